Background: an optimization exercise with open tools, aiming at small area. Do not read the settings as production practice.
RTL that was checked went through simulation tests only; none was proved equivalent to the original.
Order is by start time. A run may have started before the one above it ended, and the first run may already hold edits.
Some runs may be left out. An edit can pass the tests and still lose a function that they never use.
For run 2, only the layout was checked, not whether the RTL still works.
Power is estimated from default activity; no workload was simulated.

$ cat config.mk
export PLATFORM = sky130hd
export DESIGN_NAME = data_checker
export DESIGN_NICKNAME = data_checker
export VERILOG_FILES = /design/flow/design.v
export SDC_FILE = /design/flow/constraint.sdc
export NUM_CORES = 4
export LEC_CHECK = 0
export CAP_MARGIN = 20
export CORE_AREA = 5 5 645 645
export DIE_AREA = 0 0 650 650
export SLEW_MARGIN = 20
$ cat constraint.sdc
create_clock -name core_clock -period 10.0 [get_ports {clk}]
set_input_delay 2.0000 -clock core_clock [delete_from_list [all_inputs] [get_ports {clk}]]
set_output_delay 2.0000 -clock core_clock [all_outputs]
set_load 0.01 [all_outputs]
$ cat design.v
module byte_swap #
(
    parameter DW = 32    
)
(
    input  [DW-1:0] I,
    output [DW-1:0] O
);  
localparam BC = DW / 8;
genvar i;
for (i=0; i<BC; i=i+1) begin
    assign O[i*8 +:8] = I[(BC-1-i)*8 +:8];
end 
endmodule
module data_checker # (FREQ_HZ = 1000)
(
    input   clk, resetn,
    input   channel,
    input[31:0]     axis_pattern_tdata,
    input           axis_pattern_tvalid,
    output          axis_pattern_tready,
    input[511:0]    axis_eth_tdata,
    input           axis_eth_tvalid,
    input           axis_eth_tlast,
    input           axis_eth_tuser,
    output          axis_eth_tready,
    input[15:0]     PACKET_SIZE,
    input[31:0]     FRAME_SIZE,
    input[63:0]     RFD_ADDR, RFD_SIZE,
    input[63:0]     RMD_ADDR, RMD_SIZE,
    input[63:0]     RFC_ADDR,
    input[31:0]     PACKETS_PER_GROUP,
    output eth_active,
    output reg[63:0] total_packets_rcvd,
    output reg[63:0] malformed_packets,
    output reg[31:0] expected_fc,
    output reg[31:0] expected_frame_pattern,
    output reg[63:0] expected_rdmx_addr, 
    output reg[15:0] expected_rdmx_seq,
    output reg[17:0] error,
    output reg[511:0] error_data,
    output all_good
);
localparam DATA_TIMEOUT = FREQ_HZ * 2;
localparam PACKET_OVERHEAD   = 50;
wire[31:0] FD_IP_PACKET_SIZE = PACKET_SIZE + PACKET_OVERHEAD;
localparam MD_IP_PACKET_SIZE = 128         + PACKET_OVERHEAD;
localparam FC_IP_PACKET_SIZE = 4           + PACKET_OVERHEAD;
localparam RDMX_MAGIC = 16'h0122;
wire[511:0] be_tdata;
byte_swap#(.DW(512)) i_byte_swap (.I(axis_eth_tdata), .O(be_tdata));
wire[47:0]  w_eth_dst_mac    = be_tdata[511:464];
wire[47:0]  w_eth_src_mac    = be_tdata[463:416];
wire[15:0]  w_eth_frame_type = be_tdata[415:400];
wire[15:0]  w_ip4_ver_dsf    = be_tdata[399:384];
wire[15:0]  w_ip4_length     = be_tdata[383:368];
wire[15:0]  w_ip4_id         = be_tdata[367:352];
wire[15:0]  w_ip4_flags      = be_tdata[351:336];
wire[15:0]  w_ip4_ttl_prot   = be_tdata[335:320];
wire[15:0]  w_ip4_checksum   = be_tdata[319:304];
wire[31:0]  w_ip4_src_ip     = be_tdata[303:272];
wire[31:0]  w_ip4_dst_ip     = be_tdata[271:240];
wire[15:0]  w_udp_src_port   = be_tdata[239:224];
wire[15:0]  w_udp_dst_port   = be_tdata[223:208];
wire[15:0]  w_udp_length     = be_tdata[207:192];
wire[15:0]  w_udp_checksum   = be_tdata[191:176];
wire[15:0]  w_rdmx_magic     = be_tdata[175:160];
wire[63:0]  w_rdmx_address   = be_tdata[159:096];
wire[15:0]  w_rdmx_seq_num   = be_tdata[095:080];
assign all_good = (error == 0);
reg[2:0]   fsm_state;
localparam FSM_GET_PATTERN      = 0;
localparam FSM_GET_FDATA_HEADER = 1;
localparam FSM_GET_FDATA_PACKET = 2;
localparam FSM_GET_MDATA_HEADER = 3;
localparam FSM_GET_MDATA_PACKET = 4;
localparam FSM_GET_FC_HEADER    = 5;
localparam FSM_GET_FC_PACKET    = 6;
localparam[511:0] FRAME_HEADER_MASK = {8{64'hFFFF_FFFF_FFFF_FF00}};
localparam[255:0] FFMASK_1 = {4{64'h00FF_FFFF_FFFF_FFFF}};
localparam[255:0] FFMASK_0 = {32{8'hFF}};
localparam[511:0] FRAME_FOOTER_MASK = {FFMASK_1, FFMASK_0};
assign axis_pattern_tready = (resetn == 1) & (error || (fsm_state == FSM_GET_PATTERN));
assign axis_eth_tready     = (resetn == 1) & (error || (fsm_state != FSM_GET_PATTERN));
wire axis_pattern_handshake = axis_pattern_tvalid & axis_pattern_tready;
wire axis_eth_handshake     = axis_eth_tvalid     & axis_eth_tready;
reg [511:0] expected_frame_data, expected_frame_header, expected_frame_footer;
reg        inc_fd_offs;
reg [63:0] expected_fd_offs;
wire[63:0] next_fd_offs = expected_fd_offs + PACKET_SIZE;
wire[63:0] expected_fd_addr = RFD_ADDR + expected_fd_offs;
always @(posedge clk) begin
    if (resetn == 0)
        expected_fd_offs <= 0;
    else if (inc_fd_offs) begin
        if (next_fd_offs < RFD_SIZE)
            expected_fd_offs <= next_fd_offs;
        else
            expected_fd_offs <= 0;
    end
end
reg        inc_md_offs;
reg [63:0] expected_md_offs;
wire[63:0] next_md_offs = expected_md_offs + 128;
wire[63:0] expected_md_addr = RMD_ADDR + expected_md_offs;
always @(posedge clk) begin
    if (resetn == 0)
        expected_md_offs <= 0;
    else if (inc_md_offs) begin
        if (next_md_offs < RMD_SIZE)
            expected_md_offs <= next_md_offs;
        else
            expected_md_offs <= 0;
    end
end
reg[31:0] eth_active_timer;
assign eth_active = (eth_active_timer != 0);
always @(posedge clk) begin
    if (eth_active_timer)
        eth_active_timer <= eth_active_timer - 1;
    if (resetn == 0) 
        eth_active_timer <= 0;
    else if (axis_eth_tvalid)
        eth_active_timer <= FREQ_HZ * 2;
end
reg [31:0] packets_per_frame;
wire[31:0] packets_per_hframe = packets_per_frame / 2;
always @* begin
    case (PACKET_SIZE)
          64:   packets_per_frame = FRAME_SIZE /   64;
         128:   packets_per_frame = FRAME_SIZE /  128;
         256:   packets_per_frame = FRAME_SIZE /  256;
         512:   packets_per_frame = FRAME_SIZE /  512;
        1024:   packets_per_frame = FRAME_SIZE / 1024;
        2048:   packets_per_frame = FRAME_SIZE / 2048;
        4096:   packets_per_frame = FRAME_SIZE / 4096;
        8192:   packets_per_frame = FRAME_SIZE / 8192;
     default:   packets_per_frame = 1;
    endcase
end
wire[7:0] cycles_per_fdata_packet = PACKET_SIZE / 64;
reg[7:0] cycles_in_packet;
reg[31:0] hframe_cycle;
wire[31:0] cycles_per_hframe = (FRAME_SIZE / 64) / 2;
wire[31:0] first_footer_hframe_cycle = cycles_per_hframe - 256;
reg[31:0] fd_packet_count;
reg        reg_valid;
reg        reg_tlast;
reg[511:0] reg_tdata, reg_be_tdata, reg_frame_header, reg_frame_footer;
reg[ 15:0] reg_rdmx_magic;
reg[ 63:0] reg_rdmx_address;
reg[ 15:0] reg_rdmx_seq_num;
reg[ 15:0] reg_ip4_length;
reg[ 31:0] reg_frame_counter;
reg        reg_well_formed;
always @(posedge clk) begin
    reg_valid <= 0;
    reg_tlast <= 0;
    if (axis_eth_handshake) begin
        reg_well_formed   <= (axis_eth_tuser == 0);
        reg_tdata         <= axis_eth_tdata;
        reg_frame_header  <= axis_eth_tdata & FRAME_HEADER_MASK;
        reg_frame_footer  <= axis_eth_tdata & FRAME_FOOTER_MASK;
        reg_be_tdata      <= be_tdata;
        reg_tlast         <= axis_eth_tlast;
        reg_frame_counter <= axis_eth_tdata[31:0];
        reg_rdmx_magic    <= w_rdmx_magic;
        reg_rdmx_address  <= w_rdmx_address;
        reg_rdmx_seq_num  <= w_rdmx_seq_num;
        reg_ip4_length    <= w_ip4_length;
        reg_valid         <= 1;
    end
end
localparam BAD_FD_MAGIC =  0;
localparam BAD_FD_SEQ   =  1;
localparam BAD_FD_PSIZE =  2;
localparam BAD_FD_TADDR =  3;
localparam BAD_FD       =  4;
localparam BAD_FD_PLEN  =  5;
localparam BAD_MD_MAGIC =  6;
localparam BAD_MD_SEQ   =  7;
localparam BAD_MD_PSIZE =  8;
localparam BAD_MD_TADDR =  9;
localparam BAD_MD       = 10;
localparam BAD_MD_PLEN  = 11;
localparam BAD_FC_MAGIC = 12;
localparam BAD_FC_SEQ   = 13;
localparam BAD_FC_PSIZE = 14;
localparam BAD_FC_TADDR = 15;
localparam BAD_FC       = 16;
localparam BAD_FC_PLEN  = 17;
always @(posedge clk) begin
    inc_fd_offs <= 0;
    inc_md_offs <= 0;
    if (reg_valid & reg_tlast & !reg_well_formed)
        malformed_packets <= malformed_packets + 1;
    if (resetn == 0) begin
        fsm_state          <= FSM_GET_PATTERN;
        expected_fc        <= 0;
        error              <= 0;
        total_packets_rcvd <= 0;
        malformed_packets  <= 0;
        expected_rdmx_addr <= 0;
        expected_rdmx_seq  <= 1;
    end
    else if (error == 0) begin
        if (reg_valid)
            cycles_in_packet <= cycles_in_packet + 1;
        if (reg_valid & reg_tlast) begin
            total_packets_rcvd <= total_packets_rcvd + 1;
            expected_rdmx_seq  <= expected_rdmx_seq  + 1;
        end
        case(fsm_state)
        FSM_GET_PATTERN:
            if (axis_pattern_handshake) begin
                expected_frame_pattern <= axis_pattern_tdata;
                expected_frame_data    <= {16{axis_pattern_tdata}};
                expected_frame_header  <= {16{axis_pattern_tdata}} & FRAME_HEADER_MASK;
                expected_frame_footer  <= {16{axis_pattern_tdata}} & FRAME_FOOTER_MASK;                
                expected_fc            <= expected_fc + 1;
                fd_packet_count        <= 0;
                hframe_cycle           <= 0;
                fsm_state              <= FSM_GET_FDATA_HEADER;
            end
        FSM_GET_FDATA_HEADER:
            if (reg_valid) begin
                if (reg_well_formed) begin
                    if (reg_rdmx_magic != RDMX_MAGIC) begin
                        error[BAD_FD_MAGIC] <= 1; 
                        error_data          <= reg_be_tdata;                   
                    end
                    if (reg_rdmx_seq_num != expected_rdmx_seq) begin
                        error[BAD_FD_SEQ] <= 1;
                        error_data        <= reg_be_tdata;                   
                    end
                    if (reg_ip4_length != FD_IP_PACKET_SIZE) begin
                        error[BAD_FD_PSIZE] <= 1;
                        error_data          <= reg_be_tdata;
                    end
                    if (reg_rdmx_address != expected_fd_addr) begin
                        error[BAD_FD_TADDR] <= 1;
                        error_data          <= reg_be_tdata;
                        expected_rdmx_addr  <= expected_fd_addr;
                    end
                end
                inc_fd_offs      <= 1;
                fd_packet_count  <= fd_packet_count + 1;
                cycles_in_packet <= 1;
                fsm_state        <= FSM_GET_FDATA_PACKET;
            end
        FSM_GET_FDATA_PACKET:
            if (reg_valid) begin
                if (reg_well_formed) begin
                    if (channel == 0 && hframe_cycle < 256 && hframe_cycle[1:0] == 0) begin
                        if (reg_frame_header != expected_frame_header) begin
                            error_data    <= reg_tdata;
                            error[BAD_FD] <= 1;
                        end
                    end
                    else if (channel == 0 && hframe_cycle < 256 && hframe_cycle[1:0] == 1) begin
                        if (reg_frame_header != expected_frame_header) begin
                            error_data    <= reg_tdata;
                            error[BAD_FD] <= 1;
                        end
                    end
                    else if (channel == 1 && hframe_cycle >= first_footer_hframe_cycle && hframe_cycle[1:0] == 3) begin
                        if (reg_frame_footer != expected_frame_footer) begin
                            error_data    <= reg_tdata;
                            error[BAD_FD] <= 1;
                        end
                    end
                    else begin
                        if (reg_tdata != expected_frame_data) begin
                            error_data    <= reg_tdata;
                            error[BAD_FD] <= 1;
                        end
                    end
                    if (reg_tlast & (cycles_in_packet != cycles_per_fdata_packet)) begin
                        error_data         <= cycles_in_packet;                        
                        error[BAD_FD_PLEN] <= 1;
                    end
                end
                hframe_cycle <= hframe_cycle + 1;
                if (reg_tlast) begin
                    if (fd_packet_count == packets_per_hframe)
                        fsm_state <= FSM_GET_MDATA_HEADER;
                    else
                        fsm_state <= FSM_GET_FDATA_HEADER;
                end
            end
        FSM_GET_MDATA_HEADER:
            if (reg_valid) begin
                if (reg_well_formed) begin
                    if (reg_rdmx_magic != RDMX_MAGIC) begin
                        error[BAD_MD_MAGIC] <= 1;                    
                        error_data          <= reg_be_tdata;
                    end
                    if (reg_rdmx_seq_num != expected_rdmx_seq) begin
                        error[BAD_MD_SEQ]   <= 1;
                        error_data          <= reg_be_tdata;                   
                    end
                    if (reg_ip4_length != MD_IP_PACKET_SIZE) begin
                        error[BAD_MD_PSIZE] <= 1;
                        error_data          <= reg_be_tdata;                    
                    end
                    if (reg_rdmx_address != expected_md_addr) begin
                        error[BAD_MD_TADDR] <= 1;
                        expected_rdmx_addr  <= expected_md_addr;                    
                        error_data          <= reg_be_tdata;
                    end
                end
                inc_md_offs      <= 1;
                cycles_in_packet <= 1;
                fsm_state        <= FSM_GET_MDATA_PACKET;
            end
        FSM_GET_MDATA_PACKET:
            if (reg_valid) begin
                if (reg_well_formed) begin
                    if (reg_tlast & (cycles_in_packet != 2)) begin
                        error[BAD_MD_PLEN] <= 1;
                        error_data         <= cycles_in_packet;
                    end
                end
                if (reg_tlast) fsm_state <= FSM_GET_FC_HEADER;
            end
        FSM_GET_FC_HEADER:
            if (reg_valid) begin
                if (reg_well_formed) begin
                    if (reg_rdmx_magic != RDMX_MAGIC) begin
                        error[BAD_FC_MAGIC] <= 1; 
                        error_data          <= reg_be_tdata;
                    end
                    if (reg_rdmx_seq_num != expected_rdmx_seq) begin
                        error[BAD_FC_SEQ]   <= 1;
                        error_data          <= reg_be_tdata;                   
                    end
                    if (reg_ip4_length != FC_IP_PACKET_SIZE) begin
                        error[BAD_FC_PSIZE] <= 1;
                        error_data          <= reg_be_tdata;                    
                    end
                    if (reg_rdmx_address != RFC_ADDR) begin
                        error[BAD_FC_TADDR] <= 1;
                        expected_rdmx_addr  <= RFC_ADDR;
                        error_data          <= reg_be_tdata;
                    end
                end
                cycles_in_packet <= 1;
                fsm_state        <= FSM_GET_FC_PACKET;
            end
        FSM_GET_FC_PACKET:
            if (reg_valid) begin
                if (reg_well_formed) begin
                    if (reg_frame_counter != expected_fc) begin
                        error[BAD_FC] <= 1;
                        error_data    <= reg_be_tdata;
                    end
                    if (reg_tlast & (cycles_in_packet != 1)) begin
                        error[BAD_FC_PLEN] <= 1;
                        error_data         <= cycles_in_packet;                          
                    end
                end
                if (reg_tlast) fsm_state <= FSM_GET_PATTERN;
            end
        endcase
    end
end
endmodule
$ cat run.sh
#!/bin/bash
# synth_recipe.tcl (not shown) runs the flow's synth.tcl, then flattens the netlist and writes it again
# the make line also repeats each setting of config.mk as NAME=value (left out here)
make -C /OpenROAD-flow-scripts/flow DESIGN_CONFIG=/design/flow/config.mk WORK_HOME=/design/flow/orfs CLKGATE_MAP_FILE= SYNTH_SCRIPT=/design/flow/synth_recipe.tcl finish
==> flow_metrics.py, run 1 <==
metrics = {
    "status": {
        "outcome": "finished clean",
    },
    "pwr": {
        "power_density_mw_per_mm2": 142.7,
        "p_leak_uw": 0.04313,
        "ir_drop_v": 0.0001419,
    },
    "placement": {
        "dp.cells": 15610,
        "pre_cts_ws_ns": 0.6192,
        "place_congestion": 0.9813,
        "dp_hpwl_um": 526600,
        "place.port_buffers": 1716,
    },
    "die": {
        "die_area_mm2": 0.4225,
        "initial_core_util": 0.2200,
        "die_x_um": 650,
        "std_cell_rows": 235,
        "core-area_mm2": 0.4090,
        "io_pins": 1757,
        "die_y_um": 650,
    },
    "timing": {
        "relSlewSlack": 0.1308,
        "setup_slack_ns": 1.396,
        "period_needed_ns": 8.604,
        "setup_viol": 0,
        "maxSlewViolCount": 0,
        "hold_viol_final": 0,
        "fmax_mhz": 116.2,
        "rsz0062_at_grt": "no",
        "skew_ns": 0.07078,
        "min_period_over_period": 0.8604,
        "tightest_slew_ns": 1.304,
    },
    "finish": {
        "drive_gt1_frac": 0.07282,
        "area_growth_pct": 34.66,
        "final_util": 0.2962,
        "nNetsFinal": 11610,
        "final_cells": 16080,
    },
    "clocking": {
        "cts_sinks": 1546,
        "clockBufferDepth": 4,
        "root_buffer": "clkbuf_16",
        "cts_tree": "yes",
        "clkSlewWorstSetupHoldPaths_ns": 0.06,
        "h-tree-depth": 4,
        "postCtsHoldBufs": 0,
        "postCtsSetupBuffers": 0,
        "clk_latency_ns": 0.92,
        "cts-resized-gates": 0,
        "cts_buffers": 191,
    },
    "yosys": {
        "synthTopCellsByCount": "edfxtp_1, nor2_1, and2_1",
        "syn_area_per_cell_um2": 10.39,
        "synth_most_common_cell": "edfxtp_1",
        "synthTopCellsByArea": "edfxtp_1, dfxtp_1, a221o_1",
        "synth_warnings": 1,
        "synth_top_cell_by_area": "edfxtp_1",
        "synthesis.area_mm2": 0.08997,
        "async_reset_ff_frac": 0,
        "synth_top_cell_area_share": 0.3768,
        "synthCells": 8660,
        "syn_nets": 9916,
        "yosysSeqAreaShare": 0.4696,
        "ys_types": 114,
        "synth_ff_type": "edfxtp_1",
        "synth_edf_count": 1129,
        "ys_ff_latch": 1546,
    },
    "global_routing": {
        "track_usage": 0.2898,
        "antenna_found_initial": 205,
        "overflow": 0,
        "grt_max_degree": 190,
        "grt_pass1_vias": 77920,
        "grt_first_pass_wirelength_um": 812800,
    },
    "drt": {
        "ant_nets": 0,
        "dr.pass1.iters": 8,
        "wl_per_cell_um": 40.15,
        "drtIter0Drc": 10210,
        "via_per_inst": 5.296,
        "drc": 0,
        "drt-total-wl_um": 645600,
        "dr_total_vias": 85150,
    },
    "critical_path": {
        "endpoint": "expected_fd_offs[60]",
        "cp.required_ns": 10.80,
        "r2r_setup_slack_ns": 2.69,
        "reg2reg_depth": 18,
        "setup.worst_path.start": "PACKET_SIZE[1]",
        "start_kind": "input pin",
        "critical_path.max_stage_delay_ns": 0.66,
        "slowest_stage": "clkdlybuf4s50_1",
        "arrival_ns": 9.40,
        "cp_common_cell": "a21o_1",
        "crit_type": "in -> reg",
        "r2r_end": "error_data[192]",
        "cp_max_fo": 48,
        "end_kind": "flip-flop",
        "reg2reg_from": "expected_md_offs[54]",
    },
    "flow_run": {
        "drv_cap": 0,
    },
    "worst_hold_path": {
        "hold_path.class": "reg -> reg",
    },
}
-- metal layers --
metal  vias up  part of all wire  global-route usage
met1     42230              0.34              0.3069
met5         -           0.00059                   0
li1      36220                 -                   -
met4        58              0.10              0.2476
met2      5276              0.47              0.4783
met3      1370             0.087             0.07878
-- flip-flops by register name, summed over array words and instances, names as in the netlist, 15 cells and up --
signal,count
reg_rdmx_magic,15
malformed_packets,64
expected_fc,32
reg_be_tdata,433
expected_fd_offs,64
total_packets_rcvd,64
expected_md_offs,57
error,17
hframe_cycle,32
error_data,512
expected_frame_data,32
expected_rdmx_seq,16
expected_rdmx_addr,64
fd_packet_count,32
eth_active_timer,32
reg_rdmx_address,63
-- worst min path at each step --
stage                            to  slack (ns)                  from  cells after the start
6_report       eth_active_timer[23]        0.46  eth_active_timer[23]                      2
3_3_place_gp   eth_active_timer[19]        0.45  eth_active_timer[19]                      2
3_5_place_dp   eth_active_timer[23]        0.45  eth_active_timer[23]                      2
5_1_grt        eth_active_timer[23]        0.48  eth_active_timer[23]                      2
2_1_floorplan  eth_active_timer[19]        0.44  eth_active_timer[19]                      2
4_1_cts        eth_active_timer[23]        0.46  eth_active_timer[23]                      2
-- layout by cell type, fill, tap and decap left out, drive strengths merged, types with 25 or more instances in the layout --
cell type / n
nand4: 213
a221oi: 28
a22oi: 75
buf: 338
xnor2: 433
and2: 555
nor3: 190
o22ai: 79
a22o: 46
a211oi: 43
o21a: 34
a21o: 132
nor2b: 74
nand2: 481
a21oi: 310
and3: 205
and4: 35
a31oi: 69
xor2: 479
o21ai: 274
a2111oi: 25
clkdlybuf4s50: 1715
edfxtp: 1129
inv: 253
o31ai: 37
nor2: 628
or4: 50
nor4: 133
or3: 80
a221o: 508
ha: 303
nand2b: 48
diode: 122
clkbuf: 237
nand3: 280
clkinv: 66
o211ai: 27
dfxtp: 417
mux2i: 117
-- cells by family after synthesis --
group | share of synthesized area
buf+inv | 0.03941
compound gates | 0.1622
xor+xnor | 0.09365
simple gates | 0.1791
flops | 0.4696
other cells | 0.00004168
mux | 0.01339
fa+ha+maj | 0.04258
-- final cells by class --
type,instances,area (um^2)
Multi-Input combinational cell,6322,44480
Sequential cell,1546,42250
Inverter,238,900.9
Clock inverter,110,1099
Timing Repair Buffer,2053,20170
Tap cell,5451,6820
Fill cell,42370,287800
Clock buffer,237,5130
Antenna cell,122,305.3
-- critical path, delay by kind of cell --
family | cells | cell delay (ns)
buf+inv | 7 | 1.71
fa+ha+maj | 2 | 0.66
simple gates | 6 | 0.92
xor+xnor | 1 | 0.18
mux | 1 | 0.14
compound gates | 18 | 3.71
-- stage by stage --
| step | TNS [ns] | cell area [um^2] | power [uW] | hold WS, ns |
|---|---|---|---|---|
| 2_1_floorplan | -6207.85 | 90060 | 8670 | 0.4367 |
| 3_3_place_gp | 0 | 114500 | 10190 | 0.4491 |
| 3_5_place_dp | 0 | 114600 | 10210 | 0.4497 |
| 4_1_cts | 0 | 120800 | 17390 | 0.4580 |
| 5_1_grt | 0 | 121000 | 17720 | 0.4792 |
| 6_report | 0 | 121200 | 17290 | 0.4578 |
-- where the power goes --
part           internal [uW]  switching [uW]
registers               7160             362
clock network           3990            3190
logic                   1060            1540
total                  12200            5080
==> inputs of run 2 (changes only) <==
==> design.v (replaced) <==
module byte_swap #
(
    parameter DW = 32    
)
(
    input  [DW-1:0] I,
    output [DW-1:0] O
);  
localparam BC = DW / 8;
genvar i;
for (i=0; i<BC; i=i+1) begin
    assign O[i*8 +:8] = I[(BC-1-i)*8 +:8];
end 
endmodule
module data_checker # (FREQ_HZ = 1000)
(
    input   clk, resetn,
    input   channel,
    input[31:0]     axis_pattern_tdata,
    input           axis_pattern_tvalid,
    output          axis_pattern_tready,
    input[511:0]    axis_eth_tdata,
    input           axis_eth_tvalid,
    input           axis_eth_tlast,
    input           axis_eth_tuser,
    output          axis_eth_tready,
    input[15:0]     PACKET_SIZE,
    input[31:0]     FRAME_SIZE,
    input[63:0]     RFD_ADDR, RFD_SIZE,
    input[63:0]     RMD_ADDR, RMD_SIZE,
    input[63:0]     RFC_ADDR,
    input[31:0]     PACKETS_PER_GROUP,
    output eth_active,
    output reg[63:0] total_packets_rcvd,
    output reg[63:0] malformed_packets,
    output reg[31:0] expected_fc,
    output reg[31:0] expected_frame_pattern,
    output    [63:0] expected_rdmx_addr,
    output    [15:0] expected_rdmx_seq,
    output reg[17:0] error,
    output    [511:0] error_data,
    output all_good
);
localparam DATA_TIMEOUT = FREQ_HZ * 2;
localparam TW = $clog2(DATA_TIMEOUT + 1);
localparam RDMX_MAGIC = 16'h0122;
function [63:0] inc64;
    input [63:0] a;
    input        ci;
    integer j, k;
    reg cb, cs;
    begin
        cs = ci;
        for (j = 0; j < 8; j = j + 1) begin
            cb = cs;
            for (k = 0; k < 8; k = k + 1) begin
                inc64[8*j+k] = a[8*j+k] ^ cb;
                cb = cb & a[8*j+k];
            end
            cs = cs & (&a[8*j +: 8]);
        end
    end
endfunction
function [63:0] dec64;
    input [63:0] a;
    input        bi;
    integer j, k;
    reg cb, cs;
    begin
        cs = bi;
        for (j = 0; j < 8; j = j + 1) begin
            cb = cs;
            for (k = 0; k < 8; k = k + 1) begin
                dec64[8*j+k] = a[8*j+k] ^ cb;
                cb = cb & ~a[8*j+k];
            end
            cs = cs & ~(|a[8*j +: 8]);
        end
    end
endfunction
function [16:0] add16;
    input [15:0] a, b;
    integer k;
    reg c;
    begin
        c = 1'b0;
        for (k = 0; k < 16; k = k + 1) begin
            add16[k] = a[k] ^ b[k] ^ c;
            c = (a[k] & b[k]) | (c & (a[k] ^ b[k]));
        end
        add16[16] = c;
    end
endfunction
function le16;
    input [15:0] a, b;
    integer k, w;
    reg [15:0] lt, eq;
    begin
        lt = ~a & b;
        eq = ~(a ^ b);
        for (w = 1; w < 16; w = w * 2)
            for (k = 0; k < 16; k = k + 2 * w) begin
                lt[k] = lt[k + w] | (eq[k + w] & lt[k]);
                eq[k] = eq[k + w] & eq[k];
            end
        le16 = lt[0] | eq[0];
    end
endfunction
function [16:0] sub16;
    input [15:0] a, b;
    integer k;
    reg c;
    begin
        c = 1'b1;
        for (k = 0; k < 16; k = k + 1) begin
            sub16[k] = a[k] ^ ~b[k] ^ c;
            c = (a[k] & ~b[k]) | (c & (a[k] ^ ~b[k]));
        end
        sub16[16] = ~c;
    end
endfunction
localparam FSM_GET_PATTERN      = 0;
localparam FSM_GET_FDATA_HEADER = 1;
localparam FSM_GET_FDATA_PACKET = 2;
localparam FSM_GET_MDATA_HEADER = 3;
localparam FSM_GET_MDATA_PACKET = 4;
localparam FSM_GET_FC_HEADER    = 5;
localparam FSM_GET_FC_PACKET    = 6;
reg [2:0] fsm_state;
wire checking = (error == 0);
assign all_good = checking;
assign axis_pattern_tready = resetn & (~checking | (fsm_state == FSM_GET_PATTERN));
assign axis_eth_tready     = resetn & (~checking | (fsm_state != FSM_GET_PATTERN));
wire axis_pattern_handshake = axis_pattern_tvalid & axis_pattern_tready;
wire axis_eth_handshake     = axis_eth_tvalid     & axis_eth_tready;
wire take_pattern = checking & (fsm_state == FSM_GET_PATTERN) & axis_pattern_tvalid & resetn;
reg reg_valid, reg_tlast, reg_well_formed;
always @(posedge clk) begin
    reg_valid <= axis_eth_handshake;
    if (axis_eth_handshake) begin
        reg_tlast       <= axis_eth_tlast;
        reg_well_formed <= ~axis_eth_tuser;
    end
end
wire[511:0] e = error_data;
wire[15:0]  h_ip4_length    = e[383:368];      
wire[15:0]  h_rdmx_magic    = e[175:160];
wire[63:0]  h_rdmx_address  = e[159:096];
wire[15:0]  h_rdmx_seq_num  = e[095:080];
wire[31:0]  h_frame_counter = {e[487:480], e[495:488], e[503:496], e[511:504]};
wire in_fdh = (fsm_state == FSM_GET_FDATA_HEADER);
wire in_fdp = (fsm_state == FSM_GET_FDATA_PACKET);
wire in_mdh = (fsm_state == FSM_GET_MDATA_HEADER);
wire in_mdp = (fsm_state == FSM_GET_MDATA_PACKET);
wire in_fch = (fsm_state == FSM_GET_FC_HEADER);
wire in_fcp = (fsm_state == FSM_GET_FC_PACKET);
wire proc  = checking & reg_valid;           
wire check = proc & reg_well_formed;         
reg [TW-1:0] eth_active_timer;
assign eth_active = (eth_active_timer != 0);
wire[63:0] tmr_dec = dec64({{(64-TW){1'b0}}, eth_active_timer}, 1'b1);
always @(posedge clk) begin
    if (resetn == 0)
        eth_active_timer <= 0;
    else if (axis_eth_tvalid)
        eth_active_timer <= DATA_TIMEOUT;
    else if (eth_active)
        eth_active_timer <= tmr_dec[TW-1:0];
end
wire pkt_end = reg_valid & reg_tlast;
wire[63:0] seq_inc = inc64({48'd0, total_packets_rcvd[15:0]}, 1'b1);
assign expected_rdmx_seq = seq_inc[15:0];
always @(posedge clk) begin
    if (resetn == 0) begin
        total_packets_rcvd <= 0;
        malformed_packets  <= 0;
    end else begin
        total_packets_rcvd <= inc64(total_packets_rcvd, checking & pkt_end);
        malformed_packets  <= inc64(malformed_packets,  pkt_end & ~reg_well_formed);
    end
end
reg [31:0] pph;
always @* begin
    case (PACKET_SIZE)
          64:   pph = FRAME_SIZE >>  7;
         128:   pph = FRAME_SIZE >>  8;
         256:   pph = FRAME_SIZE >>  9;
         512:   pph = FRAME_SIZE >> 10;
        1024:   pph = FRAME_SIZE >> 11;
        2048:   pph = FRAME_SIZE >> 12;
        4096:   pph = FRAME_SIZE >> 13;
        8192:   pph = FRAME_SIZE >> 14;
     default:   pph = 0;
    endcase
end
reg [31:0] fd_packets_left;
wire[63:0] fdpl_dec = dec64({32'd0, fd_packets_left}, 1'b1);
wire       last_fd_packet = (fd_packets_left == 0);
reg [31:0] hframe_cycle;
reg        in_footer;
wire[63:0] hfc_inc = inc64({32'd0, hframe_cycle}, 1'b1);
wire[63:0] ffc_hi  = dec64({47'd0, FRAME_SIZE[31:15]}, 1'b1);
wire[31:0] first_footer_hframe_cycle = {ffc_hi[23:0], FRAME_SIZE[14:7]};
wire       footer_at_0 = (FRAME_SIZE[31:7] == 25'd256);
reg [7:0]  cycles_in_packet;
wire[63:0] cip_inc = inc64({56'd0, cycles_in_packet}, 1'b1);
wire[63:0] fc_inc = inc64({32'd0, expected_fc}, 1'b1);
reg [63:0] fd_addr, fd_left;
reg        fd_addr_cy, fd_left_bw;
reg [63:7] md_addr, md_left;
wire[16:0] fd_addr_lo = add16(fd_addr[15:0], PACKET_SIZE);
wire[16:0] fd_left_lo = sub16(fd_left[15:0], PACKET_SIZE);
wire[63:0] fd_addr_hi = inc64({16'd0, fd_addr[63:16]}, 1'b1);
wire[63:0] fd_left_hi = dec64({16'd0, fd_left[63:16]}, 1'b1);
wire       fd_wrap    = (fd_left[63:16] == 0) & le16(fd_left[15:0], PACKET_SIZE);
wire[63:0] md_addr_inc = inc64({7'd0, md_addr}, 1'b1);
wire[63:0] md_left_dec = dec64({7'd0, md_left}, 1'b1);
wire       md_wrap     = (md_left[63:8] == 0) & (~md_left[7] | (RMD_SIZE[6:0] == 0));
wire[63:0] exp_addr = ({64{in_fdh}} & fd_addr)
                    | ({64{in_mdh}} & {md_addr, RMD_ADDR[6:0]})
                    | ({64{in_fch}} & RFC_ADDR);
wire addr_error = error[3] | error[9] | error[15];
assign expected_rdmx_addr = {64{addr_error}} & fd_addr;
wire        bad_magic = (h_rdmx_magic != RDMX_MAGIC);
wire        bad_seq   = (h_rdmx_seq_num != expected_rdmx_seq);
wire [16:0] fd_ip_len = add16(PACKET_SIZE, 16'd50);
wire [15:0] exp_len   = in_fdh ? fd_ip_len[15:0] : in_mdh ? 16'd178 : 16'd54;
wire        bad_len   = (h_ip4_length != exp_len) | (in_fdh & fd_ip_len[16]);
wire        bad_addr  = (h_rdmx_address != exp_addr);
reg  hdr_bytes_diff, ftr_bytes_diff, other_diff;
reg  g_and_h, g_or_h, g_and_f, g_or_f, g_and_o, g_or_o;
integer k, m;
always @* begin
    hdr_bytes_diff = 0;
    ftr_bytes_diff = 0;
    other_diff     = 0;
    for (k = 0; k < 32; k = k + 1) begin
        g_and_h = 1; g_or_h = 0;
        g_and_f = 1; g_or_f = 0;
        g_and_o = 1; g_or_o = 0;
        for (m = 0; m < 16; m = m + 1) begin
            if (k < 8 && m % 2 == 0) begin
                g_and_h = g_and_h & e[32*m+k];
                g_or_h  = g_or_h  | e[32*m+k];
            end else if (k >= 24 && m % 2 == 1 && m >= 9) begin
                g_and_f = g_and_f & e[32*m+k];
                g_or_f  = g_or_f  | e[32*m+k];
            end else begin
                g_and_o = g_and_o & e[32*m+k];
                g_or_o  = g_or_o  | e[32*m+k];
            end
        end
        if (k < 8)
            hdr_bytes_diff = hdr_bytes_diff | (expected_frame_pattern[k] ? ~g_and_h : g_or_h);
        if (k >= 24)
            ftr_bytes_diff = ftr_bytes_diff | (expected_frame_pattern[k] ? ~g_and_f : g_or_f);
        other_diff = other_diff | (expected_frame_pattern[k] ? ~g_and_o : g_or_o);
    end
end
wire hdr_cycle  = (channel == 0) & (hframe_cycle[31:8] == 0) & (hframe_cycle[1] == 0);
wire ftr_cycle  = (channel == 1) & in_footer & (hframe_cycle[1:0] == 3);
wire bad_fdata  = other_diff | (hdr_bytes_diff & ~hdr_cycle) | (ftr_bytes_diff & ~ftr_cycle);
wire [7:0] exp_cycles = in_fdp ? PACKET_SIZE[13:6] : in_mdp ? 8'd2 : 8'd1;
wire bad_plen  = reg_tlast & (cycles_in_packet != exp_cycles);
wire bad_fc    = (h_frame_counter != expected_fc);
wire [5:0]  hdr_bits = {2'b00, bad_addr, bad_len, bad_seq, bad_magic};
wire [17:0] fail_bits =
      ({18{check & in_fdh}} & {12'b0, hdr_bits})
    | ({18{check & in_fdp}} & {12'b0, bad_plen, bad_fdata, 4'b0})
    | ({18{check & in_mdh}} & {6'b0, hdr_bits, 6'b0})
    | ({18{check & in_mdp}} & {6'b0, bad_plen, 11'b0})
    | ({18{check & in_fch}} & {hdr_bits, 12'b0})
    | ({18{check & in_fcp}} & {bad_plen, bad_fc, 16'b0});
wire fail      = (fail_bits != 0);
wire plen_fail = check & (in_fdp | in_mdp | in_fcp) & bad_plen;
wire addr_ok   = ~(reg_well_formed & bad_addr);
wire addr_fail = check & (in_fdh | in_mdh | in_fch) & bad_addr;
reg [2:0] fsm_next;
always @* begin
    fsm_next = fsm_state;
    case (fsm_state)
        FSM_GET_PATTERN:
            if (axis_pattern_tvalid) fsm_next = FSM_GET_FDATA_HEADER;
        FSM_GET_FDATA_HEADER:
            if (reg_valid) fsm_next = FSM_GET_FDATA_PACKET;
        FSM_GET_FDATA_PACKET:
            if (reg_valid & reg_tlast)
                fsm_next = last_fd_packet ? FSM_GET_MDATA_HEADER : FSM_GET_FDATA_HEADER;
        FSM_GET_MDATA_HEADER:
            if (reg_valid) fsm_next = FSM_GET_MDATA_PACKET;
        FSM_GET_MDATA_PACKET:
            if (reg_valid & reg_tlast) fsm_next = FSM_GET_FC_HEADER;
        FSM_GET_FC_HEADER:
            if (reg_valid) fsm_next = FSM_GET_FC_PACKET;
        FSM_GET_FC_PACKET:
            if (reg_valid & reg_tlast) fsm_next = FSM_GET_PATTERN;
        default: ;
    endcase
end
wire[511:0] in_data_be;
genvar gb;
generate
    for (gb = 0; gb < 64; gb = gb + 1) begin : g_swap
        assign in_data_be[gb*8 +: 8] = axis_eth_tdata[(63-gb)*8 +: 8];
    end
endgenerate
wire store_raw = (fsm_next == FSM_GET_FDATA_PACKET);
wire ed_load   = checking & ~fail;
wire ed_hold   = ~checking | (fail & ~plen_fail);
error_data_reg i_error_data (
    .clk    (clk),
    .ld_raw (ed_load & store_raw),
    .ld_swap(ed_load & ~store_raw),
    .hold   (ed_hold),
    .ld_len (checking & plen_fail),
    .raw    (axis_eth_tdata),
    .swapped(in_data_be),
    .len    (cycles_in_packet),
    .q      (error_data)
);
always @(posedge clk) begin
    if (resetn == 0) begin
        fsm_state   <= FSM_GET_PATTERN;
        expected_fc <= 0;
        error       <= 0;
    end else if (checking) begin
        fsm_state <= fsm_next;
        error     <= fail_bits;
        if (take_pattern) begin
            expected_frame_pattern <= axis_pattern_tdata;
            expected_fc            <= fc_inc[31:0];
        end
    end
end
always @(posedge clk) begin
    if (checking) begin
        if (take_pattern) begin
            fd_packets_left <= pph;
            hframe_cycle    <= 0;
            in_footer       <= footer_at_0;
        end
        if (reg_valid)
            cycles_in_packet <= cip_inc[7:0];
        if (reg_valid & (in_fdh | in_mdh | in_fch))
            cycles_in_packet <= 1;
        if (reg_valid & in_fdh)
            fd_packets_left <= fdpl_dec[31:0];
        if (reg_valid & in_fdp) begin
            hframe_cycle <= hfc_inc[31:0];
            if (hfc_inc[32])
                in_footer <= footer_at_0;
            else if (hfc_inc[31:0] == first_footer_hframe_cycle)
                in_footer <= 1'b1;
        end
    end
end
always @(posedge clk) begin
    if (resetn == 0) begin
        fd_addr    <= RFD_ADDR;
        fd_left    <= RFD_SIZE;
        fd_addr_cy <= 1'b0;
        fd_left_bw <= 1'b0;
        md_addr    <= RMD_ADDR[63:7];
        md_left    <= RMD_SIZE[63:7];
    end else begin
        fd_addr_cy <= 1'b0;
        fd_left_bw <= 1'b0;
        if (fd_addr_cy) fd_addr[63:16] <= fd_addr_hi[47:0];
        if (fd_left_bw) fd_left[63:16] <= fd_left_hi[47:0];
        if (proc & in_fdh & addr_ok) begin
            if (fd_wrap) begin
                fd_addr <= RFD_ADDR;
                fd_left <= RFD_SIZE;
            end else begin
                fd_addr[15:0] <= fd_addr_lo[15:0];
                fd_left[15:0] <= fd_left_lo[15:0];
                fd_addr_cy    <= fd_addr_lo[16];
                fd_left_bw    <= fd_left_lo[16];
            end
        end
        if (addr_fail)
            fd_addr <= exp_addr;
        if (proc & in_mdh & addr_ok) begin
            if (md_wrap) begin
                md_addr <= RMD_ADDR[63:7];
                md_left <= RMD_SIZE[63:7];
            end else begin
                md_addr <= md_addr_inc[56:0];
                md_left <= md_left_dec[56:0];
            end
        end
    end
end
endmodule
module error_data_reg
(
    input            clk,
    input            ld_raw, ld_swap, hold, ld_len,
    input  [511:0]   raw, swapped,
    input  [7:0]     len,
    output reg[511:0] q
);
always @(posedge clk)
    q <= ({512{ld_raw}}  & raw)
       | ({512{ld_swap}} & swapped)
       | ({512{hold}}    & q)
       | ({512{ld_len}}  & {504'd0, len});
endmodule
==> flow/run.sh (new file) <==
#!/bin/bash
# Standard ORFS layout, with minimum-size port buffers and no CTS dummy loads.
set -euo pipefail
export BUFFER_PORTS_ARGS="-buffer_cell sky130_fd_sc_hd__buf_1"
export CTS_ARGS="-sink_clustering_enable -repair_clock_nets -dont_use_dummy_load"
bash standard.sh > standard_flow.log 2>&1
==> standard.sh (new file) <==
#!/bin/bash
# synth_recipe.tcl (not shown) runs the flow's synth.tcl, then flattens the netlist and writes it again
# the make line also repeats each setting of config.mk as NAME=value (left out here)
make -C /OpenROAD-flow-scripts/flow DESIGN_CONFIG=/design/flow/config.mk WORK_HOME=/design/flow/orfs CLKGATE_MAP_FILE= SYNTH_SCRIPT=/design/flow/synth_recipe.tcl "${@:-finish}"
--- a/config.mk
+++ b/config.mk
@@ -7,5 +7,6 @@
 export LEC_CHECK = 0
 export CAP_MARGIN = 20
-export CORE_AREA = 5 5 645 645
-export DIE_AREA = 0 0 650 650
+export CORE_AREA = 5 5 445 445
+export DIE_AREA = 0 0 450 450
 export SLEW_MARGIN = 20
+export SYNTH_HIERARCHICAL = 1
removed: run.sh
==> flow_metrics.py, run 2 <==
metrics = {
    "status": {
        "error": "[ERROR PPL-0024] Number of IO pins (1757) exceeds maximum number of available positions (1628). Increase the die perimeter from 1800.00um to 2389.52um.",
        "stop_stage": "3_2_place_iop",
        "outcome": "did not finish",
    },
    "yosys": {
        "synth_warnings": 8,
        "synthesis.area_mm2": 0.05730,
        "ys_types": 88,
        "syn_area_per_cell_um2": 9.785,
        "synth_top_cell_area_share": 0.2802,
        "yosysSeqAreaShare": 0.4128,
        "synth_most_common_cell": "dfxtp_1",
        "synth_edf_count": 253,
        "synthCells": 5856,
        "ys_ff_latch": 1055,
        "synthTopCellsByCount": "dfxtp_1, inv_1, a222oi_1",
        "synthTopCellsByArea": "dfxtp_1, edfxtp_1, ha_1",
        "syn_nets": 7297,
        "synth_ff_type": "dfxtp_1",
        "synth_top_cell_by_area": "dfxtp_1",
        "async_reset_ff_frac": 0,
    },
    "die": {
        "std_cell_rows": 161,
        "die_y_um": 450,
        "die_x_um": 450,
        "initial_core_util": 0.2975,
    },
}
-- run 2: cell families after synthesis --
kind of cell	Yosys count	synth area share
simple gates	1497	0.1391
compound gates	1286	0.1801
buf+inv	1155	0.09319
flops	1055	0.4128
fa+ha+maj	490	0.1109
mux	220	0.04055
xor+xnor	152	0.02323
other cells	1	0.00006544
-- run 2: Yosys stat by module (local to each module, per instance) --
| module | flip-flops and latches | cells inside |
|---|---|---|
| error_data_reg | 512 | 1716 |
| data_checker | 543 | 4140 |
==> inputs of run 3 (changes only) <==
--- a/design.v
+++ b/design.v
@@ -42,6 +42,15 @@
     output all_good
 );
+function integer bits_for;
+    input integer v;
+    integer n;
+    begin
+        n = 1;
+        while ((v >> n) != 0) n = n + 1;
+        bits_for = n;
+    end
+endfunction
 localparam DATA_TIMEOUT = FREQ_HZ * 2;
-localparam TW = $clog2(DATA_TIMEOUT + 1);
+localparam TW = bits_for(DATA_TIMEOUT);
 localparam RDMX_MAGIC = 16'h0122;
 function [63:0] inc64;
@@ -180,18 +189,8 @@
     end
 end
-reg [31:0] pph;
-always @* begin
-    case (PACKET_SIZE)
-          64:   pph = FRAME_SIZE >>  7;
-         128:   pph = FRAME_SIZE >>  8;
-         256:   pph = FRAME_SIZE >>  9;
-         512:   pph = FRAME_SIZE >> 10;
-        1024:   pph = FRAME_SIZE >> 11;
-        2048:   pph = FRAME_SIZE >> 12;
-        4096:   pph = FRAME_SIZE >> 13;
-        8192:   pph = FRAME_SIZE >> 14;
-     default:   pph = 0;
-    endcase
-end
+wire [2:0] ps_log = {|PACKET_SIZE[13:10], |{PACKET_SIZE[13:12], PACKET_SIZE[9:8]}, |{PACKET_SIZE[13], PACKET_SIZE[11], PACKET_SIZE[9], PACKET_SIZE[7]}};
+wire ps_ok = (PACKET_SIZE[15:14] == 0) & (PACKET_SIZE[5:0] == 0) & (PACKET_SIZE[13:6] != 0) & ((PACKET_SIZE[13:6] & (PACKET_SIZE[13:6] - 8'd1)) == 0);
+wire [24:0] pph_s = FRAME_SIZE[31:7] >> ps_log;
+wire [31:0] pph = ps_ok ? {7'd0, pph_s} : 32'd0;
 reg [31:0] fd_packets_left;
 wire[63:0] fdpl_dec = dec64({32'd0, fd_packets_left}, 1'b1);
@@ -214,6 +213,9 @@
 wire[63:0] fd_left_hi = dec64({16'd0, fd_left[63:16]}, 1'b1);
 wire       fd_wrap    = (fd_left[63:16] == 0) & le16(fd_left[15:0], PACKET_SIZE);
-wire[63:0] md_addr_inc = inc64({7'd0, md_addr}, 1'b1);
-wire[63:0] md_left_dec = dec64({7'd0, md_left}, 1'b1);
+reg [1:0]  md_phase;              
+reg        md_addr_cy, md_left_bw;
+wire       md_step     = md_phase != 0;
+wire[63:0] md_addr_inc = inc64({45'd0, md_addr[25:7]}, md_step ? md_addr_cy : 1'b1);
+wire[63:0] md_left_dec = dec64({45'd0, md_left[25:7]}, md_step ? md_left_bw : 1'b1);
 wire       md_wrap     = (md_left[63:8] == 0) & (~md_left[7] | (RMD_SIZE[6:0] == 0));
 wire[63:0] exp_addr = ({64{in_fdh}} & fd_addr)
@@ -363,4 +365,5 @@
         md_addr    <= RMD_ADDR[63:7];
         md_left    <= RMD_SIZE[63:7];
+        md_phase   <= 2'd0;
     end else begin
         fd_addr_cy <= 1'b0;
@@ -381,4 +384,11 @@
         if (addr_fail)
             fd_addr <= exp_addr;
+        if (md_step) begin
+            md_addr    <= {md_addr_inc[18:0], md_addr[63:26]};
+            md_left    <= {md_left_dec[18:0], md_left[63:26]};
+            md_addr_cy <= md_addr_inc[19];
+            md_left_bw <= md_left_dec[19];
+            md_phase   <= md_phase - 2'd1;
+        end
         if (proc & in_mdh & addr_ok) begin
             if (md_wrap) begin
@@ -386,6 +396,9 @@
                 md_left <= RMD_SIZE[63:7];
             end else begin
-                md_addr <= md_addr_inc[56:0];
-                md_left <= md_left_dec[56:0];
+                md_addr    <= {md_addr_inc[18:0], md_addr[63:26]};
+                md_left    <= {md_left_dec[18:0], md_left[63:26]};
+                md_addr_cy <= md_addr_inc[19];
+                md_left_bw <= md_left_dec[19];
+                md_phase   <= 2'd2;
             end
         end
==> flow/run.sh (replaced) <==
#!/bin/bash
# Standard ORFS layout, with minimum-size port buffers and no CTS dummy loads.
set -euo pipefail
export BUFFER_PORTS_ARGS="-buffer_cell sky130_fd_sc_hd__buf_1"
export CTS_ARGS="-sink_clustering_enable -repair_clock_nets -dont_use_dummy_load -buf_list sky130_fd_sc_hd__clkbuf_4 -root_buf sky130_fd_sc_hd__clkbuf_16 -sink_clustering_size 8 -sink_clustering_max_diameter 40"
bash standard.sh > standard_flow.log 2>&1
--- a/config.mk
+++ b/config.mk
@@ -7,6 +7,6 @@
 export LEC_CHECK = 0
 export CAP_MARGIN = 20
-export CORE_AREA = 5 5 445 445
-export DIE_AREA = 0 0 450 450
+export CORE_AREA = 5 5 645 645
+export DIE_AREA = 0 0 650 650
 export SLEW_MARGIN = 20
 export SYNTH_HIERARCHICAL = 1
==> flow_metrics.py, run 3 <==
metrics = {
    "status": {
        "outcome": "finished clean",
    },
    "finish": {
        "nNetsFinal": 8733,
        "top_register": "i_error_data.q",
        "fillCellCount": 46320,
        "drive_gt1_frac": 0.09467,
        "largest_reg_flops": 512,
        "final_common_cell": "buf_1",
        "multi_input_area_mm2": 0.02697,
        "seqCellArea_mm2": 0.02381,
        "area_growth_pct": 27.80,
        "layout_common_cells": "buf_1, dfxtp_1, inv_1",
    },
    "yosys": {
        "synthTopCellsByArea": "dfxtp_1, edfxtp_1, a222oi_1",
        "synth_top_cell_area_share": 0.2889,
        "async_reset_ff_frac": 0,
        "synth_edf_count": 255,
        "synth_warnings": 8,
        "synthCells": 5512,
        "yosysSeqAreaShare": 0.4263,
        "syn_area_per_cell_um2": 10.11,
        "synth_most_common_cell": "dfxtp_1",
        "ys_types": 85,
        "synth_top_cell_by_area": "dfxtp_1",
        "syn_nets": 6891,
        "synth_ff_type": "dfxtp_1",
        "synthesis.area_mm2": 0.05572,
        "ys_ff_latch": 1059,
        "synthTopCellsByCount": "dfxtp_1, inv_1, a222oi_1",
    },
    "clocking": {
        "postCtsHoldBufs": 0,
        "cts_buffers": 222,
        "root_buffer": "clkbuf_16",
        "postCtsSetupBuffers": 0,
        "cts_sinks": 1059,
        "cts-resized-gates": 0,
        "h-tree-depth": 4,
        "cts_tree": "yes",
        "clockBufferDepth": 4,
        "clk_latency_ns": 1.03,
        "clkSlewWorstSetupHoldPaths_ns": 0.06,
    },
    "drt": {
        "dr.pass1.iters": 17,
        "drtIter0Drc": 11310,
        "via_per_inst": 4.616,
        "dr_total_vias": 59620,
        "drc": 0,
        "wl_per_cell_um": 39.47,
        "ant_nets": 0,
        "drt-total-wl_um": 509800,
    },
    "timing": {
        "rsz0062_at_grt": "no",
        "min_period_over_period": 0.8125,
        "period_needed_ns": 8.125,
        "fmax_mhz": 123.1,
        "tns_ns": 0,
        "hold_viol_final": 0,
        "hold_ws_ns": 0.4791,
        "setup_viol": 0,
        "skew_ns": 0.1142,
        "maxSlewViolCount": 0,
        "tightest_slew_ns": 1.142,
        "relSlewSlack": 0.2387,
    },
    "critical_path": {
        "cp.required_ns": 10.88,
        "crit_type": "in -> reg",
        "cp_common_cell": "ha_1",
        "cp_max_fo": 75,
        "r2r_setup_slack_ns": 2.73,
        "reg2reg_depth": 14,
        "reg2reg_from": "fsm_state[2]",
        "r2r_end": "i_error_data.q[190]",
        "arrival_ns": 9.01,
        "end_kind": "flip-flop",
        "endpoint": "i_error_data.q[190]",
        "start_kind": "input pin",
        "slowest_stage": "nor2b_4",
        "critical_path.max_stage_delay_ns": 0.69,
        "setup.worst_path.start": "PACKET_SIZE[1]",
    },
    "placement": {
        "place.port_buffers": 1716,
        "place_congestion": 1.000,
        "dp_hpwl_um": 441100,
    },
    "die": {
        "initial_core_util": 0.1362,
        "core-area_mm2": 0.4090,
        "die_x_um": 650,
        "die_y_um": 650,
        "io_pins": 1757,
        "std_cell_rows": 235,
        "die_area_mm2": 0.4225,
    },
    "global_routing": {
        "grt_first_pass_wirelength_um": 624200,
        "grt_pass1_vias": 54400,
        "overflow": 0,
        "antenna_found_initial": 185,
        "track_usage": 0.2285,
        "grt_max_degree": 192,
    },
    "worst_hold_path": {
        "hold_path.class": "reg -> reg",
    },
    "pwr": {
        "ir_drop_v": 0.0001221,
        "p_leak_uw": 0.02793,
        "power_density_mw_per_mm2": 203.1,
    },
    "flow_run": {
        "drv_cap": 0,
    },
}
==> run 3: cell types whose count changed after synthesis, moves of 31 or more <==
cell	change
nor3_1	-38
a21oi_1	-79
xor2_1	+31
clkbuf_1	-67
o21ai_0	-57
a211oi_1	-78
nand2_1	-45
xnor2_1	-45
ha_1	-62
mux2_1	+43
mux2_2	+44
a221o_1	+49
==> run 3: layout make-up <==
cell class	instances	area share
Tap cell	5451	0.09578
Timing Repair Buffer	1951	0.1196
Sequential cell	1059	0.3344
Inverter	756	0.03991
Antenna cell	113	0.003971
Clock buffer	222	0.02759
Multi-Input combinational cell	3364	0.3788
==> run 3: metrics by stage <==
stage | setup WS [ns] | power [uW] | utilization | cells | area [um^2]
5_1_grt | 1.533 | 15070 | 0.1736 | 12840 | 71020
4_1_cts | 2.020 | 14730 | 0.1734 | 12800 | 70910
3_3_place_gp | 0.9459 | 11590 | 0.1685 | 12580 | 68910
2_1_floorplan | 1.704 | 7590 | - | 5512 | 55720
6_report | 1.875 | 14460 | 0.1741 | 12920 | 71200
3_5_place_dp | 0.9105 | 11610 | 0.1686 | 12580 | 68950
==> run 3: cells by family (layout without fill, tap and decap cells) <==
kind of cell	count (synthesis)	after routing	synth area share
fa+ha+maj	429	429	0.1003
other cells	1	114	0.00006731
xor+xnor	138	138	0.02169
flops	1059	1059	0.4263
mux	327	327	0.06468
simple gates	1433	1433	0.1373
buf+inv	1089	2929	0.09219
compound gates	1036	1036	0.1574
==> run 3: per-module statistics from Yosys, one instance, submodules excluded <==
module          cell area, um^2  cells  times used  flip-flops and latches
data_checker              36860   3796           1                     547
error_data_reg            18860   1716           1                     512
==> run 3: how the worst min path moves through the flow <==
stage / cells past startpoint / end / slack [ns] / start
final: 2 / i_error_data.q[100] / 0.48 / i_error_data.q[100]
after global routing: 2 / i_error_data.q[99] / 0.51 / i_error_data.q[99]
after CTS: 2 / i_error_data.q[100] / 0.47 / i_error_data.q[100]
after detailed placement: 2 / i_error_data.q[100] / 0.46 / i_error_data.q[100]
after global placement: 2 / i_error_data.q[154] / 0.46 / i_error_data.q[154]
after floorplan: 2 / eth_active_timer[1] / 0.45 / eth_active_timer[1]
==> run 3: where the power goes <==
part | leakage [uW] | switching, uW | internal [uW]
Combinational | 0.0176 | 3380 | 1310
Clock | 0.00115 | 1800 | 1240
Sequential | 0.00918 | 1700 | 5040
==> run 3: critical path: cells and delay by family <==
family / cells / cell delay, ns
adders and majority gates: 14 / 2.73
and+or+nand+nor: 5 / 1.77
buffers and inverters: 7 / 1.35
AOI/OAI and AO/OA: 4 / 0.87
xor gates and xnor gates: 1 / 0.15
==> run 3: routing by layer <==
| metal | vias up | GRT usage | part of all wire |
|---|---|---|---|
| met5 | - | 0 | 0.0010 |
| met4 | 72 | 0.1084 | 0.058 |
| met3 | 934 | 0.09017 | 0.12 |
| met2 | 4586 | 0.3680 | 0.45 |
| met1 | 29350 | 0.2647 | 0.37 |
| li1 | 24680 | - | - |
==> inputs of run 4 (changes only) <==
--- a/design.v
+++ b/design.v
@@ -38,5 +38,5 @@
     output    [63:0] expected_rdmx_addr,
     output    [15:0] expected_rdmx_seq,
-    output reg[17:0] error,
+    output    [17:0] error,
     output    [511:0] error_data,
     output all_good
@@ -137,5 +137,6 @@
 localparam FSM_GET_FC_PACKET    = 6;
 reg [2:0] fsm_state;
-wire checking = (error == 0);
+reg  [5:0] err_bits;
+wire checking = (err_bits == 0);
 assign all_good = checking;
 assign axis_pattern_tready = resetn & (~checking | (fsm_state == FSM_GET_PATTERN));
@@ -166,15 +167,47 @@
 wire proc  = checking & reg_valid;           
 wire check = proc & reg_well_formed;         
-reg [TW-1:0] eth_active_timer;
-assign eth_active = (eth_active_timer != 0);
-wire[63:0] tmr_dec = dec64({{(64-TW){1'b0}}, eth_active_timer}, 1'b1);
-always @(posedge clk) begin
-    if (resetn == 0)
-        eth_active_timer <= 0;
-    else if (axis_eth_tvalid)
-        eth_active_timer <= DATA_TIMEOUT;
-    else if (eth_active)
-        eth_active_timer <= tmr_dec[TW-1:0];
+localparam [10:0] LFSR_IDLE = 11'h7FF;
+function [10:0] lfsr_step;
+    input [10:0] t;
+    lfsr_step = {t[9:0], t[10] ^ t[8]};
+endfunction
+function [10:0] lfsr_start;
+    input integer steps;
+    integer n;
+    reg [10:0] t;
+    begin
+        t = LFSR_IDLE;
+        for (n = 0; n < 2047 - steps; n = n + 1)
+            t = lfsr_step(t);
+        lfsr_start = t;
+    end
+endfunction
+generate
+if (DATA_TIMEOUT < 2047) begin : g_lfsr_timer
+    localparam [10:0] LFSR_START = lfsr_start(DATA_TIMEOUT);
+    reg [10:0] eth_active_timer;
+    assign eth_active = (eth_active_timer != LFSR_IDLE);
+    always @(posedge clk) begin
+        if (resetn == 0)
+            eth_active_timer <= LFSR_IDLE;
+        else if (axis_eth_tvalid)
+            eth_active_timer <= LFSR_START;
+        else if (eth_active)
+            eth_active_timer <= lfsr_step(eth_active_timer);
+    end
+end else begin : g_count_timer
+    reg [TW-1:0] eth_active_timer;
+    assign eth_active = (eth_active_timer != 0);
+    wire[63:0] tmr_dec = dec64({{(64-TW){1'b0}}, eth_active_timer}, 1'b1);
+    always @(posedge clk) begin
+        if (resetn == 0)
+            eth_active_timer <= 0;
+        else if (axis_eth_tvalid)
+            eth_active_timer <= DATA_TIMEOUT;
+        else if (eth_active)
+            eth_active_timer <= tmr_dec[TW-1:0];
+    end
 end
+endgenerate
 wire pkt_end = reg_valid & reg_tlast;
 wire[63:0] seq_inc = inc64({48'd0, total_packets_rcvd[15:0]}, 1'b1);
@@ -222,42 +255,14 @@
                     | ({64{in_mdh}} & {md_addr, RMD_ADDR[6:0]})
                     | ({64{in_fch}} & RFC_ADDR);
-wire addr_error = error[3] | error[9] | error[15];
+wire addr_error = err_bits[3];
 assign expected_rdmx_addr = {64{addr_error}} & fd_addr;
-wire        bad_magic = (h_rdmx_magic != RDMX_MAGIC);
-wire        bad_seq   = (h_rdmx_seq_num != expected_rdmx_seq);
-wire [16:0] fd_ip_len = add16(PACKET_SIZE, 16'd50);
-wire [15:0] exp_len   = in_fdh ? fd_ip_len[15:0] : in_mdh ? 16'd178 : 16'd54;
-wire        bad_len   = (h_ip4_length != exp_len) | (in_fdh & fd_ip_len[16]);
-wire        bad_addr  = (h_rdmx_address != exp_addr);
-reg  hdr_bytes_diff, ftr_bytes_diff, other_diff;
-reg  g_and_h, g_or_h, g_and_f, g_or_f, g_and_o, g_or_o;
-integer k, m;
-always @* begin
-    hdr_bytes_diff = 0;
-    ftr_bytes_diff = 0;
-    other_diff     = 0;
-    for (k = 0; k < 32; k = k + 1) begin
-        g_and_h = 1; g_or_h = 0;
-        g_and_f = 1; g_or_f = 0;
-        g_and_o = 1; g_or_o = 0;
-        for (m = 0; m < 16; m = m + 1) begin
-            if (k < 8 && m % 2 == 0) begin
-                g_and_h = g_and_h & e[32*m+k];
-                g_or_h  = g_or_h  | e[32*m+k];
-            end else if (k >= 24 && m % 2 == 1 && m >= 9) begin
-                g_and_f = g_and_f & e[32*m+k];
-                g_or_f  = g_or_f  | e[32*m+k];
-            end else begin
-                g_and_o = g_and_o & e[32*m+k];
-                g_or_o  = g_or_o  | e[32*m+k];
-            end
-        end
-        if (k < 8)
-            hdr_bytes_diff = hdr_bytes_diff | (expected_frame_pattern[k] ? ~g_and_h : g_or_h);
-        if (k >= 24)
-            ftr_bytes_diff = ftr_bytes_diff | (expected_frame_pattern[k] ? ~g_and_f : g_or_f);
-        other_diff = other_diff | (expected_frame_pattern[k] ? ~g_and_o : g_or_o);
-    end
-end
+wire bad_magic, bad_seq, bad_len, bad_addr;
+header_compare i_header_compare (
+    .magic(h_rdmx_magic), .seq(h_rdmx_seq_num), .len(h_ip4_length), .addr(h_rdmx_address),
+    .exp_seq(expected_rdmx_seq), .packet_size(PACKET_SIZE), .exp_addr(exp_addr),
+    .in_fdh(in_fdh), .in_mdh(in_mdh),
+    .bad_magic(bad_magic), .bad_seq(bad_seq), .bad_len(bad_len), .bad_addr(bad_addr));
+wire hdr_bytes_diff, ftr_bytes_diff, other_diff;
+pattern_compare i_pattern_compare (.e(e), .p(expected_frame_pattern), .hdr_diff(hdr_bytes_diff), .ftr_diff(ftr_bytes_diff), .other_diff(other_diff));
 wire hdr_cycle  = (channel == 0) & (hframe_cycle[31:8] == 0) & (hframe_cycle[1] == 0);
 wire ftr_cycle  = (channel == 1) & in_footer & (hframe_cycle[1:0] == 3);
@@ -267,12 +272,14 @@
 wire bad_fc    = (h_frame_counter != expected_fc);
 wire [5:0]  hdr_bits = {2'b00, bad_addr, bad_len, bad_seq, bad_magic};
-wire [17:0] fail_bits =
-      ({18{check & in_fdh}} & {12'b0, hdr_bits})
-    | ({18{check & in_fdp}} & {12'b0, bad_plen, bad_fdata, 4'b0})
-    | ({18{check & in_mdh}} & {6'b0, hdr_bits, 6'b0})
-    | ({18{check & in_mdp}} & {6'b0, bad_plen, 11'b0})
-    | ({18{check & in_fch}} & {hdr_bits, 12'b0})
-    | ({18{check & in_fcp}} & {bad_plen, bad_fc, 16'b0});
+wire [5:0] fail_bits =
+      ({6{check & (in_fdh | in_mdh | in_fch)}} & hdr_bits)
+    | ({6{check & in_fdp}} & {bad_plen, bad_fdata, 4'b0})
+    | ({6{check & in_mdp}} & {bad_plen, 5'b0})
+    | ({6{check & in_fcp}} & {bad_plen, bad_fc, 4'b0});
 wire fail      = (fail_bits != 0);
+wire kind_fd = (fsm_state == FSM_GET_FDATA_HEADER) | (fsm_state == FSM_GET_FDATA_PACKET);
+wire kind_md = (fsm_state == FSM_GET_MDATA_HEADER) | (fsm_state == FSM_GET_MDATA_PACKET);
+wire kind_fc = (fsm_state == FSM_GET_FC_HEADER)    | (fsm_state == FSM_GET_FC_PACKET);
+assign error = {err_bits & {6{kind_fc}}, err_bits & {6{kind_md}}, err_bits & {6{kind_fd}}};
 wire plen_fail = check & (in_fdp | in_mdp | in_fcp) & bad_plen;
 wire addr_ok   = ~(reg_well_formed & bad_addr);
@@ -325,8 +332,9 @@
         fsm_state   <= FSM_GET_PATTERN;
         expected_fc <= 0;
-        error       <= 0;
+        err_bits    <= 0;
     end else if (checking) begin
-        fsm_state <= fsm_next;
-        error     <= fail_bits;
+        if (~fail)
+            fsm_state <= fsm_next;
+        err_bits <= fail_bits;
         if (take_pattern) begin
             expected_frame_pattern <= axis_pattern_tdata;
@@ -420,2 +428,54 @@
        | ({512{ld_len}}  & {504'd0, len});
 endmodule
+module pattern_compare
+(
+    input  [511:0] e,
+    input  [31:0]  p,
+    output reg     hdr_diff, ftr_diff, other_diff
+);
+reg  g_and_h, g_or_h, g_and_f, g_or_f, g_and_o, g_or_o;
+integer k, m;
+always @* begin
+    hdr_diff = 0;
+    ftr_diff = 0;
+    other_diff     = 0;
+    for (k = 0; k < 32; k = k + 1) begin
+        g_and_h = 1; g_or_h = 0;
+        g_and_f = 1; g_or_f = 0;
+        g_and_o = 1; g_or_o = 0;
+        for (m = 0; m < 16; m = m + 1) begin
+            if (k < 8 && m % 2 == 0) begin
+                g_and_h = g_and_h & e[32*m+k];
+                g_or_h  = g_or_h  | e[32*m+k];
+            end else if (k >= 24 && m % 2 == 1 && m >= 9) begin
+                g_and_f = g_and_f & e[32*m+k];
+                g_or_f  = g_or_f  | e[32*m+k];
+            end else begin
+                g_and_o = g_and_o & e[32*m+k];
+                g_or_o  = g_or_o  | e[32*m+k];
+            end
+        end
+        if (k < 8)
+            hdr_diff = hdr_diff | (p[k] ? ~g_and_h : g_or_h);
+        if (k >= 24)
+            ftr_diff = ftr_diff | (p[k] ? ~g_and_f : g_or_f);
+        other_diff = other_diff | (p[k] ? ~g_and_o : g_or_o);
+    end
+end
+endmodule
+module header_compare
+(
+    input  [15:0] magic, seq, len,
+    input  [63:0] addr,
+    input  [15:0] exp_seq, packet_size,
+    input  [63:0] exp_addr,
+    input         in_fdh, in_mdh,
+    output        bad_magic, bad_seq, bad_len, bad_addr
+);
+wire [16:0] fd_ip_len = packet_size + 16'd50;
+wire [15:0] exp_len   = in_fdh ? fd_ip_len[15:0] : in_mdh ? 16'd178 : 16'd54;
+assign bad_magic = (magic != 16'h0122);
+assign bad_seq   = (seq != exp_seq);
+assign bad_len   = (len != exp_len) | (in_fdh & fd_ip_len[16]);
+assign bad_addr  = (addr != exp_addr);
+endmodule
--- a/config.mk
+++ b/config.mk
@@ -7,6 +7,9 @@
 export LEC_CHECK = 0
 export CAP_MARGIN = 20
+export CELL_PAD_IN_SITES_DETAIL_PLACEMENT = 1
+export CELL_PAD_IN_SITES_GLOBAL_PLACEMENT = 2
 export CORE_AREA = 5 5 645 645
 export DIE_AREA = 0 0 650 650
+export PLACE_DENSITY = 0.4
 export SLEW_MARGIN = 20
 export SYNTH_HIERARCHICAL = 1
==> flow_metrics.py, run 4 <==
metrics = {
    "die": {
        "io_pins": 1757,
        "die_x_um": 650,
        "die_y_um": 650,
        "initial_core_util": 0.1328,
        "die_area_mm2": 0.4225,
        "std_cell_rows": 235,
        "core-area_mm2": 0.4090,
    },
    "timing": {
        "min_period_over_period": 0.7890,
        "skew_ns": 0.1363,
        "tns_ns": 0,
        "setup_viol": 0,
        "relSlewSlack": 0.1731,
        "fmax_mhz": 126.7,
        "maxSlewViolCount": 0,
        "period_needed_ns": 7.890,
        "tightest_slew_ns": 1.229,
        "rsz0062_at_grt": "no",
        "hold_viol_final": 0,
    },
    "placement": {
        "dp_hpwl_um": 421900,
        "place.port_buffers": 1717,
        "place_congestion": 0.9459,
    },
    "finish": {
        "final_common_cell": "buf_1",
        "top_register": "i_error_data.q",
        "largest_reg_flops": 512,
        "fillCellCount": 48300,
        "area_growth_pct": 29.25,
        "final_util": 0.1717,
        "layout_common_cells": "buf_1, dfxtp_1, inv_1",
        "nNetsFinal": 8694,
        "drive_gt1_frac": 0.09106,
    },
    "drt": {
        "drt-total-wl_um": 494600,
        "dr_total_vias": 56880,
        "via_per_inst": 4.415,
        "wl_per_cell_um": 38.39,
        "drtIter0Drc": 7746,
        "dr.pass1.iters": 11,
        "ant_nets": 0,
        "drc": 0,
    },
    "yosys": {
        "synthCells": 5478,
        "ys_types": 84,
        "synthTopCellsByCount": "dfxtp_1, inv_1, a222oi_1",
        "synth_warnings": 9,
        "synth_top_cell_area_share": 0.2922,
        "synth_ff_type": "dfxtp_1",
        "syn_nets": 6834,
        "synth_edf_count": 255,
        "async_reset_ff_frac": 0,
        "synth_top_cell_by_area": "dfxtp_1",
        "synthesis.area_mm2": 0.05432,
        "yosysSeqAreaShare": 0.4332,
        "syn_area_per_cell_um2": 9.916,
        "synthTopCellsByArea": "dfxtp_1, edfxtp_1, a222oi_1",
        "ys_ff_latch": 1048,
        "synth_most_common_cell": "dfxtp_1",
    },
    "critical_path": {
        "start_kind": "input pin",
        "arrival_ns": 8.78,
        "cp_max_fo": 2,
        "cp.required_ns": 10.89,
        "crit_type": "in -> reg",
        "reg2reg_from": "fsm_state[1]",
        "end_kind": "flip-flop",
        "setup.worst_path.start": "PACKET_SIZE[0]",
    },
    "global_routing": {
        "track_usage": 0.2225,
        "antenna_found_initial": 256,
        "grt_pass1_vias": 57040,
        "grt_first_pass_wirelength_um": 619200,
        "overflow": 0,
        "grt_max_degree": 191,
    },
    "pwr": {
        "p_leak_uw": 0.02682,
        "ir_drop_v": 0.00008680,
        "power_density_mw_per_mm2": 193.8,
    },
    "clocking": {
        "cts-resized-gates": 0,
        "postCtsSetupBuffers": 0,
        "clkSlewWorstSetupHoldPaths_ns": 0.05,
        "cts_tree": "yes",
        "cts_sinks": 1048,
        "clockBufferDepth": 4,
        "root_buffer": "clkbuf_16",
        "clk_latency_ns": 1.15,
        "postCtsHoldBufs": 0,
        "cts_buffers": 320,
        "h-tree-depth": 5,
    },
    "flow_run": {
        "drv_cap": 0,
    },
    "worst_hold_path": {
        "min_from": "g_lfsr_timer.eth_active_timer[9]",
        "hold_path.class": "reg -> reg",
    },
    "status": {
        "outcome": "finished clean",
    },
}
==> run 4: cell types whose count changed in the layout (fill, tap and decap cells not counted), moves of 51 or more <==
cell,change
inv_1,-83
nand2_1,+64
nor2_1,+64
buf_4,-66
nor2b_1,-74
a221o_1,-51
clkbuf_4,+82
and2_1,+71
xnor2_1,+103
==> run 4: per-stage QoR <==
step	worst slack, ns	power (uW)	hold slack (ns)	cell area [um^2]	cells
CTS	2.262	13950	0.4532	69950	12790
detailed placement	0.9959	9796	0.4325	66970	12470
global placement	0.9853	9756	0.4322	66950	12470
floorplan	1.817	6980	0.4150	54320	5478
finish	2.110	13610	0.4501	70210	12880
global route	2.054	14260	0.4754	70070	12830
==> run 4: logic make-up after synthesis <==
kind of cell / Yosys count / share of synthesized area
AND/OR/NAND/NOR: 1534 / 0.1468
flip-flops: 1048 / 0.4332
buffers and inverters: 1018 / 0.08810
AO/OA/AOI/OAI: 1000 / 0.1470
adder cells (fa/ha/maj): 405 / 0.09743
multiplexers: 257 / 0.05268
XOR/XNOR: 216 / 0.03483
==> run 4: path summary, 6_finish.rpt <==
path	to	slack (ns)	depth (start not counted)
setup / recovery	fd_addr[15]	2.11	23
hold / removal	g_lfsr_timer.eth_active_timer[10]	0.45	1
setup reg to reg	i_error_data.q[7]	2.63	18
hold reg to reg	g_lfsr_timer.eth_active_timer[10]	0.45	1
==> run 4: Yosys stat by module (local to each module, per instance) <==
| module | flops+latches | cell area [um^2] | copies in the design |
|---|---|---|---|
| pattern_compare | 0 | 2599 | 1 |
| data_checker | 536 | 31270 | 1 |
| error_data_reg | 512 | 18860 | 1 |
| header_compare | 0 | 1595 | 1 |
==> run 4: metal layers <==
layer / GRT usage / part of all wire / wire length (um) / vias to the layer above
met1: 0.2612 / 0.39 / 194400 / 28670
met4: 0.08736 / 0.044 / 21980 / 86
met2: 0.3758 / 0.47 / 234200 / 2910
met3: 0.07045 / 0.088 / 43420 / 873
met5: 0 / 0.0011 / 568 / -
li1: - / - / - / 24340
==> run 4: worst max-delay path, cell delays in order <==
cell and delay, ns:
buf_1 0.10, ha_1 0.21, fa_1 0.39, fa_1 0.42
fa_1 0.43, fa_1 0.40, fa_1 0.40, fa_1 0.51
fa_1 0.42, fa_1 0.40, fa_1 0.39, fa_1 0.39
fa_1 0.38, inv_1 0.09, fa_1 0.17, inv_1 0.06
fa_1 0.41, fa_1 0.39, inv_1 0.08, fa_1 0.40
inv_1 0.07, o22ai_1 0.08, a2bb2oi_1 0.20
==> run 4: area by class of cell <==
type | count | area [um^2] | share of cell area
inverters | 672 | 2526 | 0.03598
multi-input cells | 3412 | 26200 | 0.3731
well taps | 5451 | 6820 | 0.09714
flip-flops and latches | 1048 | 23550 | 0.3354
repair buffers | 1884 | 7895 | 0.1124
clock buffers | 320 | 2980 | 0.04245
diodes | 97 | 242.7 | 0.003457
==> run 4: where the power goes <==
part | total, uW | leakage, uW | internal [uW] | switching (uW)
Clock | 3990 | 0.00173 | 1880 | 2110
Sequential | 6230 | 0.00908 | 4890 | 1350
Combinational | 3390 | 0.0160 | 1010 | 2380
==> inputs of run 5 (changes only) <==
==> flow/run.sh (replaced) <==
#!/bin/bash
# Standard ORFS layout, with minimum-size port buffers and no CTS dummy loads.
set -euo pipefail
export BUFFER_PORTS_ARGS="-buffer_cell sky130_fd_sc_hd__buf_1"
export CTS_ARGS="-sink_clustering_enable -repair_clock_nets -dont_use_dummy_load -buf_list sky130_fd_sc_hd__clkbuf_4 -root_buf sky130_fd_sc_hd__clkbuf_8 -sink_clustering_size 8 -sink_clustering_max_diameter 40"
bash standard.sh > standard_flow.log 2>&1
--- a/config.mk
+++ b/config.mk
@@ -6,5 +6,5 @@
 export NUM_CORES = 4
 export LEC_CHECK = 0
-export CAP_MARGIN = 20
+export CAP_MARGIN = 10
 export CELL_PAD_IN_SITES_DETAIL_PLACEMENT = 1
 export CELL_PAD_IN_SITES_GLOBAL_PLACEMENT = 2
@@ -12,4 +12,4 @@
 export DIE_AREA = 0 0 650 650
 export PLACE_DENSITY = 0.4
-export SLEW_MARGIN = 20
+export SLEW_MARGIN = 10
 export SYNTH_HIERARCHICAL = 1
==> flow_metrics.py, run 5 <==
metrics = {
    "placement": {
        "place.port_buffers": 1717,
        "dp_hpwl_um": 421900,
        "place_congestion": 0.9459,
        "place_area_mm2": 0.06696,
        "pre_cts_ws_ns": 0.9926,
        "dp.cells": 12470,
    },
    "pwr": {
        "p_leak_uw": 0.02662,
        "p_total_uw": 13260,
        "power_density_mw_per_mm2": 190.0,
        "ir_drop_v": 0.00007201,
    },
    "yosys": {
        "synthTopCellsByCount": "dfxtp_1, inv_1, a222oi_1",
        "yosysSeqAreaShare": 0.4332,
        "synthTopCellsByArea": "dfxtp_1, edfxtp_1, a222oi_1",
        "synth_ff_type": "dfxtp_1",
        "ys_types": 84,
        "synthCells": 5478,
        "syn_nets": 6834,
        "async_reset_ff_frac": 0,
        "synth_most_common_cell": "dfxtp_1",
        "synth_top_cell_area_share": 0.2922,
        "synthesis.area_mm2": 0.05432,
        "syn_area_per_cell_um2": 9.916,
        "synth_warnings": 9,
        "ys_ff_latch": 1048,
        "synth_top_cell_by_area": "dfxtp_1",
        "synth_edf_count": 255,
    },
    "critical_path": {
        "reg2reg_from": "i_error_data.q[98]",
        "crit_type": "in -> reg",
        "cp.required_ns": 10.91,
        "cp_common_cell": "fa_1",
        "critical_path.max_stage_delay_ns": 0.51,
        "arrival_ns": 8.79,
        "slowest_stage": "fa_1",
        "critPathBufInv": 5,
        "end_kind": "flip-flop",
        "cp_max_fo": 2,
        "critPathTopFamily": "adder cells",
        "start_kind": "input pin",
        "setup.worst_path.start": "PACKET_SIZE[0]",
        "path_cells": "buf_1, ha_1, fa_1, fa_1, fa_1, fa_1, fa_1, fa_1, fa_1, fa_1, fa_1, fa_1, fa_1, inv_1, fa_1, inv_1, fa_1, fa_1, inv_1, fa_1, inv_1, o22ai_1, a2bb2oi_1",
    },
    "timing": {
        "skew_ns": 0.1876,
        "setup_slack_ns": 2.118,
        "setup_viol": 0,
        "min_period_over_period": 0.7882,
        "fmax_mhz": 126.9,
        "tightest_slew_ns": 1.317,
        "maxSlewViolCount": 0,
        "relSlewSlack": 0.1147,
        "rsz0062_at_grt": "no",
        "hold_viol_final": 0,
        "tns_ns": 0,
        "period_needed_ns": 7.882,
    },
    "clocking": {
        "clk_latency_ns": 1.19,
        "cts_sinks": 1048,
        "root_buffer": "clkbuf_8",
        "cts_tree": "yes",
        "clkSlewWorstSetupHoldPaths_ns": 0.08,
        "postCtsHoldBufs": 0,
        "h-tree-depth": 5,
        "cts_buffers": 317,
        "clockBufferDepth": 4,
        "postCtsSetupBuffers": 0,
        "cts-resized-gates": 0,
    },
    "drt": {
        "dr.pass1.iters": 13,
        "wl_per_cell_um": 38.38,
        "ant_nets": 0,
        "via_per_inst": 4.406,
        "drtIter0Drc": 7222,
        "dr_total_vias": 56750,
        "drt-total-wl_um": 494400,
        "drc": 0,
    },
    "global_routing": {
        "grt_first_pass_wirelength_um": 617700,
        "grt_pass1_vias": 56710,
        "antenna_found_initial": 267,
        "track_usage": 0.2226,
        "grt_max_degree": 191,
        "overflow": 0,
    },
    "finish": {
        "fillCellCount": 48360,
        "largest_reg_flops": 512,
        "fin_area_mm2": 0.06980,
        "drive_gt1_frac": 0.08988,
        "multi_input_area_mm2": 0.02619,
        "top_register": "i_error_data.q",
        "seqCellArea_mm2": 0.02355,
        "nNetsFinal": 8690,
        "final_cells": 12880,
        "area_growth_pct": 28.49,
        "layout_common_cells": "buf_1, dfxtp_1, inv_1",
        "final_common_cell": "buf_1",
    },
    "worst_hold_path": {
        "min_from": "g_lfsr_timer.eth_active_timer[9]",
        "hold_path.class": "reg -> reg",
    },
    "die": {
        "initial_core_util": 0.1328,
        "io_pins": 1757,
        "die_y_um": 650,
        "die_x_um": 650,
        "std_cell_rows": 235,
        "core-area_mm2": 0.4090,
        "die_area_mm2": 0.4225,
    },
    "status": {
        "outcome": "finished clean",
    },
    "flow_run": {
        "drv_cap": 0,
    },
}
## run 5: layer usage
| metal | track usage | part of all wire | vias to the layer above |
|---|---|---|---|
| met5 | 0 | 0.0010 | - |
| met4 | 0.09331 | 0.047 | 76 |
| met3 | 0.07459 | 0.090 | 848 |
| met2 | 0.3748 | 0.47 | 2927 |
| met1 | 0.2572 | 0.39 | 28600 |
| li1 | - | - | 24300 |
## run 5: modules after synthesis (local to each module, per instance)
module / flops+latches / cells inside / times used / area (um^2)
data_checker: 536 / 3103 / 1 / 31270
error_data_reg: 512 / 1716 / 1 / 18860
header_compare: 0 / 209 / 1 / 1595
pattern_compare: 0 / 450 / 1 / 2599
## run 5: layout make-up
cell class,count,share of cell area
Multi-Input combinational cell,3412,0.3752
Sequential cell,1048,0.3374
Timing Repair Buffer,1883,0.1129
Tap cell,5451,0.09771
Clock buffer,317,0.03705
Inverter,672,0.03619
Antenna cell,97,0.003478
## run 5: metrics by stage
stage / util / hold slack (ns)
global placement: 0.1637 / 0.4322
CTS: 0.1700 / 0.4313
finish: 0.1707 / 0.4266
detailed placement: 0.1637 / 0.4325
global route: 0.1702 / 0.4467
floorplan: - / 0.4150
## run 5: cells by family after synthesis
kind of cell             synth area share
multiplexers                      0.05268
buffers and inverters             0.08810
AO/OA/AOI/OAI                      0.1470
flip-flops                         0.4332
XOR/XNOR                          0.03483
AND/OR/NAND/NOR                    0.1468
adder cells (fa/ha/maj)           0.09743
## run 5: where the power goes
group          switching [uW]  internal (uW)  leakage, uW
clock network            2050           1580      0.00154
registers                1350           4880      0.00908
logic                    2380           1010       0.0160
## run 5: worst paths after layout
| check | end | slack, ns | cells past startpoint |
|---|---|---|---|
| hold reg to reg | g_lfsr_timer.eth_active_timer[10] | 0.43 | 1 |
| setup reg to reg | i_error_data.q[7] | 2.67 | 15 |
| setup / recovery | fd_addr[15] | 2.12 | 23 |
| hold / removal | g_lfsr_timer.eth_active_timer[10] | 0.43 | 1 |
## run 5: worst register-to-register path, stage by stage, from the launching register on
cell      delay (ns)
dfxtp_1         1.00
nand3_1         0.48
nor3_1          0.25
a31oi_1         0.13
or4_1           0.62
nor4_2          0.91
nand4_1         0.71
a21oi_1         0.32
nand2_1         0.21
a311oi_1        0.35
buf_4           0.20
nand2b_1        0.24
nor2_4          0.76
buf_4           0.55
a22oi_1         0.33
nand2_1         0.10
==> inputs of run 6 (changes only) <==
==> flow/run.sh (replaced) <==
#!/bin/bash
# Standard ORFS layout, with minimum-size port buffers and no CTS dummy loads.
set -euo pipefail
export BUFFER_PORTS_ARGS="-buffer_cell sky130_fd_sc_hd__buf_1"
export CTS_ARGS="-sink_clustering_enable -repair_clock_nets -dont_use_dummy_load -buf_list sky130_fd_sc_hd__clkbuf_8 -root_buf sky130_fd_sc_hd__clkbuf_8 -sink_clustering_size 12 -sink_clustering_max_diameter 80"
bash standard.sh > standard_flow.log 2>&1
--- a/config.mk
+++ b/config.mk
@@ -6,5 +6,5 @@
 export NUM_CORES = 4
 export LEC_CHECK = 0
-export CAP_MARGIN = 10
+export CAP_MARGIN = 20
 export CELL_PAD_IN_SITES_DETAIL_PLACEMENT = 1
 export CELL_PAD_IN_SITES_GLOBAL_PLACEMENT = 2
@@ -12,4 +12,4 @@
 export DIE_AREA = 0 0 650 650
 export PLACE_DENSITY = 0.4
-export SLEW_MARGIN = 10
+export SLEW_MARGIN = 20
 export SYNTH_HIERARCHICAL = 1
==> flow_metrics.py, run 6 <==
metrics = {
    "finish": {
        "fillCellCount": 48260,
        "nNetsFinal": 8516,
        "drive_gt1_frac": 0.06845,
        "area_growth_pct": 27.34,
        "top_register": "i_error_data.q",
        "layout_common_cells": "buf_1, dfxtp_1, inv_1",
        "largest_reg_flops": 512,
        "final_common_cell": "buf_1",
    },
    "global_routing": {
        "grt_max_degree": 191,
        "grt_pass1_vias": 55470,
        "antenna_found_initial": 261,
        "grt_first_pass_wirelength_um": 617400,
        "track_usage": 0.2223,
        "overflow": 0,
    },
    "die": {
        "die_x_um": 650,
        "core-area_mm2": 0.4090,
        "std_cell_rows": 235,
        "die_area_mm2": 0.4225,
        "io_pins": 1757,
        "die_y_um": 650,
        "initial_core_util": 0.1328,
    },
    "yosys": {
        "synthCells": 5478,
        "synth_warnings": 9,
        "synth_edf_count": 255,
        "ys_types": 84,
        "synth_ff_type": "dfxtp_1",
        "synthesis.area_mm2": 0.05432,
        "ys_ff_latch": 1048,
        "async_reset_ff_frac": 0,
        "yosysSeqAreaShare": 0.4332,
        "synthTopCellsByArea": "dfxtp_1, edfxtp_1, a222oi_1",
        "syn_area_per_cell_um2": 9.916,
        "synth_most_common_cell": "dfxtp_1",
        "synth_top_cell_area_share": 0.2922,
        "synth_top_cell_by_area": "dfxtp_1",
        "syn_nets": 6834,
        "synthTopCellsByCount": "dfxtp_1, inv_1, a222oi_1",
    },
    "clocking": {
        "postCtsSetupBuffers": 0,
        "cts-resized-gates": 0,
        "clkSlewWorstSetupHoldPaths_ns": 0.09,
        "cts_buffers": 142,
        "cts_tree": "yes",
        "clockBufferDepth": 4,
        "root_buffer": "clkbuf_8",
        "clk_latency_ns": 1.03,
        "h-tree-depth": 4,
        "cts_sinks": 1048,
        "postCtsHoldBufs": 0,
    },
    "drt": {
        "wl_per_cell_um": 38.87,
        "dr_total_vias": 56040,
        "via_per_inst": 4.412,
        "ant_nets": 0,
        "drc": 0,
        "dr.pass1.iters": 12,
        "drtIter0Drc": 7373,
        "drt-total-wl_um": 493700,
    },
    "timing": {
        "maxSlewViolCount": 0,
        "period_needed_ns": 7.997,
        "setup_viol": 0,
        "fmax_mhz": 125.1,
        "relSlewSlack": 0.1592,
        "tns_ns": 0,
        "rsz0062_at_grt": "no",
        "min_period_over_period": 0.7997,
        "hold_viol_final": 0,
        "tightest_slew_ns": 1.250,
        "skew_ns": 0.1415,
    },
    "critical_path": {
        "critical_path.max_stage_delay_ns": 0.51,
        "r2r_end": "i_error_data.q[7]",
        "cp_max_fo": 2,
        "arrival_ns": 8.77,
        "path_cells": "buf_1, ha_1, fa_1, fa_1, fa_1, fa_1, fa_1, fa_1, fa_1, fa_1, fa_1, fa_1, fa_1, inv_1, fa_1, inv_1, fa_1, fa_1, inv_1, fa_1, inv_1, o22ai_1, a2bb2oi_1",
        "reg2reg_depth": 18,
        "start_kind": "input pin",
        "cp_common_cell": "fa_1",
        "r2r_setup_slack_ns": 2.64,
        "end_kind": "flip-flop",
        "crit_type": "in -> reg",
        "reg2reg_from": "fsm_state[1]",
        "slowest_stage": "fa_1",
        "cp.required_ns": 10.78,
    },
    "status": {
        "outcome": "finished clean",
    },
    "pwr": {
        "p_comb_frac": 0.264,
        "ir_drop_v": 0.00007407,
        "p_sw_uw": 5675,
        "p_leak_uw": 0.02612,
        "power_density_mw_per_mm2": 185.4,
        "swShare": 0.4424,
        "clock_power_share": 0.250,
        "p_int_uw": 7153,
        "seq_power_share": 0.486,
        "p_total_uw": 12830,
    },
    "worst_hold_path": {
        "min_from": "g_lfsr_timer.eth_active_timer[3]",
        "holdPathEnd": "g_lfsr_timer.eth_active_timer[4]",
        "hold_path_depth": 1,
        "hold_path.class": "reg -> reg",
    },
    "flow_run": {
        "drv_cap": 0,
    },
    "placement": {
        "place_congestion": 0.9459,
        "place.port_buffers": 1717,
        "dp_hpwl_um": 421900,
    },
}
[run 6: cells by family after synthesis]
kind of cell | after synthesis | share of synthesized area
AOI/OAI and AO/OA | 1000 | 0.1470
xor gates and xnor gates | 216 | 0.03483
adders and majority gates | 405 | 0.09743
buffers and inverters | 1018 | 0.08810
DFF | 1048 | 0.4332
muxes | 257 | 0.05268
and+or+nand+nor | 1534 | 0.1468
[run 6: per-module statistics from Yosys, one instance, submodules excluded]
module | flip-flops and latches | times used
pattern_compare | 0 | 1
header_compare | 0 | 1
error_data_reg | 512 | 1
data_checker | 536 | 1
[run 6: layout make-up]
type / count / area [um^2] / area share
multi-input cells: 3412 / 26200 / 0.3787
flip-flops and latches: 1048 / 23550 / 0.3405
inverters: 672 / 2526 / 0.03652
repair buffers: 1884 / 7895 / 0.1141
well taps: 5451 / 6820 / 0.09859
clock buffers: 142 / 1954 / 0.02825
diodes: 93 / 232.7 / 0.003364
[run 6: per-layer routing]
layer / share of wire / GRT usage / routed length, um / up-vias
li1: - / - / - / 23850
met1: 0.40 / 0.2643 / 197300 / 28720
met2: 0.48 / 0.3789 / 235600 / 2718
met3: 0.082 / 0.06578 / 40300 / 679
met4: 0.041 / 0.07811 / 20070 / 76
met5: 0.00099 / 0 / 490 / -
[run 6: power by group through the flow]
| stage | logic (uW) | clock network (uW) | registers, uW |
|---|---|---|---|
| global placement | 3420 | 0 | 6340 |
| finish | 3390 | 3210 | 6230 |
| detailed placement | 3450 | 0 | 6350 |
| floorplan | 1400 | 0 | 5590 |
| global route | 3620 | 3530 | 6260 |
| CTS | 3460 | 3410 | 6250 |
[run 6: worst max-delay path: cells and delay by family]
family / cells / cell delay, ns
AOI/OAI and AO/OA: 2 / 0.26
adders and majority gates: 16 / 6.10
buffers and inverters: 5 / 0.38
[run 6: worst max path at each step]
| stage | from | to | slack [ns] | cells past startpoint |
|---|---|---|---|---|
| finish | PACKET_SIZE[0] | fd_addr[15] | 2.00 | 23 |
| global route | PACKET_SIZE[0] | fd_addr[15] | 1.93 | 23 |
| CTS | PACKET_SIZE[0] | fd_addr[15] | 2.15 | 23 |
| detailed placement | PACKET_SIZE[0] | fd_addr[15] | 1.0 | 23 |
| global placement | PACKET_SIZE[0] | fd_addr[15] | 0.99 | 23 |
| floorplan | PACKET_SIZE[0] | fd_addr[15] | 1.82 | 22 |
[run 6: per-stage QoR]
stage               hold WS (ns)  setup WS (ns)  std cells  utilization  cell area [um^2]
floorplan                 0.4150          1.817       5478            -             54320
global placement          0.4322         0.9853      12470       0.1637             66950
detailed placement        0.4325         0.9959      12470       0.1637             66970
CTS                       0.4231          2.147      12610       0.1685             68920
global route              0.4343          1.927      12630       0.1687             69000
finish                    0.4204          2.003      12700       0.1691             69180
==> inputs of run 7 (changes only) <==
--- a/config.mk
+++ b/config.mk
@@ -6,5 +6,5 @@
 export NUM_CORES = 4
 export LEC_CHECK = 0
-export CAP_MARGIN = 20
+export CAP_MARGIN = 10
 export CELL_PAD_IN_SITES_DETAIL_PLACEMENT = 1
 export CELL_PAD_IN_SITES_GLOBAL_PLACEMENT = 2
@@ -12,4 +12,4 @@
 export DIE_AREA = 0 0 650 650
 export PLACE_DENSITY = 0.4
-export SLEW_MARGIN = 20
+export SLEW_MARGIN = 10
 export SYNTH_HIERARCHICAL = 1
==> flow_metrics.py, run 7 <==
metrics = {
    "drt": {
        "via_per_inst": 4.386,
        "drc": 0,
        "drt-total-wl_um": 493900,
        "dr.pass1.iters": 13,
        "ant_nets": 0,
        "dr_total_vias": 55740,
        "drtIter0Drc": 7625,
        "wl_per_cell_um": 38.86,
    },
    "finish": {
        "drive_gt1_frac": 0.06737,
        "top_register": "i_error_data.q",
        "final_util": 0.1691,
        "fillCellCount": 48260,
        "largest_reg_flops": 512,
        "final_cells": 12710,
        "nNetsFinal": 8513,
        "layout_common_cells": "buf_1, dfxtp_1, inv_1",
        "fin_area_mm2": 0.06915,
        "final_common_cell": "buf_1",
        "area_growth_pct": 27.29,
    },
    "critical_path": {
        "start_kind": "input pin",
        "path_cells": "buf_1, ha_1, fa_1, fa_1, fa_1, fa_1, fa_1, fa_1, fa_1, fa_1, fa_1, fa_1, fa_1, inv_1, fa_1, inv_1, fa_1, fa_1, inv_1, fa_1, inv_1, o22ai_1, a2bb2oi_1",
        "slowest_stage": "fa_1",
        "crit_type": "in -> reg",
        "cp_common_cell": "fa_1",
        "critical_path.max_stage_delay_ns": 0.50,
        "cp.required_ns": 10.79,
        "arrival_ns": 8.77,
        "cp_max_fo": 2,
        "end_kind": "flip-flop",
    },
    "timing": {
        "skew_ns": 0.1494,
        "relSlewSlack": 0.09771,
        "setup_viol": 0,
        "hold_ws_ns": 0.4240,
        "maxSlewViolCount": 0,
        "min_period_over_period": 0.7977,
        "rsz0062_at_grt": "no",
        "period_needed_ns": 7.977,
        "fmax_mhz": 125.4,
        "hold_viol_final": 0,
        "tns_ns": 0,
        "tightest_slew_ns": 1.342,
    },
    "yosys": {
        "synthCells": 5478,
        "async_reset_ff_frac": 0,
        "synth_warnings": 9,
        "ys_types": 84,
        "syn_area_per_cell_um2": 9.916,
        "synth_ff_type": "dfxtp_1",
        "synthesis.area_mm2": 0.05432,
        "synth_most_common_cell": "dfxtp_1",
        "syn_nets": 6834,
        "synth_top_cell_by_area": "dfxtp_1",
        "synthTopCellsByArea": "dfxtp_1, edfxtp_1, a222oi_1",
        "ys_ff_latch": 1048,
        "yosysSeqAreaShare": 0.4332,
        "synth_edf_count": 255,
        "synth_top_cell_area_share": 0.2922,
        "synthTopCellsByCount": "dfxtp_1, inv_1, a222oi_1",
    },
    "clocking": {
        "h-tree-depth": 4,
        "clkSlewWorstSetupHoldPaths_ns": 0.08,
        "postCtsSetupBuffers": 0,
        "clk_latency_ns": 1.05,
        "cts-resized-gates": 0,
        "root_buffer": "clkbuf_8",
        "postCtsHoldBufs": 0,
        "cts_tree": "yes",
        "clockBufferDepth": 4,
        "cts_buffers": 140,
        "cts_sinks": 1048,
    },
    "global_routing": {
        "overflow": 0,
        "grt_pass1_vias": 55300,
        "grt_first_pass_wirelength_um": 616100,
        "grt_max_degree": 191,
        "antenna_found_initial": 270,
        "track_usage": 0.2224,
    },
    "die": {
        "initial_core_util": 0.1328,
        "std_cell_rows": 235,
        "core-area_mm2": 0.4090,
        "die_y_um": 650,
        "die_x_um": 650,
        "io_pins": 1757,
        "die_area_mm2": 0.4225,
    },
    "placement": {
        "place.port_buffers": 1717,
        "dp.cells": 12470,
        "dp_hpwl_um": 421900,
        "place_congestion": 0.9459,
        "place_area_mm2": 0.06696,
    },
    "worst_hold_path": {
        "hold_path.class": "reg -> reg",
    },
    "pwr": {
        "power_density_mw_per_mm2": 185.4,
        "ir_drop_v": 0.00007438,
        "p_leak_uw": 0.02608,
    },
    "status": {
        "outcome": "finished clean",
    },
    "flow_run": {
        "drv_cap": 0,
    },
}
[run 7: cell families after synthesis]
logic type,Yosys count,synth area share
and+or+nand+nor,1534,0.1468
muxes,257,0.05268
adders and majority gates,405,0.09743
DFF,1048,0.4332
xor gates and xnor gates,216,0.03483
buffers and inverters,1018,0.08810
AOI/OAI and AO/OA,1000,0.1470
[run 7: layer usage]
layer	GRT usage	vias to the layer above	part of all wire
met5	0	-	0.0010
met3	0.07229	675	0.089
met2	0.3751	2731	0.47
li1	-	23850	-
met4	0.08736	82	0.046
met1	0.2602	28400	0.39
[run 7: path summary, 6_finish.rpt]
kind	startpoint	endpoint	slack, ns	cells after the start
setup / recovery	PACKET_SIZE[0]	fd_addr[15]	2.02	23
hold / removal	g_lfsr_timer.eth_active_timer[2]	g_lfsr_timer.eth_active_timer[3]	0.42	1
setup reg to reg	fsm_state[1]	i_error_data.q[7]	2.60	18
hold reg to reg	g_lfsr_timer.eth_active_timer[2]	g_lfsr_timer.eth_active_timer[3]	0.42	1
[run 7: per-module statistics from Yosys (local to each module, per instance)]
module	copies in the design	cells	flip-flops and latches	cell area, um^2
data_checker	1	3103	536	31270
error_data_reg	1	1716	512	18860
header_compare	1	209	0	1595
pattern_compare	1	450	0	2599
[run 7: final cells by class]
type                    instances  area (um^2)  area share
multi-input cells            3412        26180      0.3786
flip-flops and latches       1048        23550      0.3406
repair buffers               1883         7883      0.1140
well taps                    5451         6820     0.09864
inverters                     672         2526     0.03653
clock buffers                 140         1927     0.02787
diodes                        103        257.7    0.003728
[run 7: critical path: cells and delay by family]
| family | cells | cell delay, ns |
|---|---|---|
| AO/OA/AOI/OAI | 2 | 0.26 |
| buffers and inverters | 5 | 0.39 |
| adder cells (fa/ha/maj) | 16 | 6.12 |
[run 7: power breakdown]
part,leakage [uW],switching (uW),internal (uW)
clock network,0.00101,1950,1240
logic,0.0160,2380,1010
registers,0.00908,1350,4880
[run 7: through the flow]
stage	total power (uW)	worst slack, ns
3_5_place_dp	9795	0.9926
4_1_cts	13110	2.150
5_1_grt	13380	1.954
2_1_floorplan	6980	1.817
6_report	12820	2.023
3_3_place_gp	9756	0.9853

## re-timing with driven ports
Ports are ideal in the flow. The routed layouts listed here were re-timed in OpenROAD. Step 1: set_driving_cell puts a clkbuf_16 on clk and a buf_2 on each other input, an assumption about the parent block. Step 2 also shifts input and output timing later by t, the mid clock arrival at the registers, as if the neighbouring blocks saw the same clock. a / b / c = ideal ports / drivers / drivers and shift; a / b = the first two.
run	shift t [ns]	slack for setup (ns)	hold WS [ns]	cell pins on the clock port's net
run 1	0.996	1.396 / 1.368 / 0.371	0.458 / 0.458 / 0.458	1
run 3	1.071	1.875 / 1.932 / 0.861	0.479 / 0.479 / 0.479	1
run 4	1.184	2.110 / 2.161 / 0.977	0.450 / 0.450 / 0.450	1
run 5	1.196	2.118 / 2.168 / 0.973	0.427 / 0.427 / 0.427	1
run 6	1.059	2.003 / 2.054 / 0.995	0.420 / 0.420 / 0.420	1
run 7	1.075	2.023 / 2.073 / 0.997	0.424 / 0.424 / 0.424	1
After both steps every run listed still meets setup and hold. For run 5, which loses most, drivers alone change the setup slack by +0.050 ns; drivers and shift together by -1.145 ns.
